Background: an optimization exercise with open tools, aiming at small area, a short achievable clock period and few clock cycles. Do not read the settings as production practice.
Only simulation tests tie the RTL to the original design; equivalence was not proved.
The runs stand in the order in which they began. Some may have run side by side, so a run need not build on the results above it, and the first need not be the original design.
The series may have gaps, and a smaller design here may also do less where the tests do not look.
Power figures rest on the tool's default switching activity, not on a simulated workload.

==> design/flow/design.v <==
module ram(
input wire clock,
input wire reset,
input wire we,             
input wire [5:0] wa,       
input wire [31:0] wd,      
input wire ext_we,         
input wire [5:0] ra,       
output wire [31:0] rd,     
output wire rvalid,        
output wire wvalid         
);
reg [31:0] mem [0:63];
reg [63:0] valid;
always @(posedge clock) begin
    if (we) mem[wa] <= wd;
end
always @(posedge clock) begin
    if (reset) valid <= 64'b0;
    else if (ext_we) valid[wa] <= 1'b1;
end
assign rd = mem[ra];
assign rvalid = valid[ra];
assign wvalid = valid[wa];
endmodule
module alu(
input [31:0] aluA,
input [31:0] aluB,
input [15:0] valC,
input op_irm,
input op_add,
input op_sub,
input op_and,
output [31:0] valE
);
wire [31:0] sum = aluA + (op_sub ? ~aluB : aluB) + {31'b0, op_sub};
assign valE = op_irm ? {16'b0, valC} :
              (op_add | op_sub) ? sum :
              op_and ? (aluA & aluB) :
              (aluA ^ aluB);
endmodule
module regfile(
    input wire clock,
    input wire clr,
    input wire [5:0] we,        
    input wire [31:0] wd,
    input wire [5:0] selA,      
    input wire [5:0] selB,
    output wire [31:0] valA,
    output wire [31:0] valB,
    output reg [31:0] r0,
    output reg [31:0] r1,
    output reg [31:0] r2,
    output reg [31:0] r3,
    output reg [31:0] r4,
    output reg [31:0] r5
);
always @(posedge clock) begin
    if (clr) begin
        r0 <= 0; r1 <= 0; r2 <= 0; r3 <= 0; r4 <= 0; r5 <= 0;
    end
    else begin
        if (we[0]) r0 <= wd;
        if (we[1]) r1 <= wd;
        if (we[2]) r2 <= wd;
        if (we[3]) r3 <= wd;
        if (we[4]) r4 <= wd;
        if (we[5]) r5 <= wd;
    end
end
assign valA = ({32{selA[0]}} & r0) | ({32{selA[1]}} & r1) | ({32{selA[2]}} & r2) |
              ({32{selA[3]}} & r3) | ({32{selA[4]}} & r4) | ({32{selA[5]}} & r5);
assign valB = ({32{selB[0]}} & r0) | ({32{selB[1]}} & r1) | ({32{selB[2]}} & r2) |
              ({32{selB[3]}} & r3) | ({32{selB[4]}} & r4) | ({32{selB[5]}} & r5);
endmodule
module lsu #(parameter K = 4) (
input clock,
input clr,                  
input st_req,               
input [5:0] st_a,
input [31:0] st_d,
output st_stall,            
input drain_en,             
output drain_v,
output [5:0] drain_a,
output [31:0] drain_d,
input [5:0] ld_a,           
output ld_hit,
output [31:0] ld_d
);
reg [K-1:0] v;
reg [5:0] a [0:K-1];
reg [31:0] d [0:K-1];
wire [K-1:0] st_m, ld_m, free1, drn1;
genvar j;
generate for (j = 0; j < K; j = j + 1) begin : g
    assign st_m[j] = v[j] & (a[j] == st_a);
    assign ld_m[j] = v[j] & (a[j] == ld_a);
    if (j == 0) begin : f0
        assign free1[j] = ~v[j];
        assign drn1[j] = v[j];
    end else begin : fn
        assign free1[j] = ~v[j] & (&v[j-1:0]);
        assign drn1[j] = v[j] & ~(|v[j-1:0]);
    end
end endgenerate
wire any_m = |st_m;
wire [K-1:0] wr = {K{st_req}} & (any_m ? st_m : free1);
assign st_stall = st_req & ~any_m & (&v);
integer i;
always @(posedge clock) begin
    for (i = 0; i < K; i = i + 1) begin
        if (clr) v[i] <= 1'b0;
        else if (wr[i]) v[i] <= 1'b1;
        else if (drain_en & drn1[i]) v[i] <= 1'b0;
        if (wr[i]) begin
            a[i] <= st_a;
            d[i] <= st_d;
        end
    end
end
reg [5:0] da;
reg [31:0] dd, ldd;
always @(*) begin
    da = 6'b0; dd = 32'b0; ldd = 32'b0;
    for (i = 0; i < K; i = i + 1) begin
        da = da | ({6{drn1[i]}} & a[i]);
        dd = dd | ({32{drn1[i]}} & d[i]);
        ldd = ldd | ({32{ld_m[i]}} & d[i]);
    end
end
assign drain_v = |v;
assign drain_a = da;
assign drain_d = dd;
assign ld_hit = |ld_m;
assign ld_d = ldd;
endmodule
module processor(
    input wire clock,
    input wire reset,           
    input wire[8:0] addr,       
    input wire wEn,             
    input wire[31:0] wDat,      
    input wire working,
    output [31:0] r0,
    output [31:0] r1,
    output [31:0] r2,
    output [31:0] r3,
    output [31:0] r4,
    output [31:0] r5,
    output reg halted
);
    localparam SPEC = 1;        
    wire run_en = SPEC ? 1'b1 : working;
    reg [5:0] pc;
    reg restart;
    reg ir_v;
    reg op_irm, op_add, op_sub, op_and, op_xor, op_lw, op_sw, op_halt;
    reg [5:0] ra_oh, rb_oh;
    reg [15:0] valC;
    reg m_act;
    reg [5:0] lw_addr;
    reg [5:0] lw_dst;
    wire clr = reset | restart;
    wire ext_we = wEn & ~working;
    wire drain_v;
    wire [5:0] drain_a;
    wire [31:0] drain_d;
    wire mem_we = working ? (drain_v & ~restart) : wEn;
    wire [5:0] mem_wa = working ? drain_a : addr[5:0];
    wire [31:0] mem_wd = working ? drain_d : wDat;
    wire [5:0] mem_ra = m_act ? lw_addr : pc;
    wire [31:0] rd;
    wire rvalid, wvalid;
    ram inst_ram(
        .clock(clock), .reset(reset),
        .we(mem_we), .wa(mem_wa), .wd(mem_wd), .ext_we(ext_we),
        .ra(mem_ra), .rd(rd), .rvalid(rvalid), .wvalid(wvalid)
    );
    wire [31:0] valA, valB;
    wire [5:0] rf_we;
    wire [31:0] rf_wd;
    regfile inst_regfile(
        .clock(clock), .clr(clr), .we(rf_we), .wd(rf_wd),
        .selA(ra_oh), .selB(rb_oh), .valA(valA), .valB(valB),
        .r0(r0), .r1(r1), .r2(r2), .r3(r3), .r4(r4), .r5(r5)
    );
    wire [31:0] valE;
    alu inst_alu(
        .aluA(valA), .aluB(valB), .valC(valC),
        .op_irm(op_irm), .op_add(op_add), .op_sub(op_sub), .op_and(op_and),
        .valE(valE)
    );
    wire [5:0] ea = valB[5:0] + valC[5:0];      
    wire e_act = ir_v & ~m_act & run_en;
    wire st_stall;
    wire e_go = e_act & ~op_halt & ~st_stall;
    wire e_wb = op_irm | op_add | op_sub | op_and | op_xor;
    wire [5:0] e_dst = op_irm ? rb_oh : ra_oh;
    wire ld_hit;
    wire [31:0] ld_d;
    lsu #(.K(4)) inst_lsu(
        .clock(clock), .clr(clr),
        .st_req(e_act & op_sw), .st_a(ea), .st_d(valA), .st_stall(st_stall),
        .drain_en(working & ~restart), .drain_v(drain_v), .drain_a(drain_a), .drain_d(drain_d),
        .ld_a(lw_addr), .ld_hit(ld_hit), .ld_d(ld_d)
    );
    wire m_go = m_act & (ld_hit | rvalid | working);
    assign rf_we = m_act ? ({6{m_go}} & lw_dst) : ({6{e_go & e_wb}} & e_dst);
    assign rf_wd = m_act ? (ld_hit ? ld_d : rd) : valE;
    wire f_go = ~m_act & run_en & (~ir_v | e_go) & (rvalid | working);
    always @(posedge clock) begin
        if (clr) begin
            pc <= 6'd0;
            ir_v <= 1'b0;
            m_act <= 1'b0;
        end
        else begin
            if (f_go) begin
                pc <= pc + 6'd1;
                ir_v <= 1'b1;
            end
            else if (e_go)
                ir_v <= 1'b0;
            if (e_go & op_lw)
                m_act <= 1'b1;
            else if (m_go)
                m_act <= 1'b0;
        end
    end
    always @(posedge clock) begin
        if (f_go) begin
            op_irm  <= (rd[31:24] == 8'h10);
            op_add  <= (rd[31:24] == 8'h20);
            op_sub  <= (rd[31:24] == 8'h21);
            op_and  <= (rd[31:24] == 8'h32);
            op_xor  <= (rd[31:24] == 8'h33);
            op_lw   <= (rd[31:24] == 8'h40);
            op_sw   <= (rd[31:24] == 8'h41);
            op_halt <= (rd == 32'h0);
            ra_oh   <= 6'b1 << rd[23:20];
            rb_oh   <= 6'b1 << rd[19:16];
            valC    <= rd[15:0];
        end
        if (e_go & op_lw) begin
            lw_addr <= ea;
            lw_dst <= ra_oh;
        end
    end
    always @(posedge clock) begin
        if (reset) restart <= 1'b0;
        else restart <= ext_we & wvalid;
    end
    always @(posedge clock) begin
        if (reset) halted <= 1'b0;
        else if (working & ~restart & e_act & op_halt) halted <= 1'b1;
    end
endmodule
==> design/flow/run.sh <==
#!/bin/bash
# synth_recipe.tcl (not shown) runs the flow's synth.tcl, then flattens the netlist and writes it again
# the make line also repeats each setting of config.mk as NAME=value (left out here)
make -C /OpenROAD-flow-scripts/flow DESIGN_CONFIG=/design/flow/config.mk WORK_HOME=/design/flow/orfs CLKGATE_MAP_FILE= SYNTH_SCRIPT=/design/flow/synth_recipe.tcl finish
==> design/flow/config.mk <==
export PLATFORM = sky130hd
export DESIGN_NAME = processor
export DESIGN_NICKNAME = processor
export VERILOG_FILES = /design/flow/design.v
export SDC_FILE = /design/flow/constraint.sdc
export NUM_CORES = 4
export LEC_CHECK = 0
export CAP_MARGIN = 20
export CORE_MARGIN = 2
export CORE_UTILIZATION = 40
export SLEW_MARGIN = 20
==> design/flow/constraint.sdc <==
create_clock -name core_clock -period 10.0 [get_ports {clock}]
set_input_delay 2.0000 -clock core_clock [delete_from_list [all_inputs] [get_ports {clock}]]
set_output_delay 2.0000 -clock core_clock [all_outputs]
set_load 0.01 [all_outputs]
==> impl_metrics.ini, run 1 <==
[timing]
min_period_over_period_pct = 64.37
maxSlewHeadroom_pct = 19.91
fmax_mhz = 155.3
tightest_slew_ps = 1194
layout_min_cycle_time_ps = 6437
fin_worst_skew_ps = 91.00
grt_setup_unrepaired = no
report.final.hold_viol_count = 0
report.final.slew_viol_count = 0
timing.final.setup_violations = 0
final.setup.tns_ps = 0

[worst_setup_path]
worstSetupPathType = flop to flop
worst-endpoint-arrival_ps = 7080
worst_r2r_endpoint = op_halt$_DFFE_PP_
cp_slowest_cell = sky130_fd_sc_hd__buf_4
cp_data_required_time_ps = 10650
setup.worst_path.end = op_halt$_DFFE_PP_
cell_depth_of_the_worst_flop_to_flop_path = 11
path_max_fanout = 139
worst_path_most_repeated_cell = sky130_fd_sc_hd__a21oi_1
crit_path_start_kind = flop
cp_num_buf_inv = 2
crit_chain = buf_4 -> mux2_8 -> buf_12 -> mux4_2 -> a2111oi_0 -> o32ai_1 -> a21oi_1 -> a21oi_1 -> nand2b_1 -> nor3_1 -> nor4bb_1
worst_path_dominant_cell_family = compound AO/OA/AOI/OAI gates
setup.worst_path.start = lw_addr[1]$_DFFE_PP_
timing.critical_path.to_type = flop
worst_path_largest_cell_delay_ps = 680
path_depth = 11
r2r_setup_slack_ps = 3560
rr_startpoint = lw_addr[1]$_DFFE_PP_

[clock_tree]
number_of_cells_upsized_or_downsized_after_cts = 0
cts-hold-fix-buffers = 0
ctsRootBufferMaster = sky130_fd_sc_hd__clkbuf_16
numCtsBuffers = 285
cts_buffer_depth = 4
clock_transition_at_the_register_clock_pins_on_the_worst_setup_and_hold_paths_after_cts_ps = 60
cts_num_sinks = 2518
postCtsSetupRepairBufs = 0
cts_tree = yes
clk-insertion-delay-late_ps = 960
h_tree_lvls = 5

[power]
power.density_mw_per_mm2 = 233.2
total_leakage_power_uw = 0.04088
power.ir.vdd_worst_mv = 0.1626

[status]
run_status = finished clean

[final_layout]
areaGrowthSynthToFinish_pct = 14.53
num-nets-final = 8877
layoutNonFillerInstCount = 12540
drive_above_1_share_pct = 10.27

[yosys]
netlist_top_cells_count = sky130_fd_sc_hd__edfxtp_1 (2248), sky130_fd_sc_hd__nand2_1 (1350), sky130_fd_sc_hd__a21oi_1 (700)
yosysTopAreaCellShare_pct = 62.08
synth_area_mm2 = 0.1087
post_synthesis_sequential_area_ratio_pct = 67.05
yosysTopAreaCell = sky130_fd_sc_hd__edfxtp_1
ys.flop_type = sky130_fd_sc_hd__edfxtp_1
synthesis.nets = 8687
synth.avg_cell_area_um2 = 12.69
synth_area_leaders = sky130_fd_sc_hd__edfxtp_1 (62%), sky130_fd_sc_hd__dfxtp_1 (5.0%), sky130_fd_sc_hd__nand2_1 (4.7%)
postSynth.asyncResetShare_pct = 0
synth-seq-cells = 2518
synth.lib_cells_used.distinct = 103
synth.yosys.warnings = 6
synthCells = 8569
synth-edff-count = 2248
synth_most_common_cell = sky130_fd_sc_hd__edfxtp_1

[grt]
grt_start_max_net_pins = 140
grt_first_pass_wirelength_um = 530300
first_global_vias = 72750
tot_gr_track_use_pct = 26.24
grt_overflow = 0
grt_antenna_before_repair = 12

[routing]
number_of_vias_in_the_routed_layout = 77780
route.final.wire_length_um = 375700
antenna_viol_nets_final = 0
drc = 0
detail_route.wl_per_cell_um = 29.96
drt_pass1_iterations = 8
post_drt_via_cell_ratio = 6.202
drt_iter0_markers = 10950

[hold_path]
hp-start = ir_v$_SDFFE_PP0P_
timing.hold.worst.class = flop to flop

[floorplan]
die-area_mm2 = 0.2760
core_area_mm2 = 0.2705
die-width_um = 525.4
io_pins = 238
placementRows = 191
chipHeight_um = 525.4
floorplan.initialDensity_pct = 40.19

[place]
portBuffers = 234
dp_hpwl_um = 217600
gp_congestion = 0.9357
dp.cells = 12040

[flow_run]
cap_viol_max_count = 0
[sequential cells by signal, indices dropped and copies added (netlist names), 4 cells and up]
name and count:
inst_lsu.a 24, inst_regfile.r1 32, inst_lsu.d 128, inst_lsu.v 4, ra_oh 6, lw_dst 6
pc 6, inst_regfile.r4 32, rb_oh 6, inst_regfile.r0 32, inst_regfile.r3 32, inst_ram.valid 64
inst_regfile.r2 32, lw_addr 6, valC 16, inst_regfile.r5 32, inst_ram.mem 2048
[through the flow]
| stage | hold slack [ps] | util [%] | setup WS, ps | power, uW | area, um2 |
|---|---|---|---|---|---|
| after global placement | 461.6 | 42.81 | 3784 | 19070 | 115800 |
| final | 486.3 | 46.03 | 3563 | 29040 | 124500 |
| after floorplan | 424.4 | - | 4346 | 16710 | 108700 |
| after CTS | 483.0 | 46.01 | 3726 | 28960 | 124500 |
| after detailed placement | 471.2 | 42.82 | 3780 | 19160 | 115800 |
| after global routing | 501.5 | 46.02 | 3495 | 29920 | 124500 |
[per-layer routing]
| layer | track usage [%] | up-vias | wire length (um) |
|---|---|---|---|
| li1 | - | 33070 | - |
| met1 | 35.99 | 39250 | 149900 |
| met2 | 41.48 | 4702 | 173000 |
| met3 | 4.684 | 763 | 38280 |
| met4 | 10.02 | 0 | 14550 |
| met5 | 0 | - | 0 |
[cell type report]
| type | count | area, um2 |
|---|---|---|
| timing repair buffer | 504 | 4564 |
| clock buffer | 363 | 7665 |
| fill | 23780 | 146000 |
| tap | 3570 | 4467 |
| clock inverter | 121 | 968.4 |
| sequential | 2518 | 72920 |
| antenna | 15 | 37.54 |
| inverter | 43 | 161.4 |
| multi-input combinational | 5407 | 33740 |
[worst reg2reg max path: cells and delay by family (launching register included)]
family / cells / cell delay (ps)
muxes: 2 / 1330
buffers and inverters: 2 / 1300
DFF: 1 / 520
and+or+nand+nor: 3 / 1180
AOI/OAI and AO/OA: 4 / 1890
[logic make-up after synthesis]
logic type / after synthesis / synth area share (%)
compound gates: 2039 / 12.34
xor+xnor: 104 / 0.8884
fa+ha+maj: 73 / 0.8538
buf+inv: 644 / 2.944
flops: 2518 / 67.05
mux: 424 / 4.851
simple gates: 2767 / 11.07
[worst min-delay path by stage]
stage | cells past startpoint | slack (ps) | to
after floorplan | 0 | 420 | lw_dst[0]$_DFFE_PP_
after global placement | 2 | 460 | ir_v$_SDFFE_PP0P_
after CTS | 2 | 480 | ir_v$_SDFFE_PP0P_
final | 2 | 490 | ir_v$_SDFFE_PP0P_
after detailed placement | 2 | 470 | ir_v$_SDFFE_PP0P_
after global routing | 2 | 500 | inst_regfile.r3[5]$_SDFFE_PP0P_
[layout by cell type, fill, tap and decap left out, types with 41 or more instances in the layout]
cell type and count:
sky130_fd_sc_hd__xnor2_1 42, sky130_fd_sc_hd__a31oi_1 72, sky130_fd_sc_hd__dfxtp_1 265, sky130_fd_sc_hd__o21ai_0 209, sky130_fd_sc_hd__o22ai_1 108, sky130_fd_sc_hd__nor2_4 65
sky130_fd_sc_hd__nand2b_1 41, sky130_fd_sc_hd__a22oi_1 290, sky130_fd_sc_hd__and3_1 44, sky130_fd_sc_hd__clkinv_1 62, sky130_fd_sc_hd__a21oi_1 668, sky130_fd_sc_hd__mux2i_1 325
sky130_fd_sc_hd__ha_1 71, sky130_fd_sc_hd__mux4_2 77, sky130_fd_sc_hd__edfxtp_1 2248, sky130_fd_sc_hd__xor2_1 58, sky130_fd_sc_hd__nand3_1 406, sky130_fd_sc_hd__buf_4 250
sky130_fd_sc_hd__o221ai_1 86, sky130_fd_sc_hd__nand2_1 1350, sky130_fd_sc_hd__clkbuf_1 63, sky130_fd_sc_hd__clkdlybuf4s50_1 232, sky130_fd_sc_hd__nor3_1 165, sky130_fd_sc_hd__clkbuf_16 293
sky130_fd_sc_hd__nor2_1 454, sky130_fd_sc_hd__a221oi_1 67, sky130_fd_sc_hd__a211oi_1 157, sky130_fd_sc_hd__nor2b_1 48
[power breakdown]
group / internal, uW / total (uW) / switching (uW)
logic: 2190 / 7040 / 4860
registers: 11800 / 12100 / 235
clock network: 5790 / 9910 / 4110
total: 19800 / 29000 / 9210
Testbench counts, summed over its fixed seeds: cycles 11,518.
==> run 2, diff against run 1 <==
--- a/design/flow/design.v
+++ b/design/flow/design.v
@@ -13,3 +13,3 @@
 reg [31:0] mem [0:63];
-reg [63:0] valid;
+reg [6:0] hw;
 always @(posedge clock) begin
@@ -18,8 +18,8 @@
 always @(posedge clock) begin
-    if (reset) valid <= 64'b0;
-    else if (ext_we) valid[wa] <= 1'b1;
+    if (reset) hw <= 7'd0;
+    else if (ext_we & ({1'b0, wa} == hw)) hw <= hw + 7'd1;
 end
 assign rd = mem[ra];
-assign rvalid = valid[ra];
-assign wvalid = valid[wa];
+assign rvalid = {1'b0, ra} < hw;
+assign wvalid = {1'b0, wa} < hw;
 endmodule
--- a/design/flow/config.mk
+++ b/design/flow/config.mk
@@ -7,5 +7,7 @@
 export LEC_CHECK = 0
+export ABC_CLOCK_PERIOD_IN_PS = 3500
 export CAP_MARGIN = 20
 export CORE_MARGIN = 2
-export CORE_UTILIZATION = 40
+export CORE_UTILIZATION = 50
+export SETUP_SLACK_MARGIN = 5
 export SLEW_MARGIN = 20
==> impl_metrics.ini, run 2 <==
[floorplan]
chipHeight_um = 461.3
io_pins = 238
placementRows = 167
core_area_mm2 = 0.2075
floorplan.initialDensity_pct = 50.39
die-width_um = 461.3
die-area_mm2 = 0.2128

[timing]
tightest_slew_ps = 1351
layout_min_cycle_time_ps = 5047
fmax_mhz = 198.1
grt_setup_unrepaired = yes
hold_ws_ps = 488.6
maxSlewHeadroom_pct = 7.626
report.final.hold_viol_count = 0
min_period_over_period_pct = 50.47
final.setup.tns_ps = 0
fin_worst_skew_ps = 57.77
report.final.slew_viol_count = 0
timing.final.setup_violations = 0

[routing]
antenna_viol_nets_final = 0
number_of_vias_in_the_routed_layout = 73700
drt_pass1_iterations = 7
detail_route.wl_per_cell_um = 32.81
post_drt_via_cell_ratio = 6.600
drc = 0
route.final.wire_length_um = 366400
drt_iter0_markers = 10700

[yosys]
postSynth.asyncResetShare_pct = 0
netlist_top_cells_count = sky130_fd_sc_hd__edfxtp_1 (2248), sky130_fd_sc_hd__nand2_1 (1105), sky130_fd_sc_hd__a21oi_1 (610)
synth-seq-cells = 2461
synth.avg_cell_area_um2 = 13.28
post_synthesis_sequential_area_ratio_pct = 68.65
synth.yosys.warnings = 6
yosysTopAreaCellShare_pct = 64.57
ys.flop_type = sky130_fd_sc_hd__edfxtp_1
synthesis.nets = 7998
yosysTopAreaCell = sky130_fd_sc_hd__edfxtp_1
synth_area_mm2 = 0.1045
synth-edff-count = 2248
synth_area_leaders = sky130_fd_sc_hd__edfxtp_1 (65%), sky130_fd_sc_hd__dfxtp_1 (4.1%), sky130_fd_sc_hd__nand2_1 (4.0%)
synth_most_common_cell = sky130_fd_sc_hd__edfxtp_1
synth.lib_cells_used.distinct = 90
synthCells = 7871

[clock_tree]
cts_num_sinks = 2461
cts_buffer_depth = 4
clock_transition_at_the_register_clock_pins_on_the_worst_setup_and_hold_paths_after_cts_ps = 60
cts_tree = yes
numCtsBuffers = 277
clk-insertion-delay-late_ps = 940
h_tree_lvls = 5
ctsRootBufferMaster = sky130_fd_sc_hd__clkbuf_16
cts-hold-fix-buffers = 0

[hold_path]
timing.hold.worst.class = flop to flop
hp-start = inst_regfile.r4[13]$_SDFFE_PP0P_

[final_layout]
fillers = 16280
largestRegisters = inst_ram.mem x2048, inst_lsu.d x128
drive_above_1_share_pct = 12.36
largest_reg_flops = 2048
final_cell_mix = sky130_fd_sc_hd__edfxtp_1 (2248), sky130_fd_sc_hd__nand2_1 (1102), sky130_fd_sc_hd__a21oi_1 (560), sky130_fd_sc_hd__nand3_1 (371), sky130_fd_sc_hd__nor2_1 (355)
final_common_cell = sky130_fd_sc_hd__edfxtp_1
areaGrowthSynthToFinish_pct = 15.91
multi_input_comb_area_mm2 = 0.03177
seq_area_mm2 = 0.07178
register_name_with_the_most_flops = inst_ram.mem
num-nets-final = 8316

[status]
run_status = finished clean

[place]
dp_hpwl_um = 205800
portBuffers = 234
gp_congestion = 0.9177

[worst_setup_path]
path_max_fanout = 38
worstSetupPathType = flop to flop
setup.worst_path.start = pc[1]$_SDFFE_PP0P_
crit_path_start_kind = flop
rr_startpoint = pc[1]$_SDFFE_PP0P_
worst-endpoint-arrival_ps = 5860
timing.critical_path.to_type = flop
cp_data_required_time_ps = 10810

[grt]
grt_antenna_before_repair = 12
grt_first_pass_wirelength_um = 511100
grt_start_max_net_pins = 111
tot_gr_track_use_pct = 33.65
first_global_vias = 68930
grt_overflow = 0

[power]
power.ir.vdd_worst_mv = 0.2051
total_leakage_power_uw = 0.04011
power.density_mw_per_mm2 = 263.1

[flow_run]
cap_viol_max_count = 0
## run 2: changes by cell type in the layout (fill, tap and decap cells not counted), moves of 35 or more
| cell | delta |
|---|---|
| sky130_fd_sc_hd__a211oi_1 | -49 |
| sky130_fd_sc_hd__a21oi_1 | -108 |
| sky130_fd_sc_hd__o22ai_1 | -44 |
| sky130_fd_sc_hd__dfxtp_1 | -57 |
| sky130_fd_sc_hd__nand3_1 | -35 |
| sky130_fd_sc_hd__nor2_1 | -99 |
| sky130_fd_sc_hd__nand2_1 | -248 |
## run 2: path summary, 6_finish.rpt
kind                                 endpoint  slack [ps]  cells after the start
max          inst_regfile.r2[12]$_SDFFE_PP0P_        4950                     14
min          inst_regfile.r4[13]$_SDFFE_PP0P_         490                      2
max reg2reg  inst_regfile.r2[12]$_SDFFE_PP0P_        4950                     14
min reg2reg  inst_regfile.r4[13]$_SDFFE_PP0P_         490                      2
## run 2: layer usage
| layer | share of wire (%) | vias to the layer above | track usage [%] |
|---|---|---|---|
| li1 | - | 30950 | - |
| met1 | 39 | 37190 | 46.89 |
| met2 | 45 | 4691 | 51.66 |
| met3 | 11 | 871 | 5.896 |
| met4 | 5.4 | 2 | 15.59 |
| met5 | 0.0035 | - | 0 |
## run 2: report_power, final
| part | leakage (uW) | internal [uW] | switching [uW] | total (uW) |
|---|---|---|---|---|
| sequential | 0.0221 | 11800 | 306 | 12100 |
| clock | 0.00394 | 5330 | 4000 | 9330 |
| combinational | 0.0140 | 3470 | 6960 | 10400 |
## run 2: worst max-delay path, stage by stage (launching register included)
cell	delay, ps
sky130_fd_sc_hd__dfxtp_2	460
sky130_fd_sc_hd__buf_6	270
sky130_fd_sc_hd__nor3b_1	700
sky130_fd_sc_hd__nor2_4	190
sky130_fd_sc_hd__clkbuf_16	330
sky130_fd_sc_hd__o22ai_1	320
sky130_fd_sc_hd__o22ai_1	100
sky130_fd_sc_hd__a2111oi_0	1180
sky130_fd_sc_hd__a32oi_2	240
sky130_fd_sc_hd__buf_4	240
sky130_fd_sc_hd__buf_4	140
sky130_fd_sc_hd__a211oi_1	220
sky130_fd_sc_hd__buf_4	230
sky130_fd_sc_hd__nor2_1	70
sky130_fd_sc_hd__nor3_1	130
## run 2: cell type report
type,count,area share (%)
Antenna cell,7,0.01445
Clock buffer,353,6.114
Clock inverter,109,0.5286
Inverter,56,0.2003
Multi-Input combinational cell,4806,26.22
Sequential cell,2461,59.23
Tap cell,2788,2.879
Timing Repair Buffer,587,4.818
## run 2: kinds of logic (layout without fill, tap and decap cells)
kind of cell / Yosys count / in the layout / synth area share [%]
buffers and inverters: 607 / 1105 / 2.489
adders and majority gates: 82 / 82 / 0.9957
and+or+nand+nor: 2310 / 2310 / 9.589
AOI/OAI and AO/OA: 1856 / 1856 / 11.80
DFF: 2461 / 2461 / 68.65
xor gates and xnor gates: 113 / 113 / 1.012
other: 0 / 7 / 0
muxes: 442 / 445 / 5.467
## run 2: timing repair
item                                   4_1_cts  5_1_grt
resized for setup                          117       63
gates cloned                                10        7
buffers inserted                            29       26
pin swaps                                   14       16
setup endpoints to repair                  866      826
endpoints found under the hold margin        0        0
## run 2: metrics by stage
step / worst slack (ps) / util, % / area, um2 / std cells / total power (uW)
after floorplan: 4991 / - / 104700 / 7871 / 18250
after global placement: 3762 / 53.72 / 111500 / 10620 / 21720
after detailed placement: 3663 / 53.73 / 111500 / 10630 / 21840
after CTS: 4961 / 58.11 / 120600 / 11130 / 31490
after global routing: 4939 / 58.40 / 121200 / 11160 / 32890
final: 4953 / 58.41 / 121200 / 11170 / 31890
Testbench counts for the RTL of run 2, summed over its fixed seeds: cycles 11,518.
==> run 3, diff against run 2 <==
--- a/design/flow/design.v
+++ b/design/flow/design.v
@@ -10,3 +10,4 @@
 output wire rvalid,        
-output wire wvalid         
+output wire wvalid,        
+output wire wnext          
 );
@@ -19,7 +20,16 @@
     if (reset) hw <= 7'd0;
-    else if (ext_we & ({1'b0, wa} == hw)) hw <= hw + 7'd1;
-end
-assign rd = mem[ra];
+    else if (ext_we & wnext) hw <= hw + 7'd1;
+end
+wire [63:0] wl = 64'b1 << ra;
+reg [31:0] rdo;
+integer i;
+always @(*) begin
+    rdo = 32'b0;
+    for (i = 0; i < 64; i = i + 1)
+        rdo = rdo | ({32{wl[i]}} & mem[i]);
+end
+assign rd = rdo;
 assign rvalid = {1'b0, ra} < hw;
 assign wvalid = {1'b0, wa} < hw;
+assign wnext = {1'b0, wa} == hw;
 endmodule
@@ -155,3 +165,5 @@
     reg [5:0] pc;
-    reg restart;
+    reg wr_v, wr_ext;
+    reg [5:0] wr_a;
+    reg [31:0] wr_d;
     reg ir_v;
@@ -163,4 +175,2 @@
     reg [5:0] lw_dst;
-    wire clr = reset | restart;
-    wire ext_we = wEn & ~working;
     wire drain_v;
@@ -168,13 +178,22 @@
     wire [31:0] drain_d;
-    wire mem_we = working ? (drain_v & ~restart) : wEn;
-    wire [5:0] mem_wa = working ? drain_a : addr[5:0];
-    wire [31:0] mem_wd = working ? drain_d : wDat;
     wire [5:0] mem_ra = m_act ? lw_addr : pc;
     wire [31:0] rd;
-    wire rvalid, wvalid;
+    wire rvalid, wvalid, wnext;
     ram inst_ram(
         .clock(clock), .reset(reset),
-        .we(mem_we), .wa(mem_wa), .wd(mem_wd), .ext_we(ext_we),
-        .ra(mem_ra), .rd(rd), .rvalid(rvalid), .wvalid(wvalid)
-    );
+        .we(wr_v), .wa(wr_a), .wd(wr_d), .ext_we(wr_v & wr_ext),
+        .ra(mem_ra), .rd(rd), .rvalid(rvalid), .wvalid(wvalid), .wnext(wnext)
+    );
+    wire restart = wr_v & wr_ext & wvalid;
+    wire clr = reset | restart;
+    wire wr_hit_ld = wr_v & (wr_a == lw_addr);
+    wire wr_hit_pc = wr_v & (wr_a == pc);
+    always @(posedge clock) begin
+        if (reset) wr_v <= 1'b0;
+        else if (~working) wr_v <= wEn;
+        else wr_v <= drain_v & ~restart;
+        wr_ext <= ~working;
+        wr_a <= working ? drain_a : addr[5:0];
+        wr_d <= working ? drain_d : wDat;
+    end
     wire [31:0] valA, valB;
@@ -207,6 +226,7 @@
     );
-    wire m_go = m_act & (ld_hit | rvalid | working);
+    wire wr_ok = wr_hit_ld & (~wr_ext | wnext | working);
+    wire m_go = m_act & (ld_hit | wr_ok | (rvalid & ~wr_hit_ld) | working);
     assign rf_we = m_act ? ({6{m_go}} & lw_dst) : ({6{e_go & e_wb}} & e_dst);
-    assign rf_wd = m_act ? (ld_hit ? ld_d : rd) : valE;
-    wire f_go = ~m_act & run_en & (~ir_v | e_go) & (rvalid | working);
+    assign rf_wd = m_act ? (ld_hit ? ld_d : wr_hit_ld ? wr_d : rd) : valE;
+    wire f_go = ~m_act & run_en & (~ir_v | e_go) & (rvalid | working) & ~wr_hit_pc;
     always @(posedge clock) begin
@@ -250,6 +270,2 @@
     always @(posedge clock) begin
-        if (reset) restart <= 1'b0;
-        else restart <= ext_we & wvalid;
-    end
-    always @(posedge clock) begin
         if (reset) halted <= 1'b0;
--- a/design/flow/config.mk
+++ b/design/flow/config.mk
@@ -11,2 +11,4 @@
 export CORE_UTILIZATION = 50
+export CTS_CLUSTER_DIAMETER = 80
+export CTS_CLUSTER_SIZE = 30
 export SETUP_SLACK_MARGIN = 5
==> impl_metrics.ini, run 3 <==
[status]
run_status = finished clean

[yosys]
ys.flop_type = sky130_fd_sc_hd__edfxtp_1
netlist_top_cells_count = sky130_fd_sc_hd__edfxtp_1 (2248), sky130_fd_sc_hd__a22oi_1 (510), sky130_fd_sc_hd__a22o_1 (363)
post_synthesis_sequential_area_ratio_pct = 72.22
synth-edff-count = 2248
synth_area_leaders = sky130_fd_sc_hd__edfxtp_1 (67%), sky130_fd_sc_hd__dfxtp_1 (5.0%), sky130_fd_sc_hd__a22oi_1 (3.8%)
yosysTopAreaCell = sky130_fd_sc_hd__edfxtp_1
synth_most_common_cell = sky130_fd_sc_hd__edfxtp_1
synthCells = 6627
synthesis.nets = 6754
synth-seq-cells = 2500
synth.lib_cells_used.distinct = 98
yosysTopAreaCellShare_pct = 67.20
synth.avg_cell_area_um2 = 15.16
synth_area_mm2 = 0.1005
postSynth.asyncResetShare_pct = 0
synth.yosys.warnings = 6

[floorplan]
io_pins = 238
floorplan.initialDensity_pct = 50.31
die-width_um = 452.2
core_area_mm2 = 0.1997
die-area_mm2 = 0.2045
chipHeight_um = 452.2
placementRows = 164

[worst_setup_path]
worst_path_most_repeated_cell = sky130_fd_sc_hd__buf_4
rr_startpoint = lw_addr[0]$_DFFE_PP_
worst-endpoint-arrival_ps = 5990
crit_path_start_kind = flop
cp_num_buf_inv = 2
worst_path_dominant_cell_family = simple AND/OR/NAND/NOR gates
worstSetupPathType = flop to flop
worst_path_largest_cell_delay_ps = 690
setup.worst_path.start = lw_addr[0]$_DFFE_PP_
cp_data_required_time_ps = 10730
cp_slowest_cell = sky130_fd_sc_hd__and4b_1
crit_chain = buf_4 -> and3_1 -> o22ai_2 -> a21oi_1 -> a2111oi_0 -> nand4_1 -> and4b_1 -> nand2_1 -> or4_1 -> nor4_1 -> buf_4
r2r_setup_slack_ps = 4750
timing.critical_path.to_type = flop
path_max_fanout = 13

[power]
clkPwrFrac_pct = 24.3
p_sw_share_pct = 35.66
power.ir.vdd_worst_mv = 0.1916
power.combinational.fraction_pct = 27.9
seq_power_share_pct = 47.8
intPower_uw = 16500
power.net_switching_uw = 9148
total_power_uw = 25650
total_leakage_power_uw = 0.03557
power.density_mw_per_mm2 = 229.1

[clock_tree]
cts_num_sinks = 2500
clock_transition_at_the_register_clock_pins_on_the_worst_setup_and_hold_paths_after_cts_ps = 120
cts_tree = yes
cts-hold-fix-buffers = 0
ctsRootBufferMaster = sky130_fd_sc_hd__clkbuf_16
clk-insertion-delay-late_ps = 890
h_tree_lvls = 3
numCtsBuffers = 118
cts_buffer_depth = 3

[final_layout]
multi_input_comb_area_mm2 = 0.02637
largestRegisters = inst_ram.mem x2048, inst_lsu.d x128
fillers = 15780
post-route-util_pct = 56.07
drive_above_1_share_pct = 11.57
final_cell_mix = sky130_fd_sc_hd__edfxtp_1 (2248), sky130_fd_sc_hd__a22oi_1 (510), sky130_fd_sc_hd__a22o_1 (363), sky130_fd_sc_hd__buf_4 (350), sky130_fd_sc_hd__a221oi_1 (345)
largest_reg_flops = 2048
layoutNonFillerInstCount = 9594
register_name_with_the_most_flops = inst_ram.mem
seq_area_mm2 = 0.07260
num-nets-final = 6964
areaGrowthSynthToFinish_pct = 11.44
final_common_cell = sky130_fd_sc_hd__edfxtp_1

[timing]
final.setup.tns_ps = 0
maxSlewHeadroom_pct = 13.80
timing.final.setup_violations = 0
fmax_mhz = 190.4
fin_worst_skew_ps = 60.03
grt_setup_unrepaired = yes
report.final.hold_viol_count = 0
min_period_over_period_pct = 52.51
report.final.slew_viol_count = 0
tightest_slew_ps = 1290
layout_min_cycle_time_ps = 5251

[routing]
antenna_viol_nets_final = 0
route.final.wire_length_um = 460100
post_drt_via_cell_ratio = 7.759
drc = 0
drt_iter0_markers = 15990
drt_pass1_iterations = 22
number_of_vias_in_the_routed_layout = 74440
detail_route.wl_per_cell_um = 47.96

[place]
gp_congestion = 0.9538
dp.cells = 9345
dp_hpwl_um = 258500
portBuffers = 234

[hold_path]
timing.hold.worst.class = flop to flop
hp-start = inst_ram.hw[5]$_SDFFE_PP0P_

[grt]
grt_first_pass_wirelength_um = 605800
tot_gr_track_use_pct = 44.02
grt_antenna_before_repair = 22
grt_start_max_net_pins = 86
grt_overflow = 0
first_global_vias = 66530

[flow_run]
cap_viol_max_count = 0
## run 3: cell count changes after synthesis, sizes merged, moves of 102 or more
cell	before	now
nand2	1105	148
a21oi	610	260
a22o	17	363
mux2i	337	41
a221oi	58	347
nand3	376	121
a22oi	293	511
nor2	425	234
nand4	25	153
mux4	102	0
## run 3: logic make-up (layout without fill, tap and decap cells)
logic type	count (synthesis)	count (layout)	synth area share (%)
xor+xnor	113	113	1.100
mux	50	50	0.5094
flops	2500	2500	72.22
compound gates	2193	2193	16.61
simple gates	1135	1137	6.011
other cells	0	13	0
fa+ha+maj	82	82	1.036
buf+inv	554	850	2.507
## run 3: timing repair
action                     CTS  global route
setup endpoints to repair  418           363
pin swaps                    5             1
cloned                       2             0
gates resized for setup     67            35
setup buffers               24             1
## run 3: cell type report
class	instances	area share [%]
multi-input combinational	3575	23.55
sequential	2500	64.85
antenna	13	0.02906
inverter	37	0.1252
timing repair buffer	605	4.776
tap	2656	2.969
clock inverter	80	0.9847
clock buffer	128	2.709
## run 3: metrics by stage
step                instance area (um2)  worst slack (ps)  hold slack [ps]
floorplan                        100500              5024            424.4
global placement                 107000              3775            473.7
detailed placement               107100              3800            477.5
CTS                              111700              4916            493.4
global route                     111900              4898            532.4
finish                           111900              4749            491.9
## run 3: worst paths after layout
| kind | endpoint | depth (start not counted) |
|---|---|---|
| max | op_halt$_DFFE_PP_ | 11 |
| min | inst_ram.hw[5]$_SDFFE_PP0P_ | 2 |
| max reg2reg | op_halt$_DFFE_PP_ | 11 |
| min reg2reg | inst_ram.hw[5]$_SDFFE_PP0P_ | 2 |
## run 3: power groups by stage
stage | registers [uW] | logic (uW) | clock network [uW]
after floorplan | 12500 | 3360 | 0
after global placement | 12500 | 6480 | 0
after detailed placement | 12500 | 6540 | 0
after CTS | 12200 | 6770 | 6190
after global routing | 12300 | 7280 | 6540
final | 12300 | 7150 | 6240
## run 3: routing by layer
metal / GRT usage [%] / part of all wire [%]
met5: 0.6063 / 0.059
met4: 31.11 / 9.2
met1: 55.57 / 33
met2: 64.74 / 43
met3: 13.48 / 15
## run 3: worst register-to-register path, cell delays in order (launching register included)
cell and delay [ps]:
sky130_fd_sc_hd__edfxtp_1 670, sky130_fd_sc_hd__buf_4 320, sky130_fd_sc_hd__and3_1 460, sky130_fd_sc_hd__o22ai_2 560, sky130_fd_sc_hd__a21oi_1 170, sky130_fd_sc_hd__a2111oi_0 660
sky130_fd_sc_hd__nand4_1 160, sky130_fd_sc_hd__and4b_1 690, sky130_fd_sc_hd__nand2_1 270, sky130_fd_sc_hd__or4_1 630, sky130_fd_sc_hd__nor4_1 310, sky130_fd_sc_hd__buf_4 210
Testbench counts for the RTL of run 3, summed over its fixed seeds: cycles 11,518.
==> run 4, diff against run 3 <==
--- a/design/flow/design.v
+++ b/design/flow/design.v
@@ -8,2 +8,3 @@
 input wire [5:0] ra,       
+input wire [63:0] rsel,    
 output wire [31:0] rd,     
@@ -22,3 +23,3 @@
 end
-wire [63:0] wl = 64'b1 << ra;
+wire [63:0] wl = rsel;
 reg [31:0] rdo;
@@ -179,2 +180,3 @@
     wire [5:0] mem_ra = m_act ? lw_addr : pc;
+    reg [63:0] rsel;            
     wire [31:0] rd;
@@ -184,3 +186,3 @@
         .we(wr_v), .wa(wr_a), .wd(wr_d), .ext_we(wr_v & wr_ext),
-        .ra(mem_ra), .rd(rd), .rvalid(rvalid), .wvalid(wvalid), .wnext(wnext)
+        .ra(mem_ra), .rsel(rsel), .rd(rd), .rvalid(rvalid), .wvalid(wvalid), .wnext(wnext)
     );
@@ -250,2 +252,4 @@
     end
+    wire [63:0] dec_pc = 64'b1 << pc;
+    wire [63:0] dec_ea = 64'b1 << ea;
     always @(posedge clock) begin
@@ -264,2 +268,7 @@
         end
+        if (clr) rsel <= 64'b1;
+        else if (e_go & op_lw) rsel <= dec_ea;
+        else if (m_act & ~m_go) rsel <= rsel;
+        else if (f_go) rsel <= {dec_pc[62:0], dec_pc[63]};
+        else rsel <= dec_pc;
         if (e_go & op_lw) begin
==> design/flow/flow/run.sh (new file) <==
#!/bin/bash
# Own flow: the standard layout (standard.sh, ORFS unchanged, standard synthesis),
# with a larger setup-slack target for ORFS's timing repair and clock tree
# synthesis without dummy loads. Each run's full output goes to a log file here.
set -euo pipefail
bash standard.sh \
  SETUP_SLACK_MARGIN=6.3 \
  "CTS_ARGS=-sink_clustering_enable -repair_clock_nets -sink_clustering_size 30 -sink_clustering_max_diameter 80 -dont_use_dummy_load" \
  finish > flow_finish.log 2>&1
==> design/flow/standard.sh (new file) <==
#!/bin/bash
# synth_recipe.tcl (not shown) runs the flow's synth.tcl, then flattens the netlist and writes it again
# the make line also repeats each setting of config.mk as NAME=value (left out here)
make -C /OpenROAD-flow-scripts/flow DESIGN_CONFIG=/design/flow/config.mk WORK_HOME=/design/flow/orfs CLKGATE_MAP_FILE= SYNTH_SCRIPT=/design/flow/synth_recipe.tcl "${@:-finish}"
--- a/design/flow/config.mk
+++ b/design/flow/config.mk
@@ -10,6 +10,5 @@
 export CORE_MARGIN = 2
-export CORE_UTILIZATION = 50
+export CORE_UTILIZATION = 40
 export CTS_CLUSTER_DIAMETER = 80
 export CTS_CLUSTER_SIZE = 30
-export SETUP_SLACK_MARGIN = 5
 export SLEW_MARGIN = 20
removed: design/flow/run.sh
==> impl_metrics.ini, run 4 <==
[floorplan]
die-width_um = 504.2
io_pins = 238
chipHeight_um = 504.2
placementRows = 183
floorplan.initialDensity_pct = 40.25
die-area_mm2 = 0.2542
core_area_mm2 = 0.2487

[power]
intPower_uw = 18420
total_leakage_power_uw = 0.03764
power.net_switching_uw = 11000
power.ir.vdd_worst_mv = 0.2158
total_power_uw = 29430
power.density_mw_per_mm2 = 254.2
power.combinational.fraction_pct = 36.7
seq_power_share_pct = 45.3
p_sw_share_pct = 37.40
clkPwrFrac_pct = 18.0

[timing]
timing.final.ws_setup_ps = 5425
report.final.hold_viol_count = 0
timing.final.setup_violations = 0
min_period_over_period_pct = 45.75
layout_min_cycle_time_ps = 4575
final.setup.tns_ps = 0
fin_worst_skew_ps = 148.8
maxSlewHeadroom_pct = 13.34
tightest_slew_ps = 1290
grt_setup_unrepaired = yes
report.final.slew_viol_count = 0
fmax_mhz = 218.6
hold_ws_ps = 499.6

[yosys]
yosysTopAreaCell = sky130_fd_sc_hd__edfxtp_1
netlist_top_cells_count = sky130_fd_sc_hd__edfxtp_1 (2248), sky130_fd_sc_hd__a221oi_1 (570), sky130_fd_sc_hd__a22o_1 (529)
synth.yosys.warnings = 6
synth_area_leaders = sky130_fd_sc_hd__edfxtp_1 (67%), sky130_fd_sc_hd__dfxtp_1 (6.3%), sky130_fd_sc_hd__a221oi_1 (5.0%)
synth_most_common_cell = sky130_fd_sc_hd__edfxtp_1
synth-seq-cells = 2564
post_synthesis_sequential_area_ratio_pct = 73.76
ys.flop_type = sky130_fd_sc_hd__edfxtp_1
synth.lib_cells_used.distinct = 85
synthCells = 6417
synth_area_mm2 = 0.1001
synth.avg_cell_area_um2 = 15.60
synth-edff-count = 2248
postSynth.asyncResetShare_pct = 0
synthesis.nets = 6549
yosysTopAreaCellShare_pct = 67.44

[place]
placement.setup.worst_slack_ps = 3933
dp_hpwl_um = 240200
portBuffers = 234
gp_congestion = 0.9244

[final_layout]
drive_above_1_share_pct = 17.92
largestRegisters = inst_ram.mem x2048, inst_lsu.d x128, rsel x64
final_common_cell = sky130_fd_sc_hd__edfxtp_1
register_name_with_the_most_flops = inst_ram.mem
areaGrowthSynthToFinish_pct = 15.64
largest_reg_flops = 2048
final_cell_mix = sky130_fd_sc_hd__edfxtp_1 (2248), sky130_fd_sc_hd__a221oi_1 (564), sky130_fd_sc_hd__a22o_1 (529), sky130_fd_sc_hd__buf_4 (278), sky130_fd_sc_hd__a21oi_1 (247)
post-route-util_pct = 46.55
num-nets-final = 6890

[worst_setup_path]
cell_depth_of_the_worst_flop_to_flop_path = 18
cp_slowest_cell = sky130_fd_sc_hd__xnor3_2
path_max_fanout = 15
worst-endpoint-arrival_ps = 5180
cp_data_required_time_ps = 10600
r2r_setup_slack_ps = 5430
worst_path_largest_cell_delay_ps = 480
crit_chain = buf_12 -> buf_4 -> a22oi_1 -> nand3_4 -> buf_12 -> ha_4 -> o2bb2ai_4 -> xnor3_2 -> nor3_4 -> a2111oi_4 -> a22oi_4 -> buf_4 -> buf_12 -> buf_4 -> buf_4 -> o21a_4 -> nor3_1 -> a211oi_1
crit_path_start_kind = flop
timing.critical_path.to_type = flop
cp_num_buf_inv = 7
rr_startpoint = rb_oh[1]$_SDFFCE_PP0P_
setup.worst_path.start = rb_oh[1]$_SDFFCE_PP0P_
worstSetupPathType = flop to flop
worst_r2r_endpoint = inst_regfile.r5[20]$_SDFFE_PP0P_
worst_path_most_repeated_cell = sky130_fd_sc_hd__buf_4
setup.worst_path.end = inst_regfile.r5[20]$_SDFFE_PP0P_
worst_path_dominant_cell_family = compound AO/OA/AOI/OAI gates
path_depth = 18

[grt]
tot_gr_track_use_pct = 34.13
grt_antenna_before_repair = 17
grt_overflow = 0
first_global_vias = 66420
grt_start_max_net_pins = 92
grt_first_pass_wirelength_um = 594800

[clock_tree]
h_tree_lvls = 3
ctsRootBufferMaster = sky130_fd_sc_hd__clkbuf_16
cts_buffer_depth = 3
clk-insertion-delay-late_ps = 890
numCtsBuffers = 114
cts_tree = yes
cts_num_sinks = 2564
cts-hold-fix-buffers = 0
clock_transition_at_the_register_clock_pins_on_the_worst_setup_and_hold_paths_after_cts_ps = 90

[routing]
route.final.wire_length_um = 450900
detail_route.wl_per_cell_um = 44.65
antenna_viol_nets_final = 0
post_drt_via_cell_ratio = 7.313
number_of_vias_in_the_routed_layout = 73860
drt_pass1_iterations = 7
drt_iter0_markers = 14700
drc = 0

[hold_path]
hp-start = inst_ram.hw[5]$_SDFFE_PP0P_
timing.hold.worst.class = flop to flop

[status]
run_status = finished clean

[flow_run]
cap_viol_max_count = 0
run 4: kinds of logic after synthesis:
logic type      Yosys count  share of synthesized area [%]
fa+ha+maj                87                          1.103
simple gates           1032                          5.319
buf+inv                 505                          1.955
mux                      76                         0.8038
xor+xnor                118                          1.150
compound gates         2035                          15.91
flops                  2564                          73.76
run 4: worst min-delay path by stage:
stage                                             end  slack, ps  cells past startpoint
after detailed placement  inst_ram.hw[5]$_SDFFE_PP0P_        480                      2
after global placement    inst_ram.hw[5]$_SDFFE_PP0P_        480                      2
after CTS                 inst_ram.hw[5]$_SDFFE_PP0P_        500                      2
after global routing                ir_v$_SDFFE_PP0P_        520                      2
final                     inst_ram.hw[5]$_SDFFE_PP0P_        500                      2
after floorplan                   lw_dst[0]$_DFFE_PP_        420                      0
run 4: power groups by stage:
stage	Combinational [uW]	Clock, uW	Sequential [uW]
2_1_floorplan	4890	0	13200
3_3_place_gp	8180	0	13400
3_5_place_dp	8240	0	13500
4_1_cts	10100	5250	13300
5_1_grt	11100	5560	13400
6_report	10800	5280	13300
run 4: area by class of cell:
| cell class | count | area, um2 |
|---|---|---|
| Fill cell | 21240 | 132900 |
| Timing Repair inverter | 7 | 108.9 |
| Timing Repair Buffer | 664 | 6972 |
| Sequential cell | 2564 | 74190 |
| Tap cell | 3330 | 4167 |
| Inverter | 43 | 220.2 |
| Antenna cell | 14 | 35.03 |
| Clock buffer | 114 | 2853 |
| Multi-Input combinational cell | 3364 | 27200 |
run 4: metrics by stage:
| stage | area [um2] | instances |
|---|---|---|
| 2_1_floorplan | 100400 | 6417 |
| 3_3_place_gp | 107400 | 9740 |
| 3_5_place_dp | 107400 | 9740 |
| 4_1_cts | 115000 | 10070 |
| 5_1_grt | 115700 | 10090 |
| 6_report | 115700 | 10100 |
run 4: worst min-delay path, stage by stage, from the launching register on:
cell                      delay (ps)
sky130_fd_sc_hd__dfxtp_1         330
sky130_fd_sc_hd__o21ai_0          70
sky130_fd_sc_hd__a21oi_1          60
run 4: repair_timing:
item	CTS	global route
setup endpoints to repair	707	502
resized for setup	798	75
gates cloned	45	1
hold endpoints to repair	0	0
setup buffers	167	17
pin swaps	109	17
run 4: metal layers:
metal	track usage (%)	wire length [um]	vias up
li1	-	-	27270
met1	43.91	151900	37480
met2	50.84	193100	7363
met3	10.51	71030	1747
met4	20.09	34860	4
met5	0.03754	27	-
Testbench counts for the RTL of run 4, summed over its fixed seeds: cycles 11,518.
==> run 5, diff against run 4 <==
--- a/design/flow/design.v
+++ b/design/flow/design.v
@@ -104,38 +104,42 @@
 reg [31:0] d [0:K-1];
-wire [K-1:0] st_m, ld_m, free1, drn1;
+assign st_stall = st_req & v[K-1];
+wire st_go = st_req & ~v[K-1];
+wire [K-1:0] drn1 = v & ~{1'b0, v[K-1:1]};
+wire [K-1:0] drained = {K{drain_en}} & drn1;
+wire [K-1:0] v_dr = v & ~drained;
+integer i;
+always @(posedge clock) begin
+    if (clr) v <= {K{1'b0}};
+    else if (st_go) v <= {v_dr[K-2:0], 1'b1};
+    else v <= v_dr;
+    if (st_go) begin
+        a[0] <= st_a;
+        d[0] <= st_d;
+        for (i = 1; i < K; i = i + 1) begin
+            a[i] <= a[i-1];
+            d[i] <= d[i-1];
+        end
+    end
+end
+wire [K-1:0] ld_m;
 genvar j;
 generate for (j = 0; j < K; j = j + 1) begin : g
-    assign st_m[j] = v[j] & (a[j] == st_a);
     assign ld_m[j] = v[j] & (a[j] == ld_a);
-    if (j == 0) begin : f0
-        assign free1[j] = ~v[j];
-        assign drn1[j] = v[j];
-    end else begin : fn
-        assign free1[j] = ~v[j] & (&v[j-1:0]);
-        assign drn1[j] = v[j] & ~(|v[j-1:0]);
-    end
 end endgenerate
-wire any_m = |st_m;
-wire [K-1:0] wr = {K{st_req}} & (any_m ? st_m : free1);
-assign st_stall = st_req & ~any_m & (&v);
-integer i;
-always @(posedge clock) begin
-    for (i = 0; i < K; i = i + 1) begin
-        if (clr) v[i] <= 1'b0;
-        else if (wr[i]) v[i] <= 1'b1;
-        else if (drain_en & drn1[i]) v[i] <= 1'b0;
-        if (wr[i]) begin
-            a[i] <= st_a;
-            d[i] <= st_d;
-        end
-    end
-end
 reg [5:0] da;
 reg [31:0] dd, ldd;
+reg found;
+integer k;
 always @(*) begin
-    da = 6'b0; dd = 32'b0; ldd = 32'b0;
-    for (i = 0; i < K; i = i + 1) begin
-        da = da | ({6{drn1[i]}} & a[i]);
-        dd = dd | ({32{drn1[i]}} & d[i]);
-        ldd = ldd | ({32{ld_m[i]}} & d[i]);
+    da = 6'b0; dd = 32'b0;
+    for (k = 0; k < K; k = k + 1) begin
+        da = da | ({6{drn1[k]}} & a[k]);
+        dd = dd | ({32{drn1[k]}} & d[k]);
+    end
+    ldd = 32'b0; found = 1'b0;
+    for (k = 0; k < K; k = k + 1) begin
+        if (ld_m[k] & ~found) begin
+            ldd = d[k];
+            found = 1'b1;
+        end
     end
@@ -189,3 +193,8 @@
     wire restart = wr_v & wr_ext & wvalid;
-    wire clr = reset | restart;
+    reg reset_r, working_r;
+    always @(posedge clock) begin
+        reset_r <= reset;
+        working_r <= working & ~reset;
+    end
+    wire clr = reset_r | restart;
     wire wr_hit_ld = wr_v & (wr_a == lw_addr);
@@ -228,7 +237,8 @@
     );
-    wire wr_ok = wr_hit_ld & (~wr_ext | wnext | working);
-    wire m_go = m_act & (ld_hit | wr_ok | (rvalid & ~wr_hit_ld) | working);
+    wire wr_ok = wr_hit_ld & (~wr_ext | wnext | working_r);
+    wire m_go = m_act & (ld_hit | wr_ok | (rvalid & ~wr_hit_ld) | working_r);
     assign rf_we = m_act ? ({6{m_go}} & lw_dst) : ({6{e_go & e_wb}} & e_dst);
     assign rf_wd = m_act ? (ld_hit ? ld_d : wr_hit_ld ? wr_d : rd) : valE;
-    wire f_go = ~m_act & run_en & (~ir_v | e_go) & (rvalid | working) & ~wr_hit_pc;
+    wire f_halt;
+    wire f_go = ~m_act & run_en & (~ir_v | e_go) & (rvalid | working_r) & ~wr_hit_pc;
     always @(posedge clock) begin
@@ -252,2 +262,3 @@
     end
+    assign f_halt = f_go & (rd == 32'h0) & (~ir_v | ~op_lw);
     wire [63:0] dec_pc = 64'b1 << pc;
@@ -280,4 +291,4 @@
         if (reset) halted <= 1'b0;
-        else if (working & ~restart & e_act & op_halt) halted <= 1'b1;
-    end
-endmodule
+        else if (working & ~restart & ~reset_r & ((e_act & op_halt) | f_halt)) halted <= 1'b1;
+    end
+endmodule
--- a/design/flow/flow/run.sh
+++ b/design/flow/flow/run.sh
@@ -6,3 +6,3 @@
 bash standard.sh \
-  SETUP_SLACK_MARGIN=6.3 \
+  SETUP_SLACK_MARGIN=6.5 \
   "CTS_ARGS=-sink_clustering_enable -repair_clock_nets -sink_clustering_size 30 -sink_clustering_max_diameter 80 -dont_use_dummy_load" \
==> impl_metrics.ini, run 5 <==
[status]
run_status = finished clean

[final_layout]
post-route-util_pct = 47.15
final_common_cell = sky130_fd_sc_hd__edfxtp_1
layoutNonFillerInstCount = 10020
drive_above_1_share_pct = 22.66
largest_reg_flops = 2048
areaGrowthSynthToFinish_pct = 16.89
largestRegisters = inst_ram.mem x2048, inst_lsu.d x128, rsel x64
final_cell_mix = sky130_fd_sc_hd__edfxtp_1 (2248), sky130_fd_sc_hd__a22o_1 (509), sky130_fd_sc_hd__a221oi_1 (481), sky130_fd_sc_hd__buf_4 (287), sky130_fd_sc_hd__a22oi_1 (253)
post-route-cell-area_mm2 = 0.1162
register_name_with_the_most_flops = inst_ram.mem
num-nets-final = 6833

[yosys]
synth.yosys.warnings = 6
synthCells = 6293
synthesis.nets = 6425
yosysTopAreaCell = sky130_fd_sc_hd__edfxtp_1
ys.flop_type = sky130_fd_sc_hd__edfxtp_1
synth_most_common_cell = sky130_fd_sc_hd__edfxtp_1
synth.lib_cells_used.distinct = 91
synth_area_mm2 = 0.09938
synth-seq-cells = 2566
netlist_top_cells_count = sky130_fd_sc_hd__edfxtp_1 (2248), sky130_fd_sc_hd__a221oi_1 (511), sky130_fd_sc_hd__a22o_1 (509)
postSynth.asyncResetShare_pct = 0
post_synthesis_sequential_area_ratio_pct = 74.33
synth_area_leaders = sky130_fd_sc_hd__edfxtp_1 (68%), sky130_fd_sc_hd__dfxtp_1 (6.4%), sky130_fd_sc_hd__a221oi_1 (4.5%)
yosysTopAreaCellShare_pct = 67.93
synth-edff-count = 2248
synth.avg_cell_area_um2 = 15.79

[floorplan]
io_pins = 238
placementRows = 182
die-area_mm2 = 0.2525
die-width_um = 502.5
core_area_mm2 = 0.2464
chipHeight_um = 502.5
floorplan.initialDensity_pct = 40.33

[worst_setup_path]
worst_path_dominant_cell_family = compound AO/OA/AOI/OAI gates
timing.critical_path.to_type = flop
r2r_setup_slack_ps = 5980
rr_startpoint = rb_oh[4]$_SDFFCE_PP0P_
worst-endpoint-arrival_ps = 4710
worst_path_largest_cell_delay_ps = 500
crit_chain = buf_12 -> buf_8 -> a22oi_2 -> nand3_2 -> xor2_1 -> ha_1 -> nand2_2 -> buf_6 -> o21ai_4 -> or3_4 -> o21ai_4 -> a31oi_4 -> buf_6 -> buf_6 -> buf_6 -> a21boi_4 -> xnor2_2 -> a211oi_4 -> buf_6 -> a21oi_2
path_max_fanout = 6
worst_path_most_repeated_cell = sky130_fd_sc_hd__buf_6
worst_r2r_endpoint = inst_regfile.r1[25]$_SDFFE_PP0P_
cell_depth_of_the_worst_flop_to_flop_path = 20
cp_data_required_time_ps = 10690
crit_path_start_kind = flop
cp_slowest_cell = sky130_fd_sc_hd__edfxtp_1
worstSetupPathType = flop to flop
cp_num_buf_inv = 7

[routing]
drc = 0
drt_iter0_markers = 14090
number_of_vias_in_the_routed_layout = 71720
antenna_viol_nets_final = 0
route.final.wire_length_um = 438800
post_drt_via_cell_ratio = 7.155
detail_route.wl_per_cell_um = 43.78
drt_pass1_iterations = 8

[timing]
report.final.hold_viol_count = 0
tightest_slew_ps = 1244
fmax_mhz = 248.5
layout_min_cycle_time_ps = 4024
timing.final.setup_violations = 0
fin_worst_skew_ps = 114.4
report.final.slew_viol_count = 0
final.setup.tns_ps = 0
min_period_over_period_pct = 40.24
maxSlewHeadroom_pct = 17.10
grt_setup_unrepaired = yes

[power]
clkPwrFrac_pct = 18.1
total_power_uw = 30000
p_sw_share_pct = 37.35
power.net_switching_uw = 11200
intPower_uw = 18790
power.combinational.fraction_pct = 37.6
seq_power_share_pct = 44.3
total_leakage_power_uw = 0.03721
power.ir.vdd_worst_mv = 0.2289
power.density_mw_per_mm2 = 258.2

[grt]
first_global_vias = 63320
grt_first_pass_wirelength_um = 567900
grt_start_max_net_pins = 135
tot_gr_track_use_pct = 33.06
grt_antenna_before_repair = 23
grt_overflow = 0

[clock_tree]
ctsRootBufferMaster = sky130_fd_sc_hd__clkbuf_16
h_tree_lvls = 3
clock_transition_at_the_register_clock_pins_on_the_worst_setup_and_hold_paths_after_cts_ps = 100
cts_buffer_depth = 3
cts_num_sinks = 2566
clk-insertion-delay-late_ps = 880
cts-hold-fix-buffers = 0
cts_tree = yes
numCtsBuffers = 120

[flow_run]
cap_viol_max_count = 0

[hold_path]
timing.hold.worst.class = flop to flop
hold_depth = 0
hold_end = inst_lsu.d[1][14]$_DFFE_PP_
hp-start = inst_lsu.d[0][14]$_DFFE_PP_

[place]
portBuffers = 234
placedInstanceArea_mm2 = 0.1065
gp_congestion = 0.8951
dp.cells = 9632
dp_hpwl_um = 237500
-- run 5: changes by cell type after synthesis, sizes merged, moves of 21 or more --
cell / previous run / this run
nor2: 200 / 263
a31oi: 14 / 60
o31ai: 56 / 1
nor3: 203 / 18
o211a: 4 / 34
buf: 106 / 201
clkbuf: 356 / 239
a21oi: 274 / 236
nand3: 145 / 100
o22ai: 6 / 27
a221oi: 570 / 513
nand2: 144 / 194
o21ai: 92 / 236
-- run 5: kinds of logic (layout without fill, tap and decap cells) --
group | after synthesis | count (layout) | share of synthesized area, %
mux | 79 | 79 | 0.8058
buf+inv | 475 | 878 | 2.106
fa+ha+maj | 87 | 87 | 1.110
xor+xnor | 105 | 105 | 0.9254
simple gates | 865 | 868 | 4.330
flops | 2566 | 2566 | 74.33
compound gates | 2116 | 2116 | 16.39
other cells | 0 | 13 | 0
-- run 5: what timing repair did --
item,4_1_cts,5_1_grt
pin swaps,171,190
gates cloned,5,12
setup endpoints to repair,737,428
gates resized for setup,1135,474
buffers inserted,134,105
-- run 5: routing by layer --
metal,GRT usage [%],routed length [um]
met1,42.99,148900
met2,49.32,185600
met3,10.51,70780
met4,17.69,33430
met5,0,135
-- run 5: worst reg2reg max path: stages (launching register included) --
cell and delay (ps):
sky130_fd_sc_hd__edfxtp_1 500, sky130_fd_sc_hd__buf_12 200, sky130_fd_sc_hd__buf_8 140, sky130_fd_sc_hd__a22oi_2 190
sky130_fd_sc_hd__nand3_2 170, sky130_fd_sc_hd__xor2_1 190, sky130_fd_sc_hd__ha_1 350, sky130_fd_sc_hd__nand2_2 90
sky130_fd_sc_hd__buf_6 110, sky130_fd_sc_hd__o21ai_4 80, sky130_fd_sc_hd__or3_4 430, sky130_fd_sc_hd__o21ai_4 220
sky130_fd_sc_hd__a31oi_4 160, sky130_fd_sc_hd__buf_6 150, sky130_fd_sc_hd__buf_6 110, sky130_fd_sc_hd__buf_6 110
sky130_fd_sc_hd__a21boi_4 160, sky130_fd_sc_hd__xnor2_2 90, sky130_fd_sc_hd__a211oi_4 210, sky130_fd_sc_hd__buf_6 180
sky130_fd_sc_hd__a21oi_2 60
-- run 5: layout make-up --
cell class / instances / area [um2]
Fill cell: 20910 / 130200
Sequential cell: 2566 / 74350
Multi-Input combinational cell: 3255 / 26910
Timing Repair Buffer: 723 / 7590
Tap cell: 3312 / 4144
Clock buffer: 120 / 3003
Inverter: 35 / 138.9
Antenna cell: 13 / 32.53
-- run 5: through the flow --
step | worst slack [ps] | hold slack, ps
5_1_grt | 5888 | 438.2
2_1_floorplan | 6361 | 420.6
4_1_cts | 6070 | 433.0
6_report | 5976 | 406.6
3_3_place_gp | 4858 | 456.7
3_5_place_dp | 5002 | 469.5
-- run 5: worst max-delay path by stage --
| stage | from | end | cells after the start |
|---|---|---|---|
| finish | rb_oh[4]$_SDFFCE_PP0P_ | inst_regfile.r1[25]$_SDFFE_PP0P_ | 20 |
| global route | rb_oh[2]$_SDFFCE_PP0P_ | inst_regfile.r1[24]$_SDFFE_PP0P_ | 18 |
| CTS | rb_oh[2]$_SDFFCE_PP0P_ | inst_regfile.r1[24]$_SDFFE_PP0P_ | 17 |
| detailed placement | ra_oh[2]$_SDFFCE_PP0P_ | inst_regfile.r1[30]$_SDFFE_PP0P_ | 14 |
| global placement | ra_oh[2]$_SDFFCE_PP0P_ | inst_regfile.r0[8]$_SDFFE_PP0P_ | 14 |
| floorplan | m_act$_SDFFE_PP0P_ | inst_lsu.v[2]$_SDFF_PP0_ | 8 |
-- run 5: power by group through the flow --
stage	combinational, uW	sequential, uW	clock, uW
global placement	7860	13500	0
CTS	9790	13300	5380
floorplan	4470	13300	0
finish	11300	13300	5430
detailed placement	7910	13500	0
global route	11600	13300	5710
Testbench counts for the RTL of run 5, summed over its fixed seeds: cycles 11,458.
==> run 6, diff against run 5 <==
--- a/design/flow/design.v
+++ b/design/flow/design.v
@@ -44,9 +44,11 @@
 input op_and,
+input op_xor,
+input en,                    
 output [31:0] valE
 );
-wire [31:0] sum = aluA + (op_sub ? ~aluB : aluB) + {31'b0, op_sub};
-assign valE = op_irm ? {16'b0, valC} :
-              (op_add | op_sub) ? sum :
-              op_and ? (aluA & aluB) :
-              (aluA ^ aluB);
+wire [31:0] sum = aluA + (aluB ^ {32{op_sub}}) + {31'b0, op_sub};
+assign valE = ({32{en & op_irm}} & {16'b0, valC}) |
+              ({32{en & (op_add | op_sub)}} & sum) |
+              ({32{en & op_and}} & (aluA & aluB)) |
+              ({32{en & op_xor}} & (aluA ^ aluB));
 endmodule
@@ -221,3 +223,3 @@
         .op_irm(op_irm), .op_add(op_add), .op_sub(op_sub), .op_and(op_and),
-        .valE(valE)
+        .op_xor(op_xor), .en(~m_act), .valE(valE)
     );
@@ -240,3 +242,3 @@
     assign rf_we = m_act ? ({6{m_go}} & lw_dst) : ({6{e_go & e_wb}} & e_dst);
-    assign rf_wd = m_act ? (ld_hit ? ld_d : wr_hit_ld ? wr_d : rd) : valE;
+    assign rf_wd = ({32{m_act}} & (ld_hit ? ld_d : wr_hit_ld ? wr_d : rd)) | valE;
     wire f_halt;
--- a/design/flow/config.mk
+++ b/design/flow/config.mk
@@ -7,3 +7,3 @@
 export LEC_CHECK = 0
-export ABC_CLOCK_PERIOD_IN_PS = 3500
+export ABC_CLOCK_PERIOD_IN_PS = 3000
 export CAP_MARGIN = 20
==> impl_metrics.ini, run 6 <==
[status]
run_status = finished with violations
so.violations = capacitance limit, slew limit

[grt]
grt_overflow = 0
first_global_vias = 63740
grt_start_max_net_pins = 118
tot_gr_track_use_pct = 32.52
grt_antenna_before_repair = 15
grt_first_pass_wirelength_um = 560100

[yosys]
ys.flop_type = sky130_fd_sc_hd__edfxtp_1
yosysTopAreaCell = sky130_fd_sc_hd__edfxtp_1
synth_area_mm2 = 0.09898
synth_area_leaders = sky130_fd_sc_hd__edfxtp_1 (68%), sky130_fd_sc_hd__dfxtp_1 (6.4%), sky130_fd_sc_hd__a221oi_1 (4.8%)
synth.yosys.warnings = 6
synth.lib_cells_used.distinct = 82
synth-seq-cells = 2566
synthCells = 6326
synth-edff-count = 2248
synth_most_common_cell = sky130_fd_sc_hd__edfxtp_1
post_synthesis_sequential_area_ratio_pct = 74.63
postSynth.asyncResetShare_pct = 0
synth.avg_cell_area_um2 = 15.65
synthesis.nets = 6458
yosysTopAreaCellShare_pct = 68.20
netlist_top_cells_count = sky130_fd_sc_hd__edfxtp_1 (2248), sky130_fd_sc_hd__a221oi_1 (548), sky130_fd_sc_hd__a22o_1 (502)

[power]
power.combinational.fraction_pct = 38.0
intPower_uw = 18670
total_leakage_power_uw = 0.03682
power.net_switching_uw = 11290
power.density_mw_per_mm2 = 260.8
seq_power_share_pct = 44.2
power.ir.vdd_worst_mv = 0.2058
p_sw_share_pct = 37.68
clkPwrFrac_pct = 17.8

[routing]
wl_met3_um = 67260
drc = 0
drt_pass1_iterations = 7
drt_iter0_markers = 13890
number_of_vias_in_the_routed_layout = 71510
post_drt_via_cell_ratio = 7.197
m1WireLength_um = 145400
antenna_viol_nets_final = 0
route.final.wire_length_um = 426400
highest-signal-layer = met5
route.met2.wl_um = 182800
detail_route.wl_per_cell_um = 42.91

[clock_tree]
cts-hold-fix-buffers = 0
numCtsBuffers = 116
h_tree_lvls = 3
cts_tree = yes
clk-insertion-delay-late_ps = 850
clock_transition_at_the_register_clock_pins_on_the_worst_setup_and_hold_paths_after_cts_ps = 90
ctsRootBufferMaster = sky130_fd_sc_hd__clkbuf_16
cts_buffer_depth = 3
cts_num_sinks = 2566

[timing]
grt_setup_unrepaired = yes
timing.final.setup_violations = 0
fin_worst_skew_ps = 134.7
tightest_slew_ps = 1502
fmax_mhz = 239.6
min_period_over_period_pct = 41.74
timing.final.ws_setup_ps = 5826
report.final.hold_viol_count = 0
layout_min_cycle_time_ps = 4174
final.setup.tns_ps = 0
maxSlewHeadroom_pct = -0.8731
report.final.slew_viol_count = 8

[worst_setup_path]
crit_path_start_kind = flop
cp_data_required_time_ps = 10600
worst-endpoint-arrival_ps = 4770
worstSetupPathType = flop to flop
timing.critical_path.to_type = flop
cp_slowest_cell = sky130_fd_sc_hd__or4_4
worst_path_most_repeated_cell = sky130_fd_sc_hd__buf_6
worst_path_largest_cell_delay_ps = 470
crit_chain = buf_6 -> buf_12 -> a22oi_1 -> nand3_2 -> xor2_2 -> ha_1 -> and2_4 -> o41a_1 -> o2111ai_2 -> o211a_4 -> or4_4 -> a2111oi_4 -> buf_4 -> nor2_4 -> a211oi_4 -> buf_6 -> o211ai_1
r2r_setup_slack_ps = 5830
path_max_fanout = 7

[floorplan]
core_area_mm2 = 0.2459
chipHeight_um = 501.4
io_pins = 238
die-width_um = 501.4
floorplan.initialDensity_pct = 40.24
placementRows = 182
die-area_mm2 = 0.2514

[final_layout]
final_common_cell = sky130_fd_sc_hd__edfxtp_1
largestRegisters = inst_ram.mem x2048, inst_lsu.d x128, rsel x64
largest_reg_flops = 2048
drive_above_1_share_pct = 19.36
fillers = 20920
final_cell_mix = sky130_fd_sc_hd__edfxtp_1 (2248), sky130_fd_sc_hd__a22o_1 (501), sky130_fd_sc_hd__a221oi_1 (463), sky130_fd_sc_hd__a22oi_1 (313), sky130_fd_sc_hd__nor2_1 (297)
areaGrowthSynthToFinish_pct = 16.03
register_name_with_the_most_flops = inst_ram.mem
num-nets-final = 6838

[place]
dp_hpwl_um = 225800
portBuffers = 234
gp_congestion = 0.8988
placement.setup.worst_slack_ps = 5243

[hold_path]
timing.hold.worst.class = flop to flop

[flow_run]
cap_viol_max_count = 1
-- run 6: cell count changes after synthesis, sizes merged, moves of 53 or more --
cell and change:
nor2 +116, nor3 +76, buf -62, o221ai -59
a211oi +56, a21oi -53
-- run 6: cell families after synthesis --
logic type,after synthesis,synth area share [%]
xor gates and xnor gates,102,0.9026
buffers and inverters,474,1.933
DFF,2566,74.63
and+or+nand+nor,1001,4.897
muxes,33,0.3451
adders and majority gates,87,1.115
AOI/OAI and AO/OA,2063,16.17
-- run 6: final cells by class --
cell class                 instances  area, um2  share of cell area, %
sequential                      2566      74290                  64.69
timing repair buffer             689       7410                  6.452
clock buffer                     116       2903                  2.528
antenna                           12      30.03                0.02615
tap                             3220       4029                  3.508
multi-input combinational       3289      26000                  22.64
inverter                          44      180.2                 0.1569
-- run 6: per-layer routing --
layer	track usage, %	vias to the layer above
li1	-	26810
met1	42.90	36410
met2	48.76	6785
met3	9.186	1485
met4	17.20	14
met5	0	-
-- run 6: power by group through the flow --
stage          registers [uW]  logic, uW  clock network (uW)
2_1_floorplan           13300       4810                   0
5_1_grt                 13300      11800                5630
3_5_place_dp            13500       8470                   0
4_1_cts                 13200      10100                5300
6_report                13300      11400                5320
3_3_place_gp            13400       8410                   0
-- run 6: per-stage QoR --
stage               std cells  instance area, um2  util, %  hold WS (ps)  power, uW
finish                   9936              114800    46.70         447.0      29960
global placement         9575              106100    43.15         451.0      21830
detailed placement       9577              106200    43.17         458.5      21930
global route             9924              114800    46.68         467.0      30690
CTS                      9821              112300    45.65         448.5      28650
floorplan                6326               99140        -         424.4      18090
-- run 6: what timing repair did --
item | 4_1_cts | 5_1_grt
buffers inserted | 117 | 96
pin swaps | 123 | 116
gates resized for setup | 893 | 365
gates cloned | 11 | 7
setup endpoints to repair | 618 | 444
-- run 6: critical path: cells and delay by family (launching register included) --
family | cells | cell delay [ps]
AOI/OAI and AO/OA | 7 | 1490
xor gates and xnor gates | 1 | 200
adders and majority gates | 1 | 330
buffers and inverters | 4 | 660
DFF | 1 | 400
and+or+nand+nor | 4 | 870
-- run 6: worst paths after layout --
path                                            startpoint                                to  depth (start not counted)
worst max register to register      rb_oh[5]$_SDFFCE_PP0P_  inst_regfile.r5[31]$_SDFFE_PP0P_                         17
worst min register to register  inst_lsu.d[1][5]$_DFFE_PP_        inst_lsu.d[2][5]$_DFFE_PP_                          0
worst min-delay path            inst_lsu.d[1][5]$_DFFE_PP_        inst_lsu.d[2][5]$_DFFE_PP_                          0
worst max-delay path                rb_oh[5]$_SDFFCE_PP0P_  inst_regfile.r5[31]$_SDFFE_PP0P_                         17
Testbench counts for the RTL of run 6, summed over its fixed seeds: cycles 11,458.
==> run 7, diff against run 6 <==
--- a/design/flow/design.v
+++ b/design/flow/design.v
@@ -56,3 +56,2 @@
     input wire clock,
-    input wire clr,
     input wire [5:0] we,        
@@ -71,13 +70,8 @@
 always @(posedge clock) begin
-    if (clr) begin
-        r0 <= 0; r1 <= 0; r2 <= 0; r3 <= 0; r4 <= 0; r5 <= 0;
-    end
-    else begin
-        if (we[0]) r0 <= wd;
-        if (we[1]) r1 <= wd;
-        if (we[2]) r2 <= wd;
-        if (we[3]) r3 <= wd;
-        if (we[4]) r4 <= wd;
-        if (we[5]) r5 <= wd;
-    end
+    if (we[0]) r0 <= wd;
+    if (we[1]) r1 <= wd;
+    if (we[2]) r2 <= wd;
+    if (we[3]) r3 <= wd;
+    if (we[4]) r4 <= wd;
+    if (we[5]) r5 <= wd;
 end
@@ -215,3 +209,3 @@
     regfile inst_regfile(
-        .clock(clock), .clr(clr), .we(rf_we), .wd(rf_wd),
+        .clock(clock), .we(rf_we), .wd(rf_wd),
         .selA(ra_oh), .selB(rb_oh), .valA(valA), .valB(valB),
@@ -223,3 +217,3 @@
         .op_irm(op_irm), .op_add(op_add), .op_sub(op_sub), .op_and(op_and),
-        .op_xor(op_xor), .en(~m_act), .valE(valE)
+        .op_xor(op_xor), .en(~m_act & ~clr), .valE(valE)
     );
@@ -241,4 +235,4 @@
     wire m_go = m_act & (ld_hit | wr_ok | (rvalid & ~wr_hit_ld) | working_r);
-    assign rf_we = m_act ? ({6{m_go}} & lw_dst) : ({6{e_go & e_wb}} & e_dst);
-    assign rf_wd = ({32{m_act}} & (ld_hit ? ld_d : wr_hit_ld ? wr_d : rd)) | valE;
+    assign rf_we = {6{clr}} | (m_act ? ({6{m_go}} & lw_dst) : ({6{e_go & e_wb}} & e_dst));
+    assign rf_wd = ({32{m_act & ~clr}} & (ld_hit ? ld_d : wr_hit_ld ? wr_d : rd)) | valE;
     wire f_halt;
--- a/design/flow/config.mk
+++ b/design/flow/config.mk
@@ -7,3 +7,3 @@
 export LEC_CHECK = 0
-export ABC_CLOCK_PERIOD_IN_PS = 3000
+export ABC_CLOCK_PERIOD_IN_PS = 3500
 export CAP_MARGIN = 20
==> impl_metrics.ini, run 7 <==
[timing]
report.final.hold_viol_count = 0
timing.final.setup_violations = 0
layout_min_cycle_time_ps = 3951
timing.final.ws_setup_ps = 6049
maxSlewHeadroom_pct = 14.32
min_period_over_period_pct = 39.51
fmax_mhz = 253.1
grt_setup_unrepaired = yes
fin_worst_skew_ps = 150.0
tightest_slew_ps = 1285
report.final.slew_viol_count = 0
final.setup.tns_ps = 0

[yosys]
yosysTopAreaCellShare_pct = 74.26
synthCells = 5783
synth-seq-cells = 2566
synth_most_common_cell = sky130_fd_sc_hd__edfxtp_1
synth_area_mm2 = 0.09866
synth-edff-count = 2440
synth.yosys.warnings = 6
synth.avg_cell_area_um2 = 17.06
ys.flop_type = sky130_fd_sc_hd__edfxtp_1
post_synthesis_sequential_area_ratio_pct = 76.82
yosysTopAreaCell = sky130_fd_sc_hd__edfxtp_1
synthesis.nets = 5915
synth.lib_cells_used.distinct = 75
netlist_top_cells_count = sky130_fd_sc_hd__edfxtp_1 (2440), sky130_fd_sc_hd__a221oi_1 (563), sky130_fd_sc_hd__a22o_1 (518)
synth_area_leaders = sky130_fd_sc_hd__edfxtp_1 (74%), sky130_fd_sc_hd__a221oi_1 (5.0%), sky130_fd_sc_hd__a22o_1 (4.6%)
postSynth.asyncResetShare_pct = 0

[status]
run_status = finished clean

[routing]
detail_route.wl_per_cell_um = 44.14
wl_met3_um = 69400
highest-signal-layer = met5
post_drt_via_cell_ratio = 7.147
number_of_vias_in_the_routed_layout = 69430
drc = 0
drt_pass1_iterations = 6
m1WireLength_um = 143500
antenna_viol_nets_final = 0
route.final.wire_length_um = 428800
route.met2.wl_um = 179900
drt_iter0_markers = 14530

[floorplan]
floorplan.initialDensity_pct = 40.16
placementRows = 182
chipHeight_um = 500.7
core_area_mm2 = 0.2457
die-area_mm2 = 0.2507
io_pins = 238
die-width_um = 500.7

[worst_setup_path]
worst_path_largest_cell_delay_ps = 440
cp_data_required_time_ps = 10540
worst_path_dominant_cell_family = compound AO/OA/AOI/OAI gates
cp_num_buf_inv = 2
crit_path_start_kind = flop
path_max_fanout = 34
cp_slowest_cell = sky130_fd_sc_hd__fa_2
worst-endpoint-arrival_ps = 4490
timing.critical_path.to_type = flop
worstSetupPathType = flop to flop
crit_chain = buf_6 -> a22oi_1 -> nand3_2 -> fa_2 -> a21o_1 -> a221oi_4 -> o2111ai_2 -> and4b_2 -> or3_1 -> a21oi_2 -> xor2_1 -> o211ai_1 -> buf_4

[place]
dp_hpwl_um = 221300
gp_congestion = 0.9125
placement.setup.worst_slack_ps = 5364
portBuffers = 234

[hold_path]
timing.hold.worst.class = flop to flop

[clock_tree]
cts_buffer_depth = 3
clock_transition_at_the_register_clock_pins_on_the_worst_setup_and_hold_paths_after_cts_ps = 110
ctsRootBufferMaster = sky130_fd_sc_hd__clkbuf_16
h_tree_lvls = 3
numCtsBuffers = 117
cts-hold-fix-buffers = 0
clk-insertion-delay-late_ps = 870
cts_num_sinks = 2566
cts_tree = yes

[power]
total_leakage_power_uw = 0.03757
power.ir.vdd_worst_mv = 0.2593
power.density_mw_per_mm2 = 290.7
total_power_uw = 33810

[flow_run]
cap_viol_max_count = 0

[grt]
tot_gr_track_use_pct = 33.04
grt_antenna_before_repair = 35
first_global_vias = 62110
grt_start_max_net_pins = 77
grt_overflow = 0
grt_first_pass_wirelength_um = 559600

[final_layout]
num-nets-final = 6611
final_common_cell = sky130_fd_sc_hd__edfxtp_1
largestRegisters = inst_ram.mem x2048, inst_lsu.d x128, rsel x64
areaGrowthSynthToFinish_pct = 17.88
drive_above_1_share_pct = 22.87
register_name_with_the_most_flops = inst_ram.mem
largest_reg_flops = 2048
final_cell_mix = sky130_fd_sc_hd__edfxtp_1 (2440), sky130_fd_sc_hd__a22o_1 (518), sky130_fd_sc_hd__buf_4 (477), sky130_fd_sc_hd__a221oi_1 (475), sky130_fd_sc_hd__a22oi_1 (283)
[run 7: cell types whose count changed after synthesis, moves of 26 or more]
cell	change
sky130_fd_sc_hd__o311ai_0	-26
sky130_fd_sc_hd__edfxtp_1	+192
sky130_fd_sc_hd__dfxtp_1	-192
sky130_fd_sc_hd__nand2_1	-58
sky130_fd_sc_hd__clkbuf_1	-88
sky130_fd_sc_hd__buf_6	+36
sky130_fd_sc_hd__nand3_1	-27
sky130_fd_sc_hd__a211oi_1	-78
sky130_fd_sc_hd__a21oi_1	-124
sky130_fd_sc_hd__buf_1	-31
sky130_fd_sc_hd__nor2_1	-89
sky130_fd_sc_hd__nor3_1	-70
[run 7: logic make-up (layout without fill, tap and decap cells)]
| logic type | Yosys count | count (layout) | share of synthesized area, % |
|---|---|---|---|
| other | 0 | 17 | 0 |
| XOR/XNOR | 105 | 105 | 0.9321 |
| buffers and inverters | 417 | 1111 | 2.068 |
| AO/OA/AOI/OAI | 1819 | 1819 | 14.80 |
| adder cells (fa/ha/maj) | 87 | 87 | 1.118 |
| AND/OR/NAND/NOR | 759 | 759 | 3.953 |
| flip-flops | 2566 | 2566 | 76.82 |
| multiplexers | 30 | 30 | 0.3069 |
[run 7: stage by stage]
stage                     instances  area, um2  hold WS (ps)  util [%]
after floorplan                5783      98790         424.4         -
after global placement         9084     105600         456.9     43.00
after detailed placement       9086     105700         465.5     43.02
after CTS                      9613     114700         428.1     46.68
after global routing           9699     116300         454.5     47.32
final                          9714     116300         435.0     47.34
[run 7: timing repair]
item | in CTS | in global routing
pin swaps | 85 | 74
gates cloned | 23 | 3
gates resized for setup | 1215 | 229
buffers inserted | 387 | 80
setup endpoints to repair | 886 | 586
[run 7: area by class of cell]
| type | count | area (um2) |
|---|---|---|
| antenna | 17 | 42.54 |
| clock buffer | 117 | 2928 |
| fill | 20490 | 129400 |
| inverter | 39 | 152.6 |
| multi-input combinational | 2800 | 23030 |
| sequential | 2566 | 76060 |
| tap | 3220 | 4029 |
| timing repair buffer | 955 | 10070 |
[run 7: final timing paths]
kind,from,end,slack (ps),depth (start not counted)
setup / recovery,ra_oh[2]$_SDFFCE_PP0P_,inst_regfile.r2[24]$_DFFE_PP_,6050,13
hold / removal,inst_lsu.d[2][14]$_DFFE_PP_,inst_lsu.d[3][14]$_DFFE_PP_,440,0
setup reg to reg,ra_oh[2]$_SDFFCE_PP0P_,inst_regfile.r2[24]$_DFFE_PP_,6050,13
hold reg to reg,inst_lsu.d[2][14]$_DFFE_PP_,inst_lsu.d[3][14]$_DFFE_PP_,440,0
[run 7: layer usage]
| metal | vias to the layer above | global-route usage, % |
|---|---|---|
| met5 | - | 0 |
| met1 | 35240 | 42.45 |
| met4 | 28 | 20.66 |
| met3 | 1665 | 10.83 |
| li1 | 25600 | - |
| met2 | 6895 | 48.32 |
[run 7: where the power goes]
| group | switching (uW) | internal (uW) | leakage (uW) | total, uW |
|---|---|---|---|---|
| clock network | 3240 | 2080 | 0.00144 | 5320 |
| logic | 8600 | 5640 | 0.0127 | 14200 |
| registers | 794 | 13500 | 0.0234 | 14300 |
Testbench counts for the RTL of run 7, summed over its fixed seeds: cycles 11,458.
==> run 8, diff against run 7 <==
==> design/flow/flow/run.sh (replaced) <==
#!/bin/bash
# Own flow: the standard layout (standard.sh, ORFS unchanged, standard synthesis),
# with a larger setup-slack target for ORFS's timing repair and clock tree
# synthesis without dummy loads, and buf_2 as the port buffers. Each run's full output goes to a log file here.
set -euo pipefail
bash standard.sh \
  SETUP_SLACK_MARGIN=6.5 \
  "BUFFER_PORTS_ARGS=-buffer_cell sky130_fd_sc_hd__buf_2" \
  "CTS_ARGS=-sink_clustering_enable -repair_clock_nets -sink_clustering_size 30 -sink_clustering_max_diameter 80 -dont_use_dummy_load" \
  finish > flow_finish.log 2>&1
--- a/design/flow/config.mk
+++ b/design/flow/config.mk
@@ -8,3 +8,3 @@
 export ABC_CLOCK_PERIOD_IN_PS = 3500
-export CAP_MARGIN = 20
+export CAP_MARGIN = 30
 export CORE_MARGIN = 2
@@ -13,2 +13,2 @@
 export CTS_CLUSTER_SIZE = 30
-export SLEW_MARGIN = 20
+export SLEW_MARGIN = 30
==> impl_metrics.ini, run 8 <==
[status]
run_status = finished clean

[worst_setup_path]
worst_path_dominant_cell_family = compound AO/OA/AOI/OAI gates
path_max_fanout = 33
cp_data_required_time_ps = 10510
crit_chain = buf_12 -> a22oi_1 -> nand3_2 -> xor2_1 -> ha_1 -> a21o_1 -> a221oi_4 -> o2111ai_2 -> and4b_2 -> or3_1 -> a21oi_2 -> xor2_1 -> o211ai_1 -> buf_4
worst_path_largest_cell_delay_ps = 450
rr_startpoint = rb_oh[5]$_SDFFCE_PP0P_
timing.critical_path.to_type = flop
worst-endpoint-arrival_ps = 4510
r2r_setup_slack_ps = 6000
worst_path_most_repeated_cell = sky130_fd_sc_hd__xor2_1
cp_slowest_cell = sky130_fd_sc_hd__edfxtp_1
worstSetupPathType = flop to flop
worst_r2r_endpoint = inst_regfile.r0[24]$_DFFE_PP_
cp_num_buf_inv = 2
cell_depth_of_the_worst_flop_to_flop_path = 14
crit_path_start_kind = flop

[power]
total_leakage_power_uw = 0.03635
power.density_mw_per_mm2 = 289.8
power.ir.vdd_worst_mv = 0.2730
total_power_uw = 32980

[yosys]
postSynth.asyncResetShare_pct = 0
share_of_synthesized_cell_area_in_full_adder_half_adder_and_majority_cells_pct = 1.118
synthCells = 5783
synth.mux.area_fraction_pct = 0.3069
synth_most_common_cell = sky130_fd_sc_hd__edfxtp_1
synth_area_leaders = sky130_fd_sc_hd__edfxtp_1 (74%), sky130_fd_sc_hd__a221oi_1 (5.0%), sky130_fd_sc_hd__a22o_1 (4.6%)
netlist_top_cells_count = sky130_fd_sc_hd__edfxtp_1 (2440), sky130_fd_sc_hd__a221oi_1 (563), sky130_fd_sc_hd__a22o_1 (518)
post_synthesis_sequential_area_ratio_pct = 76.82
synth.avg_cell_area_um2 = 17.06
ys.flop_type = sky130_fd_sc_hd__edfxtp_1
synth-compound-area-share_pct = 14.80
synthesis.nets = 5915
synth_top_family_by_area = compound AO/OA/AOI/OAI gates
synth-xor-area-share_pct = 0.9321
yosysTopAreaCell = sky130_fd_sc_hd__edfxtp_1
yosysTopAreaCellShare_pct = 74.26
synth_area_mm2 = 0.09866
synth.yosys.warnings = 6
synth-edff-count = 2440
synth-simple-area-share_pct = 3.953
synth.lib_cells_used.distinct = 75
synth-seq-cells = 2566

[floorplan]
io_pins = 238
core_area_mm2 = 0.2457
die-area_mm2 = 0.2507
chipHeight_um = 500.7
die-width_um = 500.7
placementRows = 182
floorplan.initialDensity_pct = 40.16

[routing]
drt_iter0_markers = 14260
drc = 0
post_drt_via_cell_ratio = 7.211
drt_pass1_iterations = 8
route.final.wire_length_um = 426500
number_of_vias_in_the_routed_layout = 68660
antenna_viol_nets_final = 0
detail_route.wl_per_cell_um = 44.80

[final_layout]
final_cell_mix = sky130_fd_sc_hd__edfxtp_1 (2440), sky130_fd_sc_hd__a22o_1 (515), sky130_fd_sc_hd__a221oi_1 (492), sky130_fd_sc_hd__buf_4 (311), sky130_fd_sc_hd__a22oi_1 (298)
drive_above_1_share_pct = 21.18
final_common_cell = sky130_fd_sc_hd__edfxtp_1
largest_reg_flops = 2048
layoutNonFillerInstCount = 9521
num-nets-final = 6399
register_name_with_the_most_flops = inst_ram.mem
largestRegisters = inst_ram.mem x2048, inst_lsu.d x128, rsel x64
areaGrowthSynthToFinish_pct = 15.35

[timing]
report.final.slew_viol_count = 0
min_period_over_period_pct = 39.98
maxSlewHeadroom_pct = 20.77
final.setup.tns_ps = 0
fmax_mhz = 250.1
hold_ws_ps = 454.5
tightest_slew_ps = 1188
report.final.hold_viol_count = 0
timing.final.setup_violations = 0
grt_setup_unrepaired = yes
fin_worst_skew_ps = 151.3
layout_min_cycle_time_ps = 3998

[place]
dp_hpwl_um = 225600
dp.cells = 9091
gp_congestion = 0.8791
portBuffers = 234

[hold_path]
hold_end = inst_lsu.d[2][7]$_DFFE_PP_
hp-start = inst_lsu.d[1][7]$_DFFE_PP_
timing.hold.worst.class = flop to flop
hold_depth = 0

[clock_tree]
ctsRootBufferMaster = sky130_fd_sc_hd__clkbuf_16
h_tree_lvls = 3
cts_num_sinks = 2566
clk-insertion-delay-late_ps = 870
cts-hold-fix-buffers = 0
cts_buffer_depth = 3
numCtsBuffers = 116
cts_tree = yes
clock_transition_at_the_register_clock_pins_on_the_worst_setup_and_hold_paths_after_cts_ps = 90

[grt]
grt_start_max_net_pins = 81
grt_antenna_before_repair = 41
first_global_vias = 60840
tot_gr_track_use_pct = 32.70
grt_first_pass_wirelength_um = 554000
grt_overflow = 0

[flow_run]
cap_viol_max_count = 0
run 8: cell count changes in the layout (fill, tap and decap cells not counted), sizes merged, moves of 4 or more:
cell and delta:
buf -95, clkdlybuf4s15 -43, clkdlybuf4s50 -40, clkbuf -21, diode +19, dlygate4sd2 -10, bufbuf -4
run 8: logic make-up after synthesis:
logic type      count (synthesis)
compound gates               1819
xor+xnor                      105
fa+ha+maj                      87
buf+inv                       417
flops                        2566
mux                            30
simple gates                  759
run 8: layout make-up:
class                      count  area [um2]
multi-input combinational   2801       22870
fill                       20610      131900
timing repair buffer         743        7674
inverter                      39       150.1
clock buffer                 116        2903
antenna                       36       90.09
tap                         3220        4029
sequential                  2566       76090
run 8: worst reg2reg max path: stages (launching register included):
cell and delay (ps):
sky130_fd_sc_hd__edfxtp_1 450, sky130_fd_sc_hd__buf_12 220, sky130_fd_sc_hd__a22oi_1 260, sky130_fd_sc_hd__nand3_2 190
sky130_fd_sc_hd__xor2_1 190, sky130_fd_sc_hd__ha_1 380, sky130_fd_sc_hd__a21o_1 240, sky130_fd_sc_hd__a221oi_4 340
sky130_fd_sc_hd__o2111ai_2 180, sky130_fd_sc_hd__and4b_2 310, sky130_fd_sc_hd__or3_1 380, sky130_fd_sc_hd__a21oi_2 190
sky130_fd_sc_hd__xor2_1 170, sky130_fd_sc_hd__o211ai_1 90, sky130_fd_sc_hd__buf_4 180
run 8: how the worst max path moves through the flow:
stage,from,end,slack [ps],cells past startpoint
floorplan,m_act$_SDFFE_PP0P_,inst_regfile.r0[0]$_DFFE_PP_,6380,9
global placement,rb_oh[0]$_SDFFCE_PP0P_,inst_regfile.r2[28]$_DFFE_PP_,5510,14
detailed placement,rb_oh[0]$_SDFFCE_PP0P_,inst_regfile.r2[28]$_DFFE_PP_,5510,14
CTS,rb_oh[0]$_SDFFCE_PP0P_,inst_regfile.r3[29]$_DFFE_PP_,6110,15
global route,ra_oh[3]$_SDFFCE_PP0P_,inst_regfile.r0[24]$_DFFE_PP_,5970,14
finish,rb_oh[5]$_SDFFCE_PP0P_,inst_regfile.r0[24]$_DFFE_PP_,6000,14
run 8: through the flow:
stage | utilization, % | setup WS [ps] | instance area [um2]
after floorplan | - | 6380 | 98790
after global placement | 42.50 | 5513 | 104400
after detailed placement | 42.71 | 5513 | 104900
after CTS | 45.60 | 6107 | 112000
after global routing | 46.29 | 5965 | 113700
final | 46.32 | 6002 | 113800
run 8: repair_timing:
action | CTS | global route
resized for setup | 453 | 192
gates cloned | 20 | 5
endpoints found under the setup margin | 852 | 520
buffers inserted | 182 | 71
pin swaps | 78 | 73
run 8: per-layer routing:
layer / track usage [%] / part of all wire (%) / wire length [um]
met5: 0.5209 / 0.031 / 131
met4: 20.13 / 8.1 / 34500
met3: 11.40 / 16 / 70310
met2: 47.64 / 42 / 179600
met1: 41.79 / 33 / 142000
run 8: where the power goes:
part	internal, uW	switching, uW
combinational	5020	8310
sequential	13500	903
clock	2060	3220
==> run 9, diff against run 8 <==
--- a/design/flow/design.v
+++ b/design/flow/design.v
@@ -169,3 +169,6 @@
     reg [31:0] wr_d;
+    reg fb_v;
+    reg [31:0] fb;
     reg ir_v;
+    reg [31:0] opA, opB;
     reg op_irm, op_add, op_sub, op_and, op_xor, op_lw, op_sw, op_halt;
@@ -208,5 +211,7 @@
     wire [31:0] rf_wd;
+    wire [5:0] fa_oh = 6'b1 << fb[23:20];
+    wire [5:0] fb_oh = 6'b1 << fb[19:16];
     regfile inst_regfile(
         .clock(clock), .we(rf_we), .wd(rf_wd),
-        .selA(ra_oh), .selB(rb_oh), .valA(valA), .valB(valB),
+        .selA(fa_oh), .selB(fb_oh), .valA(valA), .valB(valB),
         .r0(r0), .r1(r1), .r2(r2), .r3(r3), .r4(r4), .r5(r5)
@@ -215,3 +220,3 @@
     alu inst_alu(
-        .aluA(valA), .aluB(valB), .valC(valC),
+        .aluA(opA), .aluB(opB), .valC(valC),
         .op_irm(op_irm), .op_add(op_add), .op_sub(op_sub), .op_and(op_and),
@@ -219,3 +224,3 @@
     );
-    wire [5:0] ea = valB[5:0] + valC[5:0];      
+    wire [5:0] ea = opB[5:0] + valC[5:0];      
     wire e_act = ir_v & ~m_act & run_en;
@@ -229,3 +234,3 @@
         .clock(clock), .clr(clr),
-        .st_req(e_act & op_sw), .st_a(ea), .st_d(valA), .st_stall(st_stall),
+        .st_req(e_act & op_sw), .st_a(ea), .st_d(opA), .st_stall(st_stall),
         .drain_en(working & ~restart), .drain_v(drain_v), .drain_a(drain_a), .drain_d(drain_d),
@@ -236,5 +241,7 @@
     assign rf_we = {6{clr}} | (m_act ? ({6{m_go}} & lw_dst) : ({6{e_go & e_wb}} & e_dst));
-    assign rf_wd = ({32{m_act & ~clr}} & (ld_hit ? ld_d : wr_hit_ld ? wr_d : rd)) | valE;
-    wire f_halt;
-    wire f_go = ~m_act & run_en & (~ir_v | e_go) & (rvalid | working_r) & ~wr_hit_pc;
+    wire [31:0] ld_val = ld_hit ? ld_d : wr_hit_ld ? wr_d : rd;
+    assign rf_wd = ({32{m_act & ~clr}} & ld_val) | valE;
+    wire ir_load = fb_v & ~m_act & run_en & (~ir_v | e_go);
+    wire f_halt = ir_load & (fb == 32'h0) & (~ir_v | ~op_lw);
+    wire f_go = ~m_act & run_en & (~fb_v | ir_load) & (rvalid | working_r) & ~wr_hit_pc;
     always @(posedge clock) begin
@@ -242,2 +249,3 @@
             pc <= 6'd0;
+            fb_v <= 1'b0;
             ir_v <= 1'b0;
@@ -248,4 +256,8 @@
                 pc <= pc + 6'd1;
+                fb_v <= 1'b1;
+            end
+            else if (ir_load)
+                fb_v <= 1'b0;
+            if (ir_load)
                 ir_v <= 1'b1;
-            end
             else if (e_go)
@@ -258,3 +270,2 @@
     end
-    assign f_halt = f_go & (rd == 32'h0) & (~ir_v | ~op_lw);
     wire [63:0] dec_pc = 64'b1 << pc;
@@ -262,14 +273,21 @@
     always @(posedge clock) begin
-        if (f_go) begin
-            op_irm  <= (rd[31:24] == 8'h10);
-            op_add  <= (rd[31:24] == 8'h20);
-            op_sub  <= (rd[31:24] == 8'h21);
-            op_and  <= (rd[31:24] == 8'h32);
-            op_xor  <= (rd[31:24] == 8'h33);
-            op_lw   <= (rd[31:24] == 8'h40);
-            op_sw   <= (rd[31:24] == 8'h41);
-            op_halt <= (rd == 32'h0);
-            ra_oh   <= 6'b1 << rd[23:20];
-            rb_oh   <= 6'b1 << rd[19:16];
-            valC    <= rd[15:0];
+        if (f_go) fb <= rd;
+        if (ir_load) begin
+            op_irm  <= (fb[31:24] == 8'h10);
+            op_add  <= (fb[31:24] == 8'h20);
+            op_sub  <= (fb[31:24] == 8'h21);
+            op_and  <= (fb[31:24] == 8'h32);
+            op_xor  <= (fb[31:24] == 8'h33);
+            op_lw   <= (fb[31:24] == 8'h40);
+            op_sw   <= (fb[31:24] == 8'h41);
+            op_halt <= (fb == 32'h0);
+            ra_oh   <= fa_oh;
+            rb_oh   <= fb_oh;
+            valC    <= fb[15:0];
+            opA <= (e_go & e_wb & |(e_dst & fa_oh)) ? valE : valA;
+            opB <= (e_go & e_wb & |(e_dst & fb_oh)) ? valE : valB;
+        end
+        else if (m_go) begin
+            if (|(lw_dst & ra_oh)) opA <= ld_val;
+            if (|(lw_dst & rb_oh)) opB <= ld_val;
         end
--- a/design/flow/flow/run.sh
+++ b/design/flow/flow/run.sh
@@ -6,3 +6,3 @@
 bash standard.sh \
-  SETUP_SLACK_MARGIN=6.5 \
+  SETUP_SLACK_MARGIN=6.6 \
   "BUFFER_PORTS_ARGS=-buffer_cell sky130_fd_sc_hd__buf_2" \
==> impl_metrics.ini, run 9 <==
[final_layout]
final_cell_mix = sky130_fd_sc_hd__edfxtp_1 (2536), sky130_fd_sc_hd__a22o_1 (525), sky130_fd_sc_hd__a221oi_1 (486), sky130_fd_sc_hd__buf_4 (467), sky130_fd_sc_hd__a22oi_1 (288)
final_common_cell = sky130_fd_sc_hd__edfxtp_1
areaGrowthSynthToFinish_pct = 16.04
register_name_with_the_most_flops = inst_ram.mem
num-nets-final = 6968
largestRegisters = inst_ram.mem x2048, inst_lsu.d x128, rsel x64
largest_reg_flops = 2048
drive_above_1_share_pct = 22.45
post-route-util_pct = 46.63
multi_input_comb_area_mm2 = 0.02485
fillers = 21750
seq_area_mm2 = 0.07896
layoutNonFillerInstCount = 10240

[hold_path]
hp-start = inst_lsu.d[1][2]$_DFFE_PP_
timing.hold.worst.class = flop to flop
hold_depth = 0
hold_end = inst_lsu.d[2][2]$_DFFE_PP_

[routing]
route.met2.wl_um = 188200
m1WireLength_um = 149000
post_drt_via_cell_ratio = 7.100
number_of_vias_in_the_routed_layout = 72670
antenna_viol_nets_final = 0
route.final.wire_length_um = 445300
detail_route.wl_per_cell_um = 43.50
drt_iter0_markers = 14680
wl_met3_um = 72600
highest-signal-layer = met5
drc = 0
drt_pass1_iterations = 7

[yosys]
ys.flop_type = sky130_fd_sc_hd__edfxtp_1
postSynth.asyncResetShare_pct = 0
post_synthesis_sequential_area_ratio_pct = 76.29
synth_top_family_by_area = compound AO/OA/AOI/OAI gates
yosysTopAreaCellShare_pct = 73.83
share_of_synthesized_cell_area_in_full_adder_half_adder_and_majority_cells_pct = 1.070
synth.avg_cell_area_um2 = 16.62
synth-edff-count = 2536
synth_area_leaders = sky130_fd_sc_hd__edfxtp_1 (74%), sky130_fd_sc_hd__a22o_1 (4.5%), sky130_fd_sc_hd__a221oi_1 (4.4%)
synth.mux.area_fraction_pct = 0.4840
synth-xor-area-share_pct = 0.8916
synth-compound-area-share_pct = 15.00
synth_area_mm2 = 0.1031
synthCells = 6207
synth-simple-area-share_pct = 4.327
synth.yosys.warnings = 6
yosysTopAreaCell = sky130_fd_sc_hd__edfxtp_1
synth_most_common_cell = sky130_fd_sc_hd__edfxtp_1
synth-seq-cells = 2663
netlist_top_cells_count = sky130_fd_sc_hd__edfxtp_1 (2536), sky130_fd_sc_hd__a22o_1 (525), sky130_fd_sc_hd__a221oi_1 (521)
synth.lib_cells_used.distinct = 95
synthesis.nets = 6339

[grt]
grt_overflow = 0
tot_gr_track_use_pct = 32.22
grt_start_max_net_pins = 79
first_global_vias = 65230
grt_first_pass_wirelength_um = 576000
grt_antenna_before_repair = 38

[clock_tree]
cts_tree = yes
h_tree_lvls = 3
clock_transition_at_the_register_clock_pins_on_the_worst_setup_and_hold_paths_after_cts_ps = 110
numCtsBuffers = 117
clk-insertion-delay-late_ps = 860
ctsRootBufferMaster = sky130_fd_sc_hd__clkbuf_16
cts_num_sinks = 2663
cts_buffer_depth = 3

[place]
portBuffers = 234
dp.cells = 9651
gp_congestion = 0.9144
dp_hpwl_um = 236400

[status]
run_status = finished clean

[floorplan]
floorplan.initialDensity_pct = 40.18
die-width_um = 511.8
io_pins = 238
placementRows = 186
die-area_mm2 = 0.2619
core_area_mm2 = 0.2567
chipHeight_um = 511.8

[worst_setup_path]
cell_depth_of_the_worst_flop_to_flop_path = 14
rr_startpoint = op_sub$_DFFE_PP_
worst-endpoint-arrival_ps = 4200
worstSetupPathType = flop to flop
timing.critical_path.to_type = flop
cp_slowest_cell = sky130_fd_sc_hd__ha_2
worst_path_largest_cell_delay_ps = 450
crit_path_start_kind = flop
path_max_fanout = 16
worst_r2r_endpoint = opB[31]$_DFFE_PP_
r2r_setup_slack_ps = 6350
cp_data_required_time_ps = 10560
crit_chain = buf_6 -> bufbuf_16 -> xor2_1 -> ha_2 -> nand2_1 -> o21a_1 -> o21ai_0 -> a221o_1 -> o31ai_4 -> buf_6 -> o21ai_2 -> xnor2_1 -> o21ai_2 -> a221o_1

[flow_run]
cap_viol_max_count = 0

[power]
total_leakage_power_uw = 0.03822
power.density_mw_per_mm2 = 260.6
power.ir.vdd_worst_mv = 0.1903

[timing]
fin_worst_skew_ps = 107.8
layout_min_cycle_time_ps = 3647
timing.final.setup_violations = 0
final.setup.tns_ps = 0
tightest_slew_ps = 1226
report.final.slew_viol_count = 0
report.final.hold_viol_count = 0
min_period_over_period_pct = 36.47
maxSlewHeadroom_pct = 18.29
fmax_mhz = 274.2
grt_setup_unrepaired = yes
==> run 9: per-stage QoR <==
step | total power, uW | setup slack (ps) | hold WS [ps] | area [um2]
after floorplan | 19230 | 6594 | 426.8 | 103200
after detailed placement | 22950 | 5174 | 447.3 | 109600
final | 31190 | 6353 | 448.0 | 119700
after CTS | 29660 | 6420 | 452.2 | 116700
after global placement | 22810 | 5162 | 433.5 | 109200
after global routing | 31920 | 6178 | 463.4 | 119600
==> run 9: logic make-up after synthesis <==
| logic type | after synthesis |
|---|---|
| flip-flops | 2663 |
| AO/OA/AOI/OAI | 1956 |
| AND/OR/NAND/NOR | 899 |
| buffers and inverters | 450 |
| XOR/XNOR | 105 |
| adder cells (fa/ha/maj) | 87 |
| multiplexers | 47 |
==> run 9: timing repair <==
action / 4_1_cts / 5_1_grt
hold buffers: 0 / 0
pin swaps: 81 / 102
setup endpoints to repair: 1052 / 999
resized for setup: 405 / 289
setup buffers: 247 / 164
cloned: 23 / 16
==> run 9: worst max path at each step <==
stage	start	to	cells after the start	slack [ps]
6_report	op_sub$_DFFE_PP_	opB[31]$_DFFE_PP_	14	6350
5_1_grt	op_sub$_DFFE_PP_	opB[17]$_DFFE_PP_	14	6180
4_1_cts	op_sub$_DFFE_PP_	opA[27]$_DFFE_PP_	13	6420
3_5_place_dp	lw_addr[5]$_DFFE_PP_	rsel[56]$_SDFFE_PP0P_	11	5170
3_3_place_gp	lw_addr[5]$_DFFE_PP_	inst_regfile.r0[12]$_DFFE_PP_	9	5160
2_1_floorplan	op_sub$_DFFE_PP_	inst_regfile.r0[23]$_DFFE_PP_	13	6590
==> run 9: layer usage <==
metal  vias up  track usage (%)
li1      27130                -
met1     36780            42.33
met2      7145            47.83
met3      1589            9.423
met4        32            18.11
met5         -                0
==> run 9: critical path: cells and delay by family (launching register included) <==
kind | cells | cell delay (ps)
buf+inv | 3 | 640
compound gates | 7 | 1490
fa+ha+maj | 1 | 450
xor+xnor | 2 | 310
simple gates | 1 | 120
flops | 1 | 380
==> run 9: layout make-up <==
type,count,area share [%]
repair buffers,906,7.104
flip-flops and latches,2663,65.97
multi-input cells,3107,20.76
well taps,3384,3.538
inverters,41,0.1380
clock buffers,117,2.446
diodes,18,0.03763
==> run 9: power by group <==
group / switching (uW) / leakage [uW] / internal (uW)
Clock: 3330 / 0.00144 / 2080
Combinational: 6570 / 0.0125 / 4220
Sequential: 1110 / 0.0243 / 13900
Total: 11000 / 0.0382 / 20200
Testbench counts for the RTL of run 9, summed over its fixed seeds: cycles 11,458.
==> run 10, diff against run 9 <==
--- a/design/flow/design.v
+++ b/design/flow/design.v
@@ -48,3 +48,3 @@
 );
-wire [31:0] sum = aluA + (aluB ^ {32{op_sub}}) + {31'b0, op_sub};
+wire [31:0] sum = aluA + aluB + {31'b0, op_sub};
 assign valE = ({32{en & op_irm}} & {16'b0, valC}) |
@@ -287,3 +287,3 @@
             opA <= (e_go & e_wb & |(e_dst & fa_oh)) ? valE : valA;
-            opB <= (e_go & e_wb & |(e_dst & fb_oh)) ? valE : valB;
+            opB <= ((e_go & e_wb & |(e_dst & fb_oh)) ? valE : valB) ^ {32{fb[31:24] == 8'h21}};
         end
@@ -291,3 +291,3 @@
             if (|(lw_dst & ra_oh)) opA <= ld_val;
-            if (|(lw_dst & rb_oh)) opB <= ld_val;
+            if (|(lw_dst & rb_oh)) opB <= ld_val ^ {32{op_sub}};
         end
==> impl_metrics.ini, run 10 <==
[status]
run_status = finished clean

[final_layout]
largestRegisters = inst_ram.mem x2048, inst_lsu.d x128, rsel x64
register_name_with_the_most_flops = inst_ram.mem
layoutNonFillerInstCount = 10260
areaGrowthSynthToFinish_pct = 16.89
num-nets-final = 6954
largest_reg_flops = 2048
final_cell_mix = sky130_fd_sc_hd__edfxtp_1 (2536), sky130_fd_sc_hd__a22o_1 (527), sky130_fd_sc_hd__buf_4 (477), sky130_fd_sc_hd__a221oi_1 (468), sky130_fd_sc_hd__a22oi_1 (287)
drive_above_1_share_pct = 22.38
final_common_cell = sky130_fd_sc_hd__edfxtp_1

[timing]
timing.final.ws_setup_ps = 6413
layout_min_cycle_time_ps = 3587
report.final.slew_viol_count = 0
fin_worst_skew_ps = 178.8
timing.final.setup_violations = 0
final.setup.tns_ps = 0
hold_ws_ps = 448.0
min_period_over_period_pct = 35.87
fmax_mhz = 278.8
report.final.hold_viol_count = 0
tightest_slew_ps = 1163
maxSlewHeadroom_pct = 22.44
grt_setup_unrepaired = yes

[place]
gp_congestion = 0.9345
dp.cells = 9659
placement.setup.worst_slack_ps = 5440
portBuffers = 234
dp_hpwl_um = 251800

[routing]
drt_iter0_markers = 14160
drc = 0
wl_met3_um = 72580
m1WireLength_um = 152900
number_of_vias_in_the_routed_layout = 73620
route.met2.wl_um = 195200
route.final.wire_length_um = 456700
highest-signal-layer = met5
drt_pass1_iterations = 6
antenna_viol_nets_final = 0
detail_route.wl_per_cell_um = 44.53
post_drt_via_cell_ratio = 7.178

[floorplan]
core_area_mm2 = 0.2565
placementRows = 186
chipHeight_um = 511.6
io_pins = 238
floorplan.initialDensity_pct = 40.19
die-width_um = 511.6
die-area_mm2 = 0.2617

[grt]
tot_gr_track_use_pct = 33.10
grt_overflow = 0
grt_antenna_before_repair = 34
grt_start_max_net_pins = 73
first_global_vias = 65100
grt_first_pass_wirelength_um = 588500

[yosys]
synthesis.nets = 6292
synth-xor-area-share_pct = 0.8073
postSynth.asyncResetShare_pct = 0
netlist_top_cells_count = sky130_fd_sc_hd__edfxtp_1 (2536), sky130_fd_sc_hd__a221oi_1 (545), sky130_fd_sc_hd__a22o_1 (527)
synth-compound-area-share_pct = 15.42
synth_top_family_by_area = compound AO/OA/AOI/OAI gates
synth_area_mm2 = 0.1031
synth.mux.area_fraction_pct = 0.5305
synth.lib_cells_used.distinct = 87
synth-simple-area-share_pct = 4.391
synth_most_common_cell = sky130_fd_sc_hd__edfxtp_1
synthCells = 6189
share_of_synthesized_cell_area_in_full_adder_half_adder_and_majority_cells_pct = 0.7260
ys.flop_type = sky130_fd_sc_hd__edfxtp_1
synth-edff-count = 2536
synth-seq-cells = 2663
yosysTopAreaCell = sky130_fd_sc_hd__edfxtp_1
synth_area_leaders = sky130_fd_sc_hd__edfxtp_1 (74%), sky130_fd_sc_hd__a221oi_1 (4.6%), sky130_fd_sc_hd__a22o_1 (4.5%)
post_synthesis_sequential_area_ratio_pct = 76.36
yosysTopAreaCellShare_pct = 73.89
synth.avg_cell_area_um2 = 16.65
synth.yosys.warnings = 6

[clock_tree]
numCtsBuffers = 116
clock_transition_at_the_register_clock_pins_on_the_worst_setup_and_hold_paths_after_cts_ps = 120
clk-insertion-delay-late_ps = 870
cts_tree = yes
cts_buffer_depth = 3
cts_num_sinks = 2663
cts-hold-fix-buffers = 0
ctsRootBufferMaster = sky130_fd_sc_hd__clkbuf_16
h_tree_lvls = 3

[hold_path]
hp-start = inst_lsu.d[0][18]$_DFFE_PP_
timing.hold.worst.class = flop to flop
hold_depth = 0

[power]
total_leakage_power_uw = 0.03858
power.ir.vdd_worst_mv = 0.1743
power.density_mw_per_mm2 = 251.7

[worst_setup_path]
cp_data_required_time_ps = 8000
crit_path_start_kind = flop
crit_chain = buf_2
path_depth = 1
setup.worst_path.start = inst_regfile.r4[19]$_DFFE_PP_
cp_num_buf_inv = 1
worstSetupPathType = flop to output port
rr_startpoint = wr_v$_SDFF_PP0_
cp_slowest_cell = sky130_fd_sc_hd__edfxtp_1
worst_path_dominant_cell_family = flip-flops
worst-endpoint-arrival_ps = 1590
timing.critical_path.to_type = output port
cell_depth_of_the_worst_flop_to_flop_path = 4
path_max_fanout = 2
worst_path_largest_cell_delay_ps = 570
r2r_setup_slack_ps = 6430

[flow_run]
cap_viol_max_count = 0
## run 10: cell types whose count changed after synthesis, sizes merged, moves of 26 or more
cell | before | now
nand2 | 207 | 158
nor2 | 268 | 220
xor2 | 58 | 27
o211ai | 21 | 48
a31o | 36 | 4
o22a | 16 | 42
a21oi | 134 | 160
buf | 181 | 145
ha | 85 | 55
## run 10: layout make-up
class                           count  area (um2)
Sequential cell                  2663       78980
Multi-Input combinational cell   3097       24990
Tap cell                         3384        4234
Clock buffer                      116        2903
Antenna cell                       23       57.56
Fill cell                       21600      136000
Inverter                           45       175.2
Timing Repair Buffer              928        9130
## run 10: worst reg2reg max path, cell delays in order, from the launching register on
cell	delay, ps
sky130_fd_sc_hd__dfxtp_1	670
sky130_fd_sc_hd__nor2b_1	510
sky130_fd_sc_hd__nand2_1	480
sky130_fd_sc_hd__nor2_4	700
sky130_fd_sc_hd__buf_4	740
## run 10: cells by family (layout without fill, tap and decap cells)
kind of cell,Yosys count,count (layout)
flip-flops,2663,2663
adder cells (fa/ha/maj),58,58
AO/OA/AOI/OAI,2020,2029
AND/OR/NAND/NOR,860,862
other,0,23
XOR/XNOR,95,95
multiplexers,53,53
buffers and inverters,440,1089
## run 10: report_power, final
part	internal, uW	total, uW	switching [uW]
Combinational	3670	9970	6300
Clock	2070	5410	3340
Sequential	13900	14900	1090
Total	19600	30300	10700
## run 10: layer usage
| metal | vias up | track usage (%) |
|---|---|---|
| met5 | - | 0 |
| met4 | 22 | 18.94 |
| met3 | 1690 | 10.30 |
| met2 | 7300 | 49.53 |
| met1 | 37360 | 42.60 |
| li1 | 27250 | - |
## run 10: final timing paths
kind	end
worst max-delay path	r4[19]
worst min-delay path	inst_lsu.d[1][18]$_DFFE_PP_
worst max register to register	inst_ram.mem[48][19]$_DFFE_PP_
worst min register to register	inst_lsu.d[1][18]$_DFFE_PP_
## run 10: metrics by stage
stage / total power (uW) / util [%] / cell area (um2)
2_1_floorplan: 18850 / - / 103200
3_3_place_gp: 22710 / 42.71 / 109500
3_5_place_dp: 22780 / 42.86 / 109900
4_1_cts: 29140 / 45.74 / 117300
5_1_grt: 30910 / 46.95 / 120400
6_report: 30320 / 46.97 / 120500
## run 10: what timing repair did
item	in CTS	in global routing
buffers inserted	252	175
cloned	14	16
resized for setup	437	272
pin swaps	72	103
endpoints found under the setup margin	1138	799
Testbench counts for the RTL of run 10, summed over its fixed seeds: cycles 11,458.

[static timing again, ports no longer ideal]
No port has a modelled driver above. Below, the same layouts with a new extraction and two added sets of constraints. Step 1 (the two cells are an assumption about what drives the block):
set clk [get_ports {clock}]
set_driving_cell -lib_cell sky130_fd_sc_hd__clkbuf_16 $clk
set_driving_cell -lib_cell sky130_fd_sc_hd__buf_2 [delete_from_list [all_inputs] $clk]
Step 2 adds t to the input delays and takes it off the output delays; t is the mean of the earliest and latest rising clock arrival at the registers after step 1. Input paths then give back, and output paths get back, about the clock's delay inside the block. Three values: ideal ports, drivers, drivers and shift; two values: the first two.
| run | t (ns) | setup WS [ns] | hold slack, ns | clock arrival spread, ns | pins driven straight from the clock port |
|---|---|---|---|---|---|
| run 1 | 1.018 | 3.563 / 3.563 / 3.563 | 0.486 / 0.486 / 0.486 | 0.091 / 0.091 | 1 |
| run 2 | 1.013 | 4.953 / 4.953 / 4.103 | 0.489 / 0.489 / 0.489 | 0.059 / 0.060 | 1 |
| run 3 | 0.956 | 4.749 / 4.749 / 4.749 | 0.492 / 0.492 / 0.492 | 0.062 / 0.062 | 1 |
| run 4 | 0.916 | 5.425 / 5.425 / 4.831 | 0.500 / 0.500 / 0.500 | 0.149 / 0.149 | 1 |
| run 5 | 0.921 | 5.976 / 5.976 / 5.976 | 0.407 / 0.407 / 0.407 | 0.125 / 0.125 | 1 |
| run 6 | 0.882 | 5.826 / 5.826 / 5.826 | 0.447 / 0.447 / 0.447 | 0.134 / 0.135 | 1 |
| run 7 | 0.885 | 6.049 / 6.049 / 6.049 | 0.435 / 0.435 / 0.435 | 0.150 / 0.150 | 1 |
| run 8 | 0.887 | 6.002 / 6.002 / 6.002 | 0.455 / 0.455 / 0.455 | 0.151 / 0.151 | 1 |
| run 9 | 0.909 | 6.353 / 6.353 / 6.004 | 0.448 / 0.448 / 0.448 | 0.112 / 0.112 | 1 |
| run 10 | 0.887 | 6.413 / 6.311 / 6.215 | 0.448 / 0.448 / 0.448 | 0.192 / 0.192 | 1 |
The setup slack of run 2, which loses most, moves by 0.000 ns with the drivers and by -0.850 ns with both steps.
